Background: an optimization exercise with open tools, aiming at small area. Do not read the settings as production practice.
In this exercise RTL edits were held to simulation tests only and were not proved equivalent to the original.
The runs stand in the order in which they began. Some may have run side by side, so a run need not build on the results above it, and the first need not be the original design.
Some runs may be left out. An edit can pass the tests and still lose a function that they never use.

## design/flow/config.mk

```make
export PLATFORM = sky130hd
export DESIGN_NAME = SystolicArray
export DESIGN_NICKNAME = SystolicArray
export VERILOG_FILES = /design/flow/design.v
export SDC_FILE = /design/flow/constraint.sdc
export NUM_CORES = 4
export LEC_CHECK = 0
export CAP_MARGIN = 20
export CORE_MARGIN = 2
export CORE_UTILIZATION = 45
export PLACE_DENSITY = 0.6
export SLEW_MARGIN = 20
```

## design/flow/constraint.sdc

```tcl
create_clock -name core_clock -period 10.0 [get_ports {clock}]
set_input_delay 2.0000 -clock core_clock [delete_from_list [all_inputs] [get_ports {clock}]]
set_output_delay 2.0000 -clock core_clock [all_outputs]
set_load 0.01 [all_outputs]
```

## design/flow/design.v

```verilog
module PE(
  input         clock,
  input  [15:0] io_inAct,
  input  [39:0] io_inWtPS,
  output [39:0] io_outWtPS,
  output [15:0] io_outAct,
  input         io_inwtValid
);
  reg [15:0] weightReg;  
  reg [15:0] actReg;  
  reg [39:0] parSumReg;  
  wire [31:0] _parSumReg_T = $signed(weightReg) * $signed(actReg);  
  wire [39:0] _GEN_2 = {{8{_parSumReg_T[31]}},_parSumReg_T};  
  wire [39:0] _GEN_0 = io_inwtValid ? $signed(io_inWtPS) : $signed({{24{weightReg[15]}},weightReg});  
  assign io_outWtPS = io_inwtValid ? $signed({{24{weightReg[15]}},weightReg}) : $signed(parSumReg);  
  assign io_outAct = actReg;  
  always @(posedge clock) begin
    weightReg <= _GEN_0[15:0];
    actReg <= io_inAct;  
    parSumReg <= $signed(io_inWtPS) + $signed(_GEN_2);  
  end
endmodule
module SystolicArray(
  input         clock,
  input  [15:0] io_inAct_0,
  input  [15:0] io_inAct_1,
  input  [15:0] io_inAct_2,
  input  [15:0] io_inAct_3,
  input  [15:0] io_inWeight_0,
  input  [15:0] io_inWeight_1,
  input  [15:0] io_inWeight_2,
  input  [15:0] io_inWeight_3,
  output [39:0] io_outSum_0,
  output [39:0] io_outSum_1,
  output [39:0] io_outSum_2,
  output [39:0] io_outSum_3,
  input         io_inwtValid
);
  wire  PEs_0_0_clock;  
  wire [15:0] PEs_0_0_io_inAct;  
  wire [39:0] PEs_0_0_io_inWtPS;  
  wire [39:0] PEs_0_0_io_outWtPS;  
  wire [15:0] PEs_0_0_io_outAct;  
  wire  PEs_0_0_io_inwtValid;  
  wire  PEs_0_1_clock;  
  wire [15:0] PEs_0_1_io_inAct;  
  wire [39:0] PEs_0_1_io_inWtPS;  
  wire [39:0] PEs_0_1_io_outWtPS;  
  wire [15:0] PEs_0_1_io_outAct;  
  wire  PEs_0_1_io_inwtValid;  
  wire  PEs_0_2_clock;  
  wire [15:0] PEs_0_2_io_inAct;  
  wire [39:0] PEs_0_2_io_inWtPS;  
  wire [39:0] PEs_0_2_io_outWtPS;  
  wire [15:0] PEs_0_2_io_outAct;  
  wire  PEs_0_2_io_inwtValid;  
  wire  PEs_0_3_clock;  
  wire [15:0] PEs_0_3_io_inAct;  
  wire [39:0] PEs_0_3_io_inWtPS;  
  wire [39:0] PEs_0_3_io_outWtPS;  
  wire [15:0] PEs_0_3_io_outAct;  
  wire  PEs_0_3_io_inwtValid;  
  wire  PEs_1_0_clock;  
  wire [15:0] PEs_1_0_io_inAct;  
  wire [39:0] PEs_1_0_io_inWtPS;  
  wire [39:0] PEs_1_0_io_outWtPS;  
  wire [15:0] PEs_1_0_io_outAct;  
  wire  PEs_1_0_io_inwtValid;  
  wire  PEs_1_1_clock;  
  wire [15:0] PEs_1_1_io_inAct;  
  wire [39:0] PEs_1_1_io_inWtPS;  
  wire [39:0] PEs_1_1_io_outWtPS;  
  wire [15:0] PEs_1_1_io_outAct;  
  wire  PEs_1_1_io_inwtValid;  
  wire  PEs_1_2_clock;  
  wire [15:0] PEs_1_2_io_inAct;  
  wire [39:0] PEs_1_2_io_inWtPS;  
  wire [39:0] PEs_1_2_io_outWtPS;  
  wire [15:0] PEs_1_2_io_outAct;  
  wire  PEs_1_2_io_inwtValid;  
  wire  PEs_1_3_clock;  
  wire [15:0] PEs_1_3_io_inAct;  
  wire [39:0] PEs_1_3_io_inWtPS;  
  wire [39:0] PEs_1_3_io_outWtPS;  
  wire [15:0] PEs_1_3_io_outAct;  
  wire  PEs_1_3_io_inwtValid;  
  wire  PEs_2_0_clock;  
  wire [15:0] PEs_2_0_io_inAct;  
  wire [39:0] PEs_2_0_io_inWtPS;  
  wire [39:0] PEs_2_0_io_outWtPS;  
  wire [15:0] PEs_2_0_io_outAct;  
  wire  PEs_2_0_io_inwtValid;  
  wire  PEs_2_1_clock;  
  wire [15:0] PEs_2_1_io_inAct;  
  wire [39:0] PEs_2_1_io_inWtPS;  
  wire [39:0] PEs_2_1_io_outWtPS;  
  wire [15:0] PEs_2_1_io_outAct;  
  wire  PEs_2_1_io_inwtValid;  
  wire  PEs_2_2_clock;  
  wire [15:0] PEs_2_2_io_inAct;  
  wire [39:0] PEs_2_2_io_inWtPS;  
  wire [39:0] PEs_2_2_io_outWtPS;  
  wire [15:0] PEs_2_2_io_outAct;  
  wire  PEs_2_2_io_inwtValid;  
  wire  PEs_2_3_clock;  
  wire [15:0] PEs_2_3_io_inAct;  
  wire [39:0] PEs_2_3_io_inWtPS;  
  wire [39:0] PEs_2_3_io_outWtPS;  
  wire [15:0] PEs_2_3_io_outAct;  
  wire  PEs_2_3_io_inwtValid;  
  wire  PEs_3_0_clock;  
  wire [15:0] PEs_3_0_io_inAct;  
  wire [39:0] PEs_3_0_io_inWtPS;  
  wire [39:0] PEs_3_0_io_outWtPS;  
  wire [15:0] PEs_3_0_io_outAct;  
  wire  PEs_3_0_io_inwtValid;  
  wire  PEs_3_1_clock;  
  wire [15:0] PEs_3_1_io_inAct;  
  wire [39:0] PEs_3_1_io_inWtPS;  
  wire [39:0] PEs_3_1_io_outWtPS;  
  wire [15:0] PEs_3_1_io_outAct;  
  wire  PEs_3_1_io_inwtValid;  
  wire  PEs_3_2_clock;  
  wire [15:0] PEs_3_2_io_inAct;  
  wire [39:0] PEs_3_2_io_inWtPS;  
  wire [39:0] PEs_3_2_io_outWtPS;  
  wire [15:0] PEs_3_2_io_outAct;  
  wire  PEs_3_2_io_inwtValid;  
  wire  PEs_3_3_clock;  
  wire [15:0] PEs_3_3_io_inAct;  
  wire [39:0] PEs_3_3_io_inWtPS;  
  wire [39:0] PEs_3_3_io_outWtPS;  
  wire [15:0] PEs_3_3_io_outAct;  
  wire  PEs_3_3_io_inwtValid;  
  reg  validReg;  
  PE PEs_0_0 (  
    .clock(PEs_0_0_clock),
    .io_inAct(PEs_0_0_io_inAct),
    .io_inWtPS(PEs_0_0_io_inWtPS),
    .io_outWtPS(PEs_0_0_io_outWtPS),
    .io_outAct(PEs_0_0_io_outAct),
    .io_inwtValid(PEs_0_0_io_inwtValid)
  );
  PE PEs_0_1 (  
    .clock(PEs_0_1_clock),
    .io_inAct(PEs_0_1_io_inAct),
    .io_inWtPS(PEs_0_1_io_inWtPS),
    .io_outWtPS(PEs_0_1_io_outWtPS),
    .io_outAct(PEs_0_1_io_outAct),
    .io_inwtValid(PEs_0_1_io_inwtValid)
  );
  PE PEs_0_2 (  
    .clock(PEs_0_2_clock),
    .io_inAct(PEs_0_2_io_inAct),
    .io_inWtPS(PEs_0_2_io_inWtPS),
    .io_outWtPS(PEs_0_2_io_outWtPS),
    .io_outAct(PEs_0_2_io_outAct),
    .io_inwtValid(PEs_0_2_io_inwtValid)
  );
  PE PEs_0_3 (  
    .clock(PEs_0_3_clock),
    .io_inAct(PEs_0_3_io_inAct),
    .io_inWtPS(PEs_0_3_io_inWtPS),
    .io_outWtPS(PEs_0_3_io_outWtPS),
    .io_outAct(PEs_0_3_io_outAct),
    .io_inwtValid(PEs_0_3_io_inwtValid)
  );
  PE PEs_1_0 (  
    .clock(PEs_1_0_clock),
    .io_inAct(PEs_1_0_io_inAct),
    .io_inWtPS(PEs_1_0_io_inWtPS),
    .io_outWtPS(PEs_1_0_io_outWtPS),
    .io_outAct(PEs_1_0_io_outAct),
    .io_inwtValid(PEs_1_0_io_inwtValid)
  );
  PE PEs_1_1 (  
    .clock(PEs_1_1_clock),
    .io_inAct(PEs_1_1_io_inAct),
    .io_inWtPS(PEs_1_1_io_inWtPS),
    .io_outWtPS(PEs_1_1_io_outWtPS),
    .io_outAct(PEs_1_1_io_outAct),
    .io_inwtValid(PEs_1_1_io_inwtValid)
  );
  PE PEs_1_2 (  
    .clock(PEs_1_2_clock),
    .io_inAct(PEs_1_2_io_inAct),
    .io_inWtPS(PEs_1_2_io_inWtPS),
    .io_outWtPS(PEs_1_2_io_outWtPS),
    .io_outAct(PEs_1_2_io_outAct),
    .io_inwtValid(PEs_1_2_io_inwtValid)
  );
  PE PEs_1_3 (  
    .clock(PEs_1_3_clock),
    .io_inAct(PEs_1_3_io_inAct),
    .io_inWtPS(PEs_1_3_io_inWtPS),
    .io_outWtPS(PEs_1_3_io_outWtPS),
    .io_outAct(PEs_1_3_io_outAct),
    .io_inwtValid(PEs_1_3_io_inwtValid)
  );
  PE PEs_2_0 (  
    .clock(PEs_2_0_clock),
    .io_inAct(PEs_2_0_io_inAct),
    .io_inWtPS(PEs_2_0_io_inWtPS),
    .io_outWtPS(PEs_2_0_io_outWtPS),
    .io_outAct(PEs_2_0_io_outAct),
    .io_inwtValid(PEs_2_0_io_inwtValid)
  );
  PE PEs_2_1 (  
    .clock(PEs_2_1_clock),
    .io_inAct(PEs_2_1_io_inAct),
    .io_inWtPS(PEs_2_1_io_inWtPS),
    .io_outWtPS(PEs_2_1_io_outWtPS),
    .io_outAct(PEs_2_1_io_outAct),
    .io_inwtValid(PEs_2_1_io_inwtValid)
  );
  PE PEs_2_2 (  
    .clock(PEs_2_2_clock),
    .io_inAct(PEs_2_2_io_inAct),
    .io_inWtPS(PEs_2_2_io_inWtPS),
    .io_outWtPS(PEs_2_2_io_outWtPS),
    .io_outAct(PEs_2_2_io_outAct),
    .io_inwtValid(PEs_2_2_io_inwtValid)
  );
  PE PEs_2_3 (  
    .clock(PEs_2_3_clock),
    .io_inAct(PEs_2_3_io_inAct),
    .io_inWtPS(PEs_2_3_io_inWtPS),
    .io_outWtPS(PEs_2_3_io_outWtPS),
    .io_outAct(PEs_2_3_io_outAct),
    .io_inwtValid(PEs_2_3_io_inwtValid)
  );
  PE PEs_3_0 (  
    .clock(PEs_3_0_clock),
    .io_inAct(PEs_3_0_io_inAct),
    .io_inWtPS(PEs_3_0_io_inWtPS),
    .io_outWtPS(PEs_3_0_io_outWtPS),
    .io_outAct(PEs_3_0_io_outAct),
    .io_inwtValid(PEs_3_0_io_inwtValid)
  );
  PE PEs_3_1 (  
    .clock(PEs_3_1_clock),
    .io_inAct(PEs_3_1_io_inAct),
    .io_inWtPS(PEs_3_1_io_inWtPS),
    .io_outWtPS(PEs_3_1_io_outWtPS),
    .io_outAct(PEs_3_1_io_outAct),
    .io_inwtValid(PEs_3_1_io_inwtValid)
  );
  PE PEs_3_2 (  
    .clock(PEs_3_2_clock),
    .io_inAct(PEs_3_2_io_inAct),
    .io_inWtPS(PEs_3_2_io_inWtPS),
    .io_outWtPS(PEs_3_2_io_outWtPS),
    .io_outAct(PEs_3_2_io_outAct),
    .io_inwtValid(PEs_3_2_io_inwtValid)
  );
  PE PEs_3_3 (  
    .clock(PEs_3_3_clock),
    .io_inAct(PEs_3_3_io_inAct),
    .io_inWtPS(PEs_3_3_io_inWtPS),
    .io_outWtPS(PEs_3_3_io_outWtPS),
    .io_outAct(PEs_3_3_io_outAct),
    .io_inwtValid(PEs_3_3_io_inwtValid)
  );
  assign io_outSum_0 = PEs_3_0_io_outWtPS;  
  assign io_outSum_1 = PEs_3_1_io_outWtPS;  
  assign io_outSum_2 = PEs_3_2_io_outWtPS;  
  assign io_outSum_3 = PEs_3_3_io_outWtPS;  
  assign PEs_0_0_clock = clock;
  assign PEs_0_0_io_inAct = io_inAct_0;  
  assign PEs_0_0_io_inWtPS = {{24{io_inWeight_0[15]}},io_inWeight_0};  
  assign PEs_0_0_io_inwtValid = validReg;  
  assign PEs_0_1_clock = clock;
  assign PEs_0_1_io_inAct = PEs_0_0_io_outAct;  
  assign PEs_0_1_io_inWtPS = {{24{io_inWeight_1[15]}},io_inWeight_1};  
  assign PEs_0_1_io_inwtValid = validReg;  
  assign PEs_0_2_clock = clock;
  assign PEs_0_2_io_inAct = PEs_0_1_io_outAct;  
  assign PEs_0_2_io_inWtPS = {{24{io_inWeight_2[15]}},io_inWeight_2};  
  assign PEs_0_2_io_inwtValid = validReg;  
  assign PEs_0_3_clock = clock;
  assign PEs_0_3_io_inAct = PEs_0_2_io_outAct;  
  assign PEs_0_3_io_inWtPS = {{24{io_inWeight_3[15]}},io_inWeight_3};  
  assign PEs_0_3_io_inwtValid = validReg;  
  assign PEs_1_0_clock = clock;
  assign PEs_1_0_io_inAct = io_inAct_1;  
  assign PEs_1_0_io_inWtPS = PEs_0_0_io_outWtPS;  
  assign PEs_1_0_io_inwtValid = validReg;  
  assign PEs_1_1_clock = clock;
  assign PEs_1_1_io_inAct = PEs_1_0_io_outAct;  
  assign PEs_1_1_io_inWtPS = PEs_0_1_io_outWtPS;  
  assign PEs_1_1_io_inwtValid = validReg;  
  assign PEs_1_2_clock = clock;
  assign PEs_1_2_io_inAct = PEs_1_1_io_outAct;  
  assign PEs_1_2_io_inWtPS = PEs_0_2_io_outWtPS;  
  assign PEs_1_2_io_inwtValid = validReg;  
  assign PEs_1_3_clock = clock;
  assign PEs_1_3_io_inAct = PEs_1_2_io_outAct;  
  assign PEs_1_3_io_inWtPS = PEs_0_3_io_outWtPS;  
  assign PEs_1_3_io_inwtValid = validReg;  
  assign PEs_2_0_clock = clock;
  assign PEs_2_0_io_inAct = io_inAct_2;  
  assign PEs_2_0_io_inWtPS = PEs_1_0_io_outWtPS;  
  assign PEs_2_0_io_inwtValid = validReg;  
  assign PEs_2_1_clock = clock;
  assign PEs_2_1_io_inAct = PEs_2_0_io_outAct;  
  assign PEs_2_1_io_inWtPS = PEs_1_1_io_outWtPS;  
  assign PEs_2_1_io_inwtValid = validReg;  
  assign PEs_2_2_clock = clock;
  assign PEs_2_2_io_inAct = PEs_2_1_io_outAct;  
  assign PEs_2_2_io_inWtPS = PEs_1_2_io_outWtPS;  
  assign PEs_2_2_io_inwtValid = validReg;  
  assign PEs_2_3_clock = clock;
  assign PEs_2_3_io_inAct = PEs_2_2_io_outAct;  
  assign PEs_2_3_io_inWtPS = PEs_1_3_io_outWtPS;  
  assign PEs_2_3_io_inwtValid = validReg;  
  assign PEs_3_0_clock = clock;
  assign PEs_3_0_io_inAct = io_inAct_3;  
  assign PEs_3_0_io_inWtPS = PEs_2_0_io_outWtPS;  
  assign PEs_3_0_io_inwtValid = validReg;  
  assign PEs_3_1_clock = clock;
  assign PEs_3_1_io_inAct = PEs_3_0_io_outAct;  
  assign PEs_3_1_io_inWtPS = PEs_2_1_io_outWtPS;  
  assign PEs_3_1_io_inwtValid = validReg;  
  assign PEs_3_2_clock = clock;
  assign PEs_3_2_io_inAct = PEs_3_1_io_outAct;  
  assign PEs_3_2_io_inWtPS = PEs_2_2_io_outWtPS;  
  assign PEs_3_2_io_inwtValid = validReg;  
  assign PEs_3_3_clock = clock;
  assign PEs_3_3_io_inAct = PEs_3_2_io_outAct;  
  assign PEs_3_3_io_inWtPS = PEs_2_3_io_outWtPS;  
  assign PEs_3_3_io_inwtValid = validReg;  
  always @(posedge clock) begin
    validReg <= io_inwtValid;  
  end
endmodule
```

## design/flow/run.sh

```bash
#!/bin/bash
# synth_recipe.tcl (not shown) runs the flow's synth.tcl, then flattens the netlist and writes it again
# the make line also repeats each setting of config.mk as NAME=value (left out here)
make -C /OpenROAD-flow-scripts/flow DESIGN_CONFIG=/design/flow/config.mk WORK_HOME=/design/flow/orfs CLKGATE_MAP_FILE= SYNTH_SCRIPT=/design/flow/synth_recipe.tcl finish
```

==> flow_metrics.tcl, run 1 <==
set metrics [dict create \
    yosysUniqueCellTypes 89 \
    r2r-end "PEs_3_2.parSumReg[37]" \
    place_congestion 0.8805 \
    synth_fa_ha_area_share_pct 56.22 \
    reg2reg_depth 18 \
    drtIter0Drc 7773 \
    synth-edff-count 256 \
    detail-route-antenna-nets 0 \
    drive_gt1_share_pct 2.885 \
    status "complete, no violations" \
    synth_compound_area_share_pct 5.157 \
    relSlewSlack_pct 20.75 \
    core_um2 479300 \
    tightestPinTransition_ns 1.187 \
    cap_violations 0 \
    hold_ws_ns 0.4305 \
    seq_area_frac_synth_pct 11.56 \
    hpwlAfterDp_um 443700 \
    synth_top_family_by_area "adder cells" \
    clkSlewWorstSetupHoldPaths_ns 0.07 \
    hp-class "reg2reg" \
    holdPathEnd "PEs_2_3.actReg[15]" \
    finalCritPeriodShare_pct 81.97 \
    synth-seq-cells 1125 \
    cts_root_buf "clkbuf_16" \
    cts_resized 0 \
    nets 29350 \
    cts_buffers 161 \
    layout_commonest_cell "inv_1" \
    clock-sinks 1125 \
    r2r_slack_ns 1.80 \
    wl_per_cell_um 18.87 \
    finalClockSkew_ns 0.05754 \
    grt_max_degree 114 \
    grt_pass1_vias 162300 \
    drt_pass1_iterations 6 \
    hold_depth 0 \
    required_ns 10.79 \
    rsz0062_at_grt "false" \
    ys.flop_type "dfxtp_1" \
    synthXorXnorAreaFrac_pct 2.217 \
    fp-row-count 254 \
    htreeDepth 4 \
    synth_top_area_share_pct 46.51 \
    layout_min_cycle_time_ns 8.197 \
    synthSimpleGateAreaFrac_pct 11.30 \
    report.final.slew_viol_count 0 \
    clock_latency_ns 0.92 \
    synth_area_leaders "fa_1, inv_1, ha_1" \
    synth_area_um2 216900 \
    gr-total-overflow 0 \
    dieArea_um2 487600 \
    worstSetupPathType "reg2reg" \
    num_io_pins 290 \
    cts_tree "done" \
    cts_hold_buf 0 \
    cp_max_fo 86 \
    grt_usage_pct 23.18 \
    post-cts-setup-buffers 0 \
    clockBufferDepth 4 \
    setup_viol 0 \
    vias 145100 \
    cp-start-kind "register" \
    avgSynthCellArea_um2 9.600 \
    regToRegStartpoint "validReg" \
    finalSetupTns_ns 0 \
    yosys.area.top_type "fa_1" \
    portBuffers 289 \
    start_util_pct 45.26 \
    cp.arrival_ns 8.98 \
    muxShareOfSynthArea_pct 1.269 \
    max_freq_mhz 122.0 \
    dieHeight_um 698.3 \
    synth_async_sr_flop_share_pct 0 \
    crit_path_end_kind "register" \
    wl_um 548000 \
    synth_cells 22600 \
    area_delta_synth_final_pct 6.817 \
    finalNonFillerCells 29040 \
    ys.warnings.count 2 \
    drc 0 \
    die_w_um 698.3 \
    hold_violations 0 \
    grt_pass1_wl_um 895800 \
    antenna_found_initial 25 \
    dp_cells 28740 \
    final_cell_mix "inv_1, fa_1, nand2_1" \
    via_per_inst 4.995 \
    min_from "PEs_2_2.actReg[15]" \
]
[cell usage after synthesis (25+ instances only)]
cell      count
nor2_1      488
nand4_1      30
mux2_2      240
dfxtp_1     869
nor3_1       81
a21oi_1     433
clkbuf_1    633
edfxtp_1    256
ha_1       1684
inv_1      6442
o21a_1       98
o21bai_1     84
nand2_1    2328
and3_1       43
nor2b_1      57
a21o_1      210
xnor2_1     430
nand2b_1    108
fa_1       5040
and2_1     1756
o31ai_1      25
a211oi_1     55
nand3_1      79
xor2_1      119
a31oi_1      42
o21ai_0     610
o211ai_1     36
[how the worst max path moves through the flow]
stage	startpoint	endpoint	depth (start not counted)
after floorplan	validReg	PEs_2_1.parSumReg[28]	25
after global placement	io_inWeight_2[15]	PEs_0_2.parSumReg[31]	21
after detailed placement	io_inWeight_2[15]	PEs_0_2.parSumReg[31]	21
after CTS	validReg	PEs_1_0.parSumReg[39]	21
after global routing	validReg	PEs_1_0.parSumReg[39]	21
final	validReg	PEs_3_2.parSumReg[37]	18
[metrics by stage]
step                      setup slack (ns)  instance area, um2  utilization [%]
after floorplan                     0.8888              216900                -
after global placement               1.570              226200            47.19
after detailed placement             1.606              226200            47.20
after CTS                            1.784              231700            48.34
after global routing                 1.301              231700            48.35
final                                1.803              231700            48.35
[worst max-delay path, cell delays in order (launching register included)]
cell      delay (ns)
dfxtp_4         0.98
buf_12          0.34
nand2_1         0.57
o21a_1          0.30
fa_1            0.53
inv_1           0.05
fa_1            0.53
fa_1            0.45
fa_1            0.54
inv_1           0.05
fa_1            0.47
inv_1           0.04
ha_1            0.35
nand3_1         0.13
o311ai_1        0.84
nand3_1         0.34
a21oi_1         0.75
nor4bb_1        0.15
a211o_1         0.25
[area by class of cell]
cell class,count,area (um2)
Antenna cell,12,30.03
Clock buffer,202,4493
Clock inverter,93,1012
Fill cell,45560,247500
Inverter,6442,24180
Multi-Input combinational cell,14380,165200
Sequential cell,1125,25090
Tap cell,6400,8008
Timing Repair Buffer,386,3671
[sequential cells by signal, indices dropped and copies added, names as in the netlist, 33 cells and up]
register / count
PEs_1_0.parSumReg: 40
PEs_1_1.parSumReg: 40
PEs_1_2.parSumReg: 40
PEs_1_3.parSumReg: 40
PEs_2_0.parSumReg: 40
PEs_2_1.parSumReg: 40
PEs_2_2.parSumReg: 40
PEs_2_3.parSumReg: 40
PEs_3_0.parSumReg: 40
PEs_3_1.parSumReg: 40
PEs_3_2.parSumReg: 40
PEs_3_3.parSumReg: 40
PEs_0_0.parSumReg: 33
PEs_0_1.parSumReg: 33
PEs_0_2.parSumReg: 33
PEs_0_3.parSumReg: 33
[logic make-up after synthesis]
logic type	Yosys count
AOI/OAI and AO/OA	1804
buffers and inverters	7088
muxes	245
adders and majority gates	6724
DFF	1125
xor gates and xnor gates	549
and+or+nand+nor	5062
[per-layer routing]
layer / vias up / global-route usage (%) / share of wire [%]
li1: 65710 / - / -
met1: 75210 / 30.97 / 44
met2: 3391 / 40.00 / 49
met3: 760 / 2.634 / 4.7
met4: 14 / 6.357 / 3.0
met5: - / 0 / 0.015
Power of run 1 is not shown: default switching activity piles up to over one toggle a cycle in this logic, so the estimate is an artifact.
==> run 2: too many edits to list; what changed since run 1 <==
design/flow/design.v: 335 -> 4087 lines; modules unchanged: 0
  FA: new, 4 lines
  HA: new, 4 lines
  HAN: new, 4 lines
  BPP0: new, 3 lines
  BPP1: new, 3 lines
  MAC0: new, 935 lines, not shown
  MAC1: new, 987 lines, not shown
  MAC2: new, 992 lines, not shown
  MAC3: new, 1002 lines, shown in part
  SystolicArray: edited, 313 -> 153 lines
  removed: PE
==> module FA as of run 2 <==
module FA(input a, input b, input ci, output s, output co);
  assign s = a ^ b ^ ci;
  assign co = (a & b) | (ci & (a ^ b));
endmodule
==> module HA as of run 2 <==
module HA(input a, input b, output s, output co);
  assign s = a ^ b;
  assign co = a & b;
endmodule
==> module HAN as of run 2 <==
module HAN(input a, input b, output s, output co);
  assign s = ~(a ^ b);
  assign co = a | b;
endmodule
==> module BPP0 as of run 2 <==
module BPP0(input one, input two, input neg, input x, input xm, output p);
  assign p = (((one & x) | (two & xm)) ^ neg);
endmodule
==> module BPP1 as of run 2 <==
module BPP1(input one, input two, input neg, input x, input xm, output p);
  assign p = ~(((one & x) | (two & xm)) ^ neg);
endmodule
==> module MAC3 as of run 2, first 130 of 1002 lines <==
module MAC3(input [15:0] w, input [15:0] a, input [32:0] u, output [33:0] s);
  wire one1;
  wire two2;
  wire neg3;
  wire pp4;
  wire pp5;
  wire pp6;
  wire pp7;
  wire pp8;
  wire pp9;
  wire pp10;
  wire pp11;
  wire pp12;
  wire pp13;
  wire pp14;
  wire pp15;
  wire pp16;
  wire pp17;
  wire pp18;
  wire pp19;
  wire pp20;
  wire one21;
  wire two22;
  wire neg23;
  wire pp24;
  wire pp25;
  wire pp26;
  wire pp27;
  wire pp28;
  wire pp29;
  wire pp30;
  wire pp31;
  wire pp32;
  wire pp33;
  wire pp34;
  wire pp35;
  wire pp36;
  wire pp37;
  wire pp38;
  wire pp39;
  wire pp40;
  wire one41;
  wire two42;
  wire neg43;
  wire pp44;
  wire pp45;
  wire pp46;
  wire pp47;
  wire pp48;
  wire pp49;
  wire pp50;
  wire pp51;
  wire pp52;
  wire pp53;
  wire pp54;
  wire pp55;
  wire pp56;
  wire pp57;
  wire pp58;
  wire pp59;
  wire pp60;
  wire one61;
  wire two62;
  wire neg63;
  wire pp64;
  wire pp65;
  wire pp66;
  wire pp67;
  wire pp68;
  wire pp69;
  wire pp70;
  wire pp71;
  wire pp72;
  wire pp73;
  wire pp74;
  wire pp75;
  wire pp76;
  wire pp77;
  wire pp78;
  wire pp79;
  wire pp80;
  wire one81;
  wire two82;
  wire neg83;
  wire pp84;
  wire pp85;
  wire pp86;
  wire pp87;
  wire pp88;
  wire pp89;
  wire pp90;
  wire pp91;
  wire pp92;
  wire pp93;
  wire pp94;
  wire pp95;
  wire pp96;
  wire pp97;
  wire pp98;
  wire pp99;
  wire pp100;
  wire one101;
  wire two102;
  wire neg103;
  wire pp104;
  wire pp105;
  wire pp106;
  wire pp107;
  wire pp108;
  wire pp109;
  wire pp110;
  wire pp111;
  wire pp112;
  wire pp113;
  wire pp114;
  wire pp115;
  wire pp116;
  wire pp117;
  wire pp118;
  wire pp119;
  wire pp120;
  wire one121;
  wire two122;
  wire neg123;
  wire pp124;
  wire pp125;
  wire pp126;
  wire pp127;
  wire pp128;
  wire pp129;
==> module SystolicArray as of run 2 <==
module SystolicArray(
  input         clock,
  input  [15:0] io_inAct_0,
  input  [15:0] io_inAct_1,
  input  [15:0] io_inAct_2,
  input  [15:0] io_inAct_3,
  input  [15:0] io_inWeight_0,
  input  [15:0] io_inWeight_1,
  input  [15:0] io_inWeight_2,
  input  [15:0] io_inWeight_3,
  output [39:0] io_outSum_0,
  output [39:0] io_outSum_1,
  output [39:0] io_outSum_2,
  output [39:0] io_outSum_3,
  input         io_inwtValid
);
  reg validReg;
  reg [15:0] w_0_0, a_0_0;
  reg [31:0] p_0_0;
  wire [31:0] s_0_0;
  reg [15:0] w_0_1, a_0_1;
  reg [31:0] p_0_1;
  wire [31:0] s_0_1;
  reg [15:0] w_0_2, a_0_2;
  reg [31:0] p_0_2;
  wire [31:0] s_0_2;
  reg [15:0] w_0_3, a_0_3;
  reg [31:0] p_0_3;
  wire [31:0] s_0_3;
  reg [15:0] w_1_0, a_1_0;
  reg [32:0] p_1_0;
  wire [32:0] s_1_0;
  reg [15:0] w_1_1, a_1_1;
  reg [32:0] p_1_1;
  wire [32:0] s_1_1;
  reg [15:0] w_1_2, a_1_2;
  reg [32:0] p_1_2;
  wire [32:0] s_1_2;
  reg [15:0] w_1_3, a_1_3;
  reg [32:0] p_1_3;
  wire [32:0] s_1_3;
  reg [15:0] w_2_0, a_2_0;
  reg [32:0] p_2_0;
  wire [32:0] s_2_0;
  reg [15:0] w_2_1, a_2_1;
  reg [32:0] p_2_1;
  wire [32:0] s_2_1;
  reg [15:0] w_2_2, a_2_2;
  reg [32:0] p_2_2;
  wire [32:0] s_2_2;
  reg [15:0] w_2_3, a_2_3;
  reg [32:0] p_2_3;
  wire [32:0] s_2_3;
  reg [15:0] w_3_0, a_3_0;
  reg [33:0] p_3_0;
  wire [33:0] s_3_0;
  reg [15:0] w_3_1, a_3_1;
  reg [33:0] p_3_1;
  wire [33:0] s_3_1;
  reg [15:0] w_3_2, a_3_2;
  reg [33:0] p_3_2;
  wire [33:0] s_3_2;
  reg [15:0] w_3_3, a_3_3;
  reg [33:0] p_3_3;
  wire [33:0] s_3_3;
  wire [31:0] d_0_0 = validReg ? {{16{w_0_0[15]}}, w_0_0} : p_0_0;
  wire [31:0] d_0_1 = validReg ? {{16{w_0_1[15]}}, w_0_1} : p_0_1;
  wire [31:0] d_0_2 = validReg ? {{16{w_0_2[15]}}, w_0_2} : p_0_2;
  wire [31:0] d_0_3 = validReg ? {{16{w_0_3[15]}}, w_0_3} : p_0_3;
  wire [32:0] d_1_0 = validReg ? {{17{w_1_0[15]}}, w_1_0} : p_1_0;
  wire [32:0] d_1_1 = validReg ? {{17{w_1_1[15]}}, w_1_1} : p_1_1;
  wire [32:0] d_1_2 = validReg ? {{17{w_1_2[15]}}, w_1_2} : p_1_2;
  wire [32:0] d_1_3 = validReg ? {{17{w_1_3[15]}}, w_1_3} : p_1_3;
  wire [32:0] d_2_0 = validReg ? {{17{w_2_0[15]}}, w_2_0} : p_2_0;
  wire [32:0] d_2_1 = validReg ? {{17{w_2_1[15]}}, w_2_1} : p_2_1;
  wire [32:0] d_2_2 = validReg ? {{17{w_2_2[15]}}, w_2_2} : p_2_2;
  wire [32:0] d_2_3 = validReg ? {{17{w_2_3[15]}}, w_2_3} : p_2_3;
  wire [33:0] d_3_0 = validReg ? {{18{w_3_0[15]}}, w_3_0} : p_3_0;
  wire [33:0] d_3_1 = validReg ? {{18{w_3_1[15]}}, w_3_1} : p_3_1;
  wire [33:0] d_3_2 = validReg ? {{18{w_3_2[15]}}, w_3_2} : p_3_2;
  wire [33:0] d_3_3 = validReg ? {{18{w_3_3[15]}}, w_3_3} : p_3_3;
  MAC0 mac_0_0(.w(w_0_0), .a(a_0_0), .u(io_inWeight_0), .s(s_0_0));
  MAC0 mac_0_1(.w(w_0_1), .a(a_0_1), .u(io_inWeight_1), .s(s_0_1));
  MAC0 mac_0_2(.w(w_0_2), .a(a_0_2), .u(io_inWeight_2), .s(s_0_2));
  MAC0 mac_0_3(.w(w_0_3), .a(a_0_3), .u(io_inWeight_3), .s(s_0_3));
  MAC1 mac_1_0(.w(w_1_0), .a(a_1_0), .u(d_0_0), .s(s_1_0));
  MAC1 mac_1_1(.w(w_1_1), .a(a_1_1), .u(d_0_1), .s(s_1_1));
  MAC1 mac_1_2(.w(w_1_2), .a(a_1_2), .u(d_0_2), .s(s_1_2));
  MAC1 mac_1_3(.w(w_1_3), .a(a_1_3), .u(d_0_3), .s(s_1_3));
  MAC2 mac_2_0(.w(w_2_0), .a(a_2_0), .u(d_1_0), .s(s_2_0));
  MAC2 mac_2_1(.w(w_2_1), .a(a_2_1), .u(d_1_1), .s(s_2_1));
  MAC2 mac_2_2(.w(w_2_2), .a(a_2_2), .u(d_1_2), .s(s_2_2));
  MAC2 mac_2_3(.w(w_2_3), .a(a_2_3), .u(d_1_3), .s(s_2_3));
  MAC3 mac_3_0(.w(w_3_0), .a(a_3_0), .u(d_2_0), .s(s_3_0));
  MAC3 mac_3_1(.w(w_3_1), .a(a_3_1), .u(d_2_1), .s(s_3_1));
  MAC3 mac_3_2(.w(w_3_2), .a(a_3_2), .u(d_2_2), .s(s_3_2));
  MAC3 mac_3_3(.w(w_3_3), .a(a_3_3), .u(d_2_3), .s(s_3_3));
  assign io_outSum_0 = {{6{d_3_0[33]}}, d_3_0};
  assign io_outSum_1 = {{6{d_3_1[33]}}, d_3_1};
  assign io_outSum_2 = {{6{d_3_2[33]}}, d_3_2};
  assign io_outSum_3 = {{6{d_3_3[33]}}, d_3_3};
  always @(posedge clock) begin
    validReg <= io_inwtValid;
    if (validReg) w_0_0 <= io_inWeight_0;
    a_0_0 <= io_inAct_0;
    p_0_0 <= s_0_0;
    if (validReg) w_0_1 <= io_inWeight_1;
    a_0_1 <= a_0_0;
    p_0_1 <= s_0_1;
    if (validReg) w_0_2 <= io_inWeight_2;
    a_0_2 <= a_0_1;
    p_0_2 <= s_0_2;
    if (validReg) w_0_3 <= io_inWeight_3;
    a_0_3 <= a_0_2;
    p_0_3 <= s_0_3;
    if (validReg) w_1_0 <= w_0_0;
    a_1_0 <= io_inAct_1;
    p_1_0 <= s_1_0;
    if (validReg) w_1_1 <= w_0_1;
    a_1_1 <= a_1_0;
    p_1_1 <= s_1_1;
    if (validReg) w_1_2 <= w_0_2;
    a_1_2 <= a_1_1;
    p_1_2 <= s_1_2;
    if (validReg) w_1_3 <= w_0_3;
    a_1_3 <= a_1_2;
    p_1_3 <= s_1_3;
    if (validReg) w_2_0 <= w_1_0;
    a_2_0 <= io_inAct_2;
    p_2_0 <= s_2_0;
    if (validReg) w_2_1 <= w_1_1;
    a_2_1 <= a_2_0;
    p_2_1 <= s_2_1;
    if (validReg) w_2_2 <= w_1_2;
    a_2_2 <= a_2_1;
    p_2_2 <= s_2_2;
    if (validReg) w_2_3 <= w_1_3;
    a_2_3 <= a_2_2;
    p_2_3 <= s_2_3;
    if (validReg) w_3_0 <= w_2_0;
    a_3_0 <= io_inAct_3;
    p_3_0 <= s_3_0;
    if (validReg) w_3_1 <= w_2_1;
    a_3_1 <= a_3_0;
    p_3_1 <= s_3_1;
    if (validReg) w_3_2 <= w_2_2;
    a_3_2 <= a_3_1;
    p_3_2 <= s_3_2;
    if (validReg) w_3_3 <= w_2_3;
    a_3_3 <= a_3_2;
    p_3_3 <= s_3_3;
  end
endmodule
--- a/design/flow/config.mk
+++ b/design/flow/config.mk
@@ -11,2 +11,4 @@
 export PLACE_DENSITY = 0.6
 export SLEW_MARGIN = 20
+export SYNTH_HIERARCHICAL = 1
+export SYNTH_MINIMUM_KEEP_SIZE = 0
==> run 2 against run 1 <==
Net effect:
- design area fell by 32%
- critical endpoint is now p_1_2[27]
- via count fell by 37%
- core utilization rose by 1.9 points
- synthesized area fell by 34%
- worst setup slack got worse by 0.060 ns
- die area fell by 34%
- largest cell class unchanged
- maximum frequency fell by 0.73%
- non-clock buffer count rose by 421
- sequential cell count fell by 84
==> flow_metrics.tcl, run 2 <==
set metrics [dict create \
    nets 14620 \
    regToRegStartpoint "w_1_2[1]" \
    wl_um 399700 \
    final_cell_mix "fa_1, xnor2_1, a22oi_2" \
    grtUsageMet3_pct 3.388 \
    gr-total-overflow 0 \
    yosys.area.top_type "fa_1" \
    yosysMostFrequentCell "fa_1" \
    finalNonFillerCells 15710 \
    synth_area_um2 142900 \
    grt_pass1_vias 100000 \
    via_per_inst 5.799 \
    vias 91100 \
    yosysUniqueCellTypes 42 \
    layout_min_cycle_time_ns 8.257 \
    report.final.slew_viol_count 0 \
    reg2reg_depth 22 \
    synth-seq-cells 1041 \
    cp_max_fo 17 \
    rsz0062_at_grt "false" \
    num_io_pins 290 \
    finalClockSkew_ns 0.06978 \
    antenna_found_initial 9 \
    drt_pass1_iterations 5 \
    area_delta_synth_final_pct 10.92 \
    portBuffers 289 \
    cp-start-kind "register" \
    clock_latency_ns 0.84 \
    synth-edff-count 256 \
    hpwlAfterDp_um 307000 \
    r2r-end "p_1_2[27]" \
    drive_gt1_share_pct 32.95 \
    hold_ws_ns 0.5561 \
    final_util_pct 50.24 \
    drtIter0Drc 6357 \
    finalSetupTns_ns 0 \
    core_um2 315500 \
    tightestPinTransition_ns 1.181 \
    synth_async_sr_flop_share_pct 0 \
    drc 0 \
    grt_pass1_wl_um 628800 \
    cts_tree "done" \
    endpoint "p_1_2[27]" \
    grt_usage_pct 24.99 \
    grtUsageMet2_pct 39.42 \
    clockBufferDepth 4 \
    post-cts-setup-buffers 0 \
    fp-row-count 206 \
    start_util_pct 45.29 \
    hp-class "reg2reg" \
    avgSynthCellArea_um2 13.40 \
    crit_path_end_kind "register" \
    busiest_layer "met2" \
    seq_area_frac_synth_pct 16.38 \
    wl_per_cell_um 25.44 \
    synth_top_area_share_pct 32.34 \
    yosys-top-cells-count "fa_1, xnor2_1, a22oi_2, dfxtp_1, ha_1" \
    worstSetupPathType "reg2reg" \
    die_w_um 567.5 \
    grt_max_degree 83 \
    hold_violations 0 \
    finalCritPeriodShare_pct 82.57 \
    required_ns 10.68 \
    crit_start "w_1_2[1]" \
    cts_hold_buf 0 \
    cts_resized 0 \
    ys.warnings.count 7 \
    met1_usage_pct 36.86 \
    dieArea_um2 322000 \
    detail-route-antenna-nets 0 \
    cp.arrival_ns 8.93 \
    relSlewSlack_pct 21.14 \
    htreeDepth 4 \
    ys.flop_type "dfxtp_1" \
    cts_buffers 139 \
    place_congestion 0.8970 \
    clock-sinks 1041 \
    synth_area_leaders "fa_1, a22oi_2, xnor2_1" \
    setup_viol 0 \
    r2r_slack_ns 1.74 \
    cap_violations 0 \
    max_freq_mhz 121.1 \
    dieHeight_um 567.5 \
    clkSlewWorstSetupHoldPaths_ns 0.06 \
    cts_root_buf "clkbuf_16" \
    layout_commonest_cell "fa_1" \
    status "complete, no violations" \
    dp_cells 15450 \
    synth_cells 10660 \
]
-- run 2: changes by cell type after synthesis, sizes merged, moves of 1749 or more --
cell   before   now
inv      6442   168
fa       5040  2308
nand2    2328   128
a22oi       5  2176
xnor2     430  2212
and2     1757     8
-- run 2: through the flow --
| step | area, um2 | worst slack (ns) |
|---|---|---|
| floorplan | 143300 | 1.279 |
| global placement | 153700 | 1.516 |
| detailed placement | 153700 | 1.514 |
| CTS | 158400 | 1.768 |
| global route | 158500 | 1.339 |
| finish | 158500 | 1.743 |
-- run 2: cell type report --
cell class / count / area [um2]
diodes: 7 / 17.52
clock buffers: 179 / 3919
clock inverters: 72 / 704.4
fillers: 27420 / 157000
inverters: 168 / 630.6
multi-input cells: 9276 / 117700
flip-flops and latches: 1041 / 23420
well taps: 4160 / 5205
repair buffers: 807 / 6870
-- run 2: metal layers --
layer	wire length, um	part of all wire (%)
met1	186300	47
met2	182600	46
met3	24060	6.0
met4	6716	1.7
met5	13	0.0033
-- run 2: worst min path at each step --
stage	startpoint	end	depth (start not counted)
after floorplan	w_0_0[10]	w_1_0[10]	0
after global placement	w_0_3[4]	w_1_3[4]	0
after detailed placement	w_0_3[4]	w_1_3[4]	0
after CTS	w_0_3[4]	w_1_3[4]	0
after global routing	w_0_3[4]	w_1_3[4]	0
final	w_0_3[4]	w_1_3[4]	0
-- run 2: worst max-delay path: stages, from the launching register on --
cell	delay, ns
edfxtp_1	0.82
buf_4	0.33
nand2_1	0.09
o21ai_2	0.85
a22oi_2	0.12
xnor2_1	0.20
ha_1	0.26
fa_1	0.38
fa_1	0.52
fa_1	0.45
fa_1	0.47
ha_1	0.23
fa_1	0.37
fa_1	0.38
fa_1	0.39
fa_1	0.39
fa_1	0.46
fa_1	0.52
nand4_1	0.12
o21bai_1	0.14
or2_2	0.31
ha_1	0.21
xor2_1	0.16
-- run 2: kinds of logic after synthesis --
logic type	Yosys count	share of synthesized area [%]
adder cells (fa/ha/maj)	3052	38.85
XOR/XNOR	2464	15.10
AO/OA/AOI/OAI	2360	19.99
flip-flops	1041	16.38
AND/OR/NAND/NOR	732	3.359
multiplexers	528	4.161
buffers and inverters	459	2.081
other	28	0.07356
-- run 2: per-module statistics from Yosys (local to each module, per instance) --
| module | cells | copies in the design | cell area [um2] | flops+latches |
|---|---|---|---|---|
| SystolicArray | 1668 | 1 | 30250 | 1041 |
| MAC1 | 110 | 4 | 829.5 | 0 |
| MAC3 | 112 | 4 | 807.0 | 0 |
| MAC0 | 109 | 4 | 805.8 | 0 |
| MAC2 | 107 | 4 | 767.0 | 0 |
| BPP0 | 2 | 2048 | 21.27 | 0 |
| BPP1 | 2 | 128 | 21.27 | 0 |
| FA | 1 | 2308 | 20.02 | 0 |
| HA | 1 | 584 | 12.51 | 0 |
Power of run 2 is left out for the same reason.
--- run 3: outline of the changes from run 2 ---
design/flow/design.v: 4087 -> 3835 lines; modules unchanged: 6
  BPP2: new, 4 lines
  MAC0: edited, 935 -> 871 lines, not shown
  MAC1: edited, 987 -> 923 lines, not shown
  MAC2: edited, 992 -> 928 lines, not shown
  MAC3: edited, 1002 -> 938 lines, shown in part
==> module BPP2 as of run 3 <==
module BPP2(input one, input two, input neg, input x0, input x1, input xm, output p0, output p1);
  assign p0 = ((one & x0) | (two & xm)) ^ neg;
  assign p1 = ((one & x1) | (two & x0)) ^ neg;
endmodule
==> module MAC3, changes in run 3, first 127 of 1304 lines <==
@@ -4,139 +4,99 @@
   wire neg3;
   wire pp4;
-  wire pp5;
-  wire pp6;
+  wire pq5;
   wire pp7;
-  wire pp8;
-  wire pp9;
+  wire pq8;
   wire pp10;
-  wire pp11;
-  wire pp12;
+  wire pq11;
   wire pp13;
-  wire pp14;
-  wire pp15;
+  wire pq14;
   wire pp16;
-  wire pp17;
-  wire pp18;
+  wire pq17;
   wire pp19;
-  wire pp20;
-  wire one21;
-  wire two22;
-  wire neg23;
-  wire pp24;
+  wire pq20;
+  wire pp22;
+  wire pq23;
   wire pp25;
-  wire pp26;
-  wire pp27;
+  wire pq26;
   wire pp28;
-  wire pp29;
-  wire pp30;
-  wire pp31;
+  wire one29;
+  wire two30;
+  wire neg31;
   wire pp32;
-  wire pp33;
-  wire pp34;
+  wire pq33;
   wire pp35;
-  wire pp36;
-  wire pp37;
+  wire pq36;
   wire pp38;
-  wire pp39;
-  wire pp40;
-  wire one41;
-  wire two42;
-  wire neg43;
+  wire pq39;
+  wire pp41;
+  wire pq42;
   wire pp44;
-  wire pp45;
-  wire pp46;
+  wire pq45;
   wire pp47;
-  wire pp48;
-  wire pp49;
+  wire pq48;
   wire pp50;
-  wire pp51;
-  wire pp52;
+  wire pq51;
   wire pp53;
-  wire pp54;
-  wire pp55;
+  wire pq54;
   wire pp56;
-  wire pp57;
-  wire pp58;
-  wire pp59;
+  wire one57;
+  wire two58;
+  wire neg59;
   wire pp60;
-  wire one61;
-  wire two62;
-  wire neg63;
-  wire pp64;
-  wire pp65;
+  wire pq61;
+  wire pp63;
+  wire pq64;
   wire pp66;
-  wire pp67;
-  wire pp68;
+  wire pq67;
   wire pp69;
-  wire pp70;
-  wire pp71;
+  wire pq70;
   wire pp72;
-  wire pp73;
-  wire pp74;
+  wire pq73;
   wire pp75;
-  wire pp76;
-  wire pp77;
+  wire pq76;
   wire pp78;
-  wire pp79;
-  wire pp80;
-  wire one81;
-  wire two82;
-  wire neg83;
+  wire pq79;
+  wire pp81;
+  wire pq82;
   wire pp84;
-  wire pp85;
-  wire pp86;
-  wire pp87;
+  wire one85;
+  wire two86;
+  wire neg87;
   wire pp88;
-  wire pp89;
-  wire pp90;
+  wire pq89;
==> run 3 against run 2 <==
Net effect:
- die area fell by 7.1%
- worst setup slack improved by 0.19 ns
- critical path depth did not move
- maximum frequency rose by 2.3%
- clock-buffer cell count fell by 2
- wire length fell by 4.2%
- worst hold slack got worse by 0.028 ns
- synthesized area fell by 7.2%
- sequential cell count did not move
- sequential share of layout area rose by 1.3 points
- critical endpoint unchanged
- highest routed layer is now met4
==> flow_metrics.tcl, run 3 <==
set metrics [dict create \
    status "complete, no violations" \
    yosys.area.top_type "fa_1" \
    synth_area_leaders "fa_1, xnor2_1, dfxtp_1" \
    die_w_um 546.9 \
    finalWorstSetupSlack_ns 1.933 \
    layout_commonest_cell "fa_1" \
    synth_cells 10660 \
    multi_input_area_um2 107100 \
    grt_pass1_wl_um 598300 \
    clockBufferDepth 4 \
    place_congestion 0.9420 \
    drt_pass1_iterations 8 \
    critPathSlowestCell "edfxtp_1" \
    relSlewSlack_pct 21.13 \
    wl_per_cell_um 25.09 \
    portBuffers 289 \
    htreeDepth 4 \
    hold_violations 0 \
    grt_usage_pct 25.47 \
    muxShareOfSynthArea_pct 4.483 \
    slowest_delay_ns 0.77 \
    gr-total-overflow 0 \
    post-cts-setup-buffers 0 \
    worstSetupPathType "reg2reg" \
    n_fill_cell 25730 \
    dieHeight_um 546.9 \
    ys.warnings.count 7 \
    reg2reg_depth 22 \
    finalCritPeriodShare_pct 80.67 \
    cts_tree "done" \
    synth-edff-count 256 \
    required_ns 10.75 \
    antenna_found_initial 11 \
    place_ws_ns 1.609 \
    yosysMostFrequentCell "fa_1" \
    dp_cells 15010 \
    cp_max_fo 13 \
    avgSynthCellArea_um2 12.44 \
    wl_um 382900 \
    max_freq_mhz 124.0 \
    cts_hold_buf 0 \
    cp.arrival_ns 8.82 \
    synth-seq-cells 1041 \
    dieArea_um2 299100 \
    nets 14410 \
    grt_pass1_vias 96460 \
    ys.flop_type "dfxtp_1" \
    hold_depth 0 \
    rsz0062_at_grt "false" \
    area_delta_synth_final_pct 10.03 \
    cp-start-kind "register" \
    synth_fa_ha_area_share_pct 41.86 \
    vias 90820 \
    yosys-top-cells-count "fa_1, xnor2_1, a22oi_1, dfxtp_1, ha_1" \
    tightestPinTransition_ns 1.183 \
    synth_async_sr_flop_share_pct 0 \
    synth_compound_area_share_pct 13.81 \
    yosysUniqueCellTypes 43 \
    clock-sinks 1041 \
    clock_latency_ns 0.85 \
    path_common_cell "fa_1" \
    finalNonFillerCells 15260 \
    hpwlAfterDp_um 287400 \
    cts_buffers 137 \
    report.final.slew_viol_count 0 \
    fp-row-count 199 \
    setup_viol 0 \
    synthSimpleGateAreaFrac_pct 3.619 \
    drc 0 \
    layout_min_cycle_time_ns 8.067 \
    clkSlewWorstSetupHoldPaths_ns 0.06 \
    start_util_pct 45.18 \
    final_util_pct 49.71 \
    cap_violations 0 \
    synthXorXnorAreaFrac_pct 16.27 \
    drtIter0Drc 9267 \
    via_per_inst 5.951 \
    synth_area_um2 132600 \
    grt_max_degree 66 \
    detail-route-antenna-nets 0 \
    path_cells "buf_4 > nand2_1 > o21ai_1 > a22oi_1 > xnor2_1 > ha_1 > fa_1 > fa_1 > fa_1 > fa_1 > ha_1 > fa_1 > fa_1 > fa_1 > fa_1 > fa_1 > fa_1 > nand4_1 > o21bai_1 > or2_2 > ha_1 > xor2_1" \
    finalSetupTns_ns 0 \
    finalClockSkew_ns 0.03885 \
    seq_area_frac_synth_pct 17.64 \
    synth_top_area_share_pct 34.84 \
    cts_root_buf "clkbuf_16" \
    final_cell_mix "fa_1, xnor2_1, a22oi_1" \
    crit_path_end_kind "register" \
    drive_gt1_share_pct 12.69 \
    cts_resized 0 \
    num_io_pins 290 \
    core_um2 293600 \
    synth_top_family_by_area "adder cells" \
    hp-class "reg2reg" \
    regArea_um2 23410 \
]
## run 3: layout make-up
type	instances	share of cell area, %
Clock buffer	177	2.653
Sequential cell	1041	16.04
Tap cell	3919	3.360
Multi-Input combinational cell	9276	73.39
Clock inverter	70	0.4519
Inverter	168	0.4321
Timing Repair Buffer	607	3.670
Antenna cell	4	0.006859
## run 3: kinds of logic (layout without fill, tap and decap cells)
| family | count (synthesis) | after routing |
|---|---|---|
| adder cells (fa/ha/maj) | 3052 | 3052 |
| XOR/XNOR | 2464 | 2464 |
| multiplexers | 528 | 528 |
| flip-flops | 1041 | 1041 |
| AND/OR/NAND/NOR | 732 | 732 |
| buffers and inverters | 459 | 1022 |
| AO/OA/AOI/OAI | 2360 | 2360 |
| other | 28 | 144 |
## run 3: worst max-delay path, delay by kind of cell (launching register included)
family	cells	cell delay (ns)
fa+ha+maj	13	5.01
flops	1	0.77
compound gates	3	1.11
simple gates	3	0.40
xor+xnor	2	0.34
buf+inv	1	0.34
## run 3: final timing paths
path / from / to / slack [ns]
worst max-delay path: w_1_2[1] / p_1_2[27] / 1.93
worst max register to register: w_1_2[1] / p_1_2[27] / 1.93
worst min-delay path: w_0_1[14] / w_1_1[14] / 0.53
worst min register to register: w_0_1[14] / w_1_1[14] / 0.53
## run 3: per-layer routing
layer  share of wire [%]  wire, um  up-vias  GRT usage [%]
li1                    -         -    39270              -
met1                  46    176900    47050          38.59
met2                  43    165300     3987          37.76
met3                 8.5     32660      520          4.615
met4                 2.1      8049        0          5.497
met5                   0         0        -              0
## run 3: Yosys stat by module (local to each module, per instance)
module | copies in the design | flip-flops and latches | area (um2) | cells inside
BPP1 | 128 | 0 | 21.27 | 2
BPP2 | 1024 | 0 | 32.53 | 4
FA | 2308 | 0 | 20.02 | 1
HA | 584 | 0 | 12.51 | 1
MAC0 | 4 | 0 | 805.8 | 109
MAC1 | 4 | 0 | 829.5 | 110
MAC2 | 4 | 0 | 767.0 | 107
MAC3 | 4 | 0 | 807.0 | 112
SystolicArray | 1 | 1041 | 30250 | 1668
## run 3: per-stage QoR
step | hold slack (ns) | instance area [um2]
2_1_floorplan | 0.4853 | 133100
5_1_grt | 0.5617 | 145900
3_5_place_dp | 0.5248 | 141300
6_report | 0.5281 | 145900
4_1_cts | 0.5345 | 145900
3_3_place_gp | 0.5094 | 141300
Power of run 3 is left out for the same reason.
==> inputs of run 4 (changes only) <==
--- a/design/flow/config.mk
+++ b/design/flow/config.mk
@@ -8,6 +8,8 @@
 export CAP_MARGIN = 20
 export CORE_MARGIN = 2
-export CORE_UTILIZATION = 45
-export PLACE_DENSITY = 0.6
+export CORE_UTILIZATION = 60
+export CTS_BUF_LIST = sky130_fd_sc_hd__clkbuf_4
+export CTS_CLUSTER_SIZE = 16
+export PLACE_DENSITY = 0.7
 export SLEW_MARGIN = 20
 export SYNTH_HIERARCHICAL = 1
==> run 4 against run 3 <==
Net effect:
- critical path depth is 1 lower
- maximum frequency is 0.47% lower
- design area shrank 1.5%
- worst setup slack lost 0.038 ns
- sequential cell count unchanged
- non-clock buffer count is 17 lower
- highest routed layer is now met5
- critical path type unchanged
- first-iteration DRC count is 4.7% higher
- die area fell by 25%
- clock-buffer cell count is 246 higher
- via count up 2.1%
- register-to-register slack got worse by 0.04 ns
- clock skew increased by 0.090 ns
- still clean
==> flow_metrics.tcl, run 4 <==
set metrics [dict create \
    gr-total-overflow 0 \
    hold_violations 0 \
    max_freq_mhz 123.4 \
    cp-start-kind "register" \
    synth-seq-cells 1041 \
    slowest_delay_ns 0.80 \
    relSlewSlack_pct 21.50 \
    die_w_um 474.2 \
    start_util_pct 60.36 \
    worst-path-buf-inv 2 \
    clock_latency_ns 1.37 \
    hp-class "reg2reg" \
    synth-edff-count 256 \
    crit_path_end_kind "register" \
    r2r-end "p_3_2[27]" \
    grt_pass1_vias 97290 \
    drive_gt1_share_pct 14.30 \
    setup_viol 0 \
    cap_violations 0 \
    core_um2 219700 \
    clockBufferDepth 4 \
    num_io_pins 290 \
    reg2reg_depth 21 \
    dieHeight_um 474.2 \
    synth_cells 10660 \
    tightestPinTransition_ns 1.176 \
    nets 14560 \
    crit_start "validReg" \
    report.final.slew_viol_count 0 \
    post-cts-setup-buffers 0 \
    drc 0 \
    avgSynthCellArea_um2 12.44 \
    grt_max_degree 76 \
    synth_top_area_share_pct 34.84 \
    ys.flop_type "dfxtp_1" \
    clock-sinks 1041 \
    cp_max_fo 68 \
    n_fill_cell 17030 \
    yosysMostFrequentCell "fa_1" \
    finalClockSkew_ns 0.1289 \
    htreeDepth 5 \
    ys.warnings.count 7 \
    finalCritPeriodShare_pct 81.06 \
    area_delta_synth_final_pct 8.389 \
    layout_commonest_cell "fa_1" \
    layout_min_cycle_time_ns 8.106 \
    worstSetupPathType "reg2reg" \
    cts_resized 0 \
    place_congestion 0.9454 \
    status "complete, no violations" \
    fp-row-count 172 \
    min_from "w_0_1[6]" \
    synth_async_sr_flop_share_pct 0 \
    cp.arrival_ns 9.26 \
    wl_um 362800 \
    detail-route-antenna-nets 0 \
    wl_per_cell_um 24.93 \
    drtIter0Drc 9700 \
    required_ns 11.16 \
    via_per_inst 6.370 \
    clkSlewWorstSetupHoldPaths_ns 0.07 \
    regToRegStartpoint "validReg" \
    vias 92730 \
    seq_area_frac_synth_pct 17.64 \
    yosysUniqueCellTypes 43 \
    rsz0062_at_grt "false" \
    cts_root_buf "clkbuf_4" \
    r2r_slack_ns 1.89 \
    hold_depth 0 \
    portBuffers 289 \
    crit_family "adder cells" \
    holdPathEnd "w_1_1[6]" \
    path_common_cell "fa_1" \
    grt_pass1_wl_um 569800 \
    yosys-top-cells-count "fa_1, xnor2_1, a22oi_1, dfxtp_1, ha_1" \
    yosys.area.top_type "fa_1" \
    cts_hold_buf 0 \
    antenna_found_initial 12 \
    critPathSlowestCell "dfxtp_4" \
    synth_area_um2 132600 \
    grt_usage_pct 32.39 \
    cts_tree "done" \
    final_cell_mix "fa_1, xnor2_1, a22oi_1" \
    drt_pass1_iterations 6 \
    hpwlAfterDp_um 271500 \
    finalSetupTns_ns 0 \
    synth_area_leaders "fa_1, xnor2_1, dfxtp_1" \
    dieArea_um2 224800 \
    cts_buffers 305 \
    path_cells "buf_16 > buf_12 > mux2_2 > ha_1 > ha_1 > fa_1 > fa_1 > fa_1 > fa_1 > fa_1 > fa_1 > fa_1 > fa_1 > fa_1 > fa_1 > fa_1 > nand4_4 > o21bai_4 > a21o_4 > ha_1 > xor2_1" \
]
[run 4: cell types whose count changed in the layout (fill, tap and decap cells not counted), moves of 7 or more]
cell and change:
clkbuf_4 +423, clkbuf_16 -147, clkinv_1 +48, clkbuf_1 -22, buf_4 -17, inv_2 +10
clkinvlp_4 -9, o21ai_1 +9, o21ai_2 -9, clkbuf_8 -8, clkinv_4 -7, inv_6 -7
[run 4: metal layers]
layer | track usage (%) | vias up | wire, um
met2 | 46.61 | 5020 | 156200
met3 | 8.721 | 601 | 42110
met5 | 0 | - | 16
met1 | 48.36 | 47390 | 157200
met4 | 8.226 | 4 | 7341
li1 | - | 39720 | -
[run 4: cells by family (layout without fill, tap and decap cells)]
| group | count (synthesis) | in the layout | share of synthesized area (%) |
|---|---|---|---|
| AND/OR/NAND/NOR | 732 | 732 | 3.619 |
| buffers and inverters | 459 | 1274 | 2.241 |
| XOR/XNOR | 2464 | 2464 | 16.27 |
| other | 28 | 148 | 0.07924 |
| AO/OA/AOI/OAI | 2360 | 2360 | 13.81 |
| flip-flops | 1041 | 1041 | 17.64 |
| multiplexers | 528 | 528 | 4.483 |
| adder cells (fa/ha/maj) | 3052 | 3052 | 41.86 |
[run 4: area by class of cell]
class	count	area (um2)	area share [%]
multi-input combinational	9276	107100	74.47
sequential	1041	23410	16.28
timing repair buffer	590	5235	3.642
tap	2958	3701	2.574
clock buffer	423	3176	2.209
inverter	168	630.6	0.4387
clock inverter	93	538.0	0.3742
antenna	8	20.02	0.01393
[run 4: how the worst max path moves through the flow]
stage,end,slack [ns],depth (start not counted)
after floorplan,p_1_0[27],1.28,22
after global placement,p_0_0[27],1.64,18
after detailed placement,p_0_0[27],1.62,18
after CTS,p_3_1[27],1.93,21
after global routing,p_1_0[27],1.67,20
final,p_3_2[27],1.89,21
[run 4: through the flow]
stage,cell area (um2),instances,worst slack (ns),hold slack (ns),utilization [%]
floorplan,133100,10780,1.279,0.4853,-
global placement,140000,14030,1.645,0.5113,63.70
detailed placement,140000,14030,1.616,0.5206,63.72
CTS,143700,14550,1.929,0.5169,65.41
global route,143700,14550,1.667,0.5510,65.42
finish,143800,14560,1.894,0.5379,65.43
[run 4: worst register-to-register path: stages (launching register included)]
cell and delay, ns:
dfxtp_4 0.80, buf_16 0.35, buf_12 0.40, mux2_2 0.48, ha_1 0.28, ha_1 0.19
fa_1 0.39, fa_1 0.41, fa_1 0.41, fa_1 0.41, fa_1 0.42, fa_1 0.44
fa_1 0.41, fa_1 0.40, fa_1 0.40, fa_1 0.40, fa_1 0.46, nand4_4 0.17
o21bai_4 0.10, a21o_4 0.24, ha_1 0.19, xor2_1 0.15
[run 4: Yosys stat by module (local to each module, per instance)]
| module | flops+latches | cell area [um2] | cells | copies in the design |
|---|---|---|---|---|
| FA | 0 | 20.02 | 1 | 2308 |
| BPP2 | 0 | 32.53 | 4 | 1024 |
| MAC1 | 0 | 829.5 | 110 | 4 |
| BPP1 | 0 | 21.27 | 2 | 128 |
| HA | 0 | 12.51 | 1 | 584 |
| MAC3 | 0 | 807.0 | 112 | 4 |
| MAC2 | 0 | 767.0 | 107 | 4 |
| MAC0 | 0 | 805.8 | 109 | 4 |
| SystolicArray | 1041 | 30250 | 1668 | 1 |
Power of run 4 is left out for the same reason.
==> inputs of run 5 (changes only) <==
--- a/design/flow/design.v
+++ b/design/flow/design.v
@@ -11,4 +11,8 @@
   assign co = a | b;
 endmodule
+module BPP2Z(input one, input two, input neg, input x0, input x1, output p0, output p1);
+  assign p0 = (one & x0) ^ neg;
+  assign p1 = ((one & x1) | (two & x0)) ^ neg;
+endmodule
 module BPP2(input one, input two, input neg, input x0, input x1, input xm, output p0, output p1);
   assign p0 = ((one & x0) | (two & xm)) ^ neg;
@@ -547,5 +551,5 @@
   assign two2 = (w[1] & ~w[0] & ~1'b0) | (~w[1] & w[0] & 1'b0);
   assign neg3 = w[1] & ~(w[0] & 1'b0);
-  BPP2 bp5(.one(one1), .two(two2), .neg(neg3), .x0(a[0]), .x1(a[1]), .xm(1'b0), .p0(pp4), .p1(pq5));
+  BPP2Z bp5(.one(one1), .two(two2), .neg(neg3), .x0(a[0]), .x1(a[1]), .p0(pp4), .p1(pq5));
   BPP2 bp8(.one(one1), .two(two2), .neg(neg3), .x0(a[2]), .x1(a[3]), .xm(a[1]), .p0(pp7), .p1(pq8));
   BPP2 bp11(.one(one1), .two(two2), .neg(neg3), .x0(a[4]), .x1(a[5]), .xm(a[3]), .p0(pp10), .p1(pq11));
@@ -559,5 +563,5 @@
   assign two30 = (w[3] & ~w[2] & ~w[1]) | (~w[3] & w[2] & w[1]);
   assign neg31 = w[3] & ~(w[2] & w[1]);
-  BPP2 bp33(.one(one29), .two(two30), .neg(neg31), .x0(a[0]), .x1(a[1]), .xm(1'b0), .p0(pp32), .p1(pq33));
+  BPP2Z bp33(.one(one29), .two(two30), .neg(neg31), .x0(a[0]), .x1(a[1]), .p0(pp32), .p1(pq33));
   BPP2 bp36(.one(one29), .two(two30), .neg(neg31), .x0(a[2]), .x1(a[3]), .xm(a[1]), .p0(pp35), .p1(pq36));
   BPP2 bp39(.one(one29), .two(two30), .neg(neg31), .x0(a[4]), .x1(a[5]), .xm(a[3]), .p0(pp38), .p1(pq39));
@@ -571,5 +575,5 @@
   assign two58 = (w[5] & ~w[4] & ~w[3]) | (~w[5] & w[4] & w[3]);
   assign neg59 = w[5] & ~(w[4] & w[3]);
-  BPP2 bp61(.one(one57), .two(two58), .neg(neg59), .x0(a[0]), .x1(a[1]), .xm(1'b0), .p0(pp60), .p1(pq61));
+  BPP2Z bp61(.one(one57), .two(two58), .neg(neg59), .x0(a[0]), .x1(a[1]), .p0(pp60), .p1(pq61));
   BPP2 bp64(.one(one57), .two(two58), .neg(neg59), .x0(a[2]), .x1(a[3]), .xm(a[1]), .p0(pp63), .p1(pq64));
   BPP2 bp67(.one(one57), .two(two58), .neg(neg59), .x0(a[4]), .x1(a[5]), .xm(a[3]), .p0(pp66), .p1(pq67));
@@ -583,5 +587,5 @@
   assign two86 = (w[7] & ~w[6] & ~w[5]) | (~w[7] & w[6] & w[5]);
   assign neg87 = w[7] & ~(w[6] & w[5]);
-  BPP2 bp89(.one(one85), .two(two86), .neg(neg87), .x0(a[0]), .x1(a[1]), .xm(1'b0), .p0(pp88), .p1(pq89));
+  BPP2Z bp89(.one(one85), .two(two86), .neg(neg87), .x0(a[0]), .x1(a[1]), .p0(pp88), .p1(pq89));
   BPP2 bp92(.one(one85), .two(two86), .neg(neg87), .x0(a[2]), .x1(a[3]), .xm(a[1]), .p0(pp91), .p1(pq92));
   BPP2 bp95(.one(one85), .two(two86), .neg(neg87), .x0(a[4]), .x1(a[5]), .xm(a[3]), .p0(pp94), .p1(pq95));
@@ -595,5 +599,5 @@
   assign two114 = (w[9] & ~w[8] & ~w[7]) | (~w[9] & w[8] & w[7]);
   assign neg115 = w[9] & ~(w[8] & w[7]);
-  BPP2 bp117(.one(one113), .two(two114), .neg(neg115), .x0(a[0]), .x1(a[1]), .xm(1'b0), .p0(pp116), .p1(pq117));
+  BPP2Z bp117(.one(one113), .two(two114), .neg(neg115), .x0(a[0]), .x1(a[1]), .p0(pp116), .p1(pq117));
   BPP2 bp120(.one(one113), .two(two114), .neg(neg115), .x0(a[2]), .x1(a[3]), .xm(a[1]), .p0(pp119), .p1(pq120));
   BPP2 bp123(.one(one113), .two(two114), .neg(neg115), .x0(a[4]), .x1(a[5]), .xm(a[3]), .p0(pp122), .p1(pq123));
@@ -607,5 +611,5 @@
   assign two142 = (w[11] & ~w[10] & ~w[9]) | (~w[11] & w[10] & w[9]);
   assign neg143 = w[11] & ~(w[10] & w[9]);
-  BPP2 bp145(.one(one141), .two(two142), .neg(neg143), .x0(a[0]), .x1(a[1]), .xm(1'b0), .p0(pp144), .p1(pq145));
+  BPP2Z bp145(.one(one141), .two(two142), .neg(neg143), .x0(a[0]), .x1(a[1]), .p0(pp144), .p1(pq145));
   BPP2 bp148(.one(one141), .two(two142), .neg(neg143), .x0(a[2]), .x1(a[3]), .xm(a[1]), .p0(pp147), .p1(pq148));
   BPP2 bp151(.one(one141), .two(two142), .neg(neg143), .x0(a[4]), .x1(a[5]), .xm(a[3]), .p0(pp150), .p1(pq151));
@@ -619,5 +623,5 @@
   assign two170 = (w[13] & ~w[12] & ~w[11]) | (~w[13] & w[12] & w[11]);
   assign neg171 = w[13] & ~(w[12] & w[11]);
-  BPP2 bp173(.one(one169), .two(two170), .neg(neg171), .x0(a[0]), .x1(a[1]), .xm(1'b0), .p0(pp172), .p1(pq173));
+  BPP2Z bp173(.one(one169), .two(two170), .neg(neg171), .x0(a[0]), .x1(a[1]), .p0(pp172), .p1(pq173));
   BPP2 bp176(.one(one169), .two(two170), .neg(neg171), .x0(a[2]), .x1(a[3]), .xm(a[1]), .p0(pp175), .p1(pq176));
   BPP2 bp179(.one(one169), .two(two170), .neg(neg171), .x0(a[4]), .x1(a[5]), .xm(a[3]), .p0(pp178), .p1(pq179));
@@ -631,5 +635,5 @@
   assign two198 = (w[15] & ~w[14] & ~w[13]) | (~w[15] & w[14] & w[13]);
   assign neg199 = w[15] & ~(w[14] & w[13]);
-  BPP2 bp201(.one(one197), .two(two198), .neg(neg199), .x0(a[0]), .x1(a[1]), .xm(1'b0), .p0(pp200), .p1(pq201));
+  BPP2Z bp201(.one(one197), .two(two198), .neg(neg199), .x0(a[0]), .x1(a[1]), .p0(pp200), .p1(pq201));
   BPP2 bp204(.one(one197), .two(two198), .neg(neg199), .x0(a[2]), .x1(a[3]), .xm(a[1]), .p0(pp203), .p1(pq204));
   BPP2 bp207(.one(one197), .two(two198), .neg(neg199), .x0(a[4]), .x1(a[5]), .xm(a[3]), .p0(pp206), .p1(pq207));
@@ -1451,5 +1455,5 @@
   assign two2 = (w[1] & ~w[0] & ~1'b0) | (~w[1] & w[0] & 1'b0);
   assign neg3 = w[1] & ~(w[0] & 1'b0);
-  BPP2 bp5(.one(one1), .two(two2), .neg(neg3), .x0(a[0]), .x1(a[1]), .xm(1'b0), .p0(pp4), .p1(pq5));
+  BPP2Z bp5(.one(one1), .two(two2), .neg(neg3), .x0(a[0]), .x1(a[1]), .p0(pp4), .p1(pq5));
   BPP2 bp8(.one(one1), .two(two2), .neg(neg3), .x0(a[2]), .x1(a[3]), .xm(a[1]), .p0(pp7), .p1(pq8));
   BPP2 bp11(.one(one1), .two(two2), .neg(neg3), .x0(a[4]), .x1(a[5]), .xm(a[3]), .p0(pp10), .p1(pq11));
@@ -1463,5 +1467,5 @@
   assign two30 = (w[3] & ~w[2] & ~w[1]) | (~w[3] & w[2] & w[1]);
   assign neg31 = w[3] & ~(w[2] & w[1]);
-  BPP2 bp33(.one(one29), .two(two30), .neg(neg31), .x0(a[0]), .x1(a[1]), .xm(1'b0), .p0(pp32), .p1(pq33));
+  BPP2Z bp33(.one(one29), .two(two30), .neg(neg31), .x0(a[0]), .x1(a[1]), .p0(pp32), .p1(pq33));
   BPP2 bp36(.one(one29), .two(two30), .neg(neg31), .x0(a[2]), .x1(a[3]), .xm(a[1]), .p0(pp35), .p1(pq36));
   BPP2 bp39(.one(one29), .two(two30), .neg(neg31), .x0(a[4]), .x1(a[5]), .xm(a[3]), .p0(pp38), .p1(pq39));
@@ -1475,5 +1479,5 @@
   assign two58 = (w[5] & ~w[4] & ~w[3]) | (~w[5] & w[4] & w[3]);
   assign neg59 = w[5] & ~(w[4] & w[3]);
-  BPP2 bp61(.one(one57), .two(two58), .neg(neg59), .x0(a[0]), .x1(a[1]), .xm(1'b0), .p0(pp60), .p1(pq61));
+  BPP2Z bp61(.one(one57), .two(two58), .neg(neg59), .x0(a[0]), .x1(a[1]), .p0(pp60), .p1(pq61));
   BPP2 bp64(.one(one57), .two(two58), .neg(neg59), .x0(a[2]), .x1(a[3]), .xm(a[1]), .p0(pp63), .p1(pq64));
   BPP2 bp67(.one(one57), .two(two58), .neg(neg59), .x0(a[4]), .x1(a[5]), .xm(a[3]), .p0(pp66), .p1(pq67));
@@ -1487,5 +1491,5 @@
   assign two86 = (w[7] & ~w[6] & ~w[5]) | (~w[7] & w[6] & w[5]);
   assign neg87 = w[7] & ~(w[6] & w[5]);
-  BPP2 bp89(.one(one85), .two(two86), .neg(neg87), .x0(a[0]), .x1(a[1]), .xm(1'b0), .p0(pp88), .p1(pq89));
+  BPP2Z bp89(.one(one85), .two(two86), .neg(neg87), .x0(a[0]), .x1(a[1]), .p0(pp88), .p1(pq89));
   BPP2 bp92(.one(one85), .two(two86), .neg(neg87), .x0(a[2]), .x1(a[3]), .xm(a[1]), .p0(pp91), .p1(pq92));
   BPP2 bp95(.one(one85), .two(two86), .neg(neg87), .x0(a[4]), .x1(a[5]), .xm(a[3]), .p0(pp94), .p1(pq95));
@@ -1499,5 +1503,5 @@
   assign two114 = (w[9] & ~w[8] & ~w[7]) | (~w[9] & w[8] & w[7]);
   assign neg115 = w[9] & ~(w[8] & w[7]);
-  BPP2 bp117(.one(one113), .two(two114), .neg(neg115), .x0(a[0]), .x1(a[1]), .xm(1'b0), .p0(pp116), .p1(pq117));
+  BPP2Z bp117(.one(one113), .two(two114), .neg(neg115), .x0(a[0]), .x1(a[1]), .p0(pp116), .p1(pq117));
   BPP2 bp120(.one(one113), .two(two114), .neg(neg115), .x0(a[2]), .x1(a[3]), .xm(a[1]), .p0(pp119), .p1(pq120));
   BPP2 bp123(.one(one113), .two(two114), .neg(neg115), .x0(a[4]), .x1(a[5]), .xm(a[3]), .p0(pp122), .p1(pq123));
@@ -1511,5 +1515,5 @@
   assign two142 = (w[11] & ~w[10] & ~w[9]) | (~w[11] & w[10] & w[9]);
   assign neg143 = w[11] & ~(w[10] & w[9]);
-  BPP2 bp145(.one(one141), .two(two142), .neg(neg143), .x0(a[0]), .x1(a[1]), .xm(1'b0), .p0(pp144), .p1(pq145));
+  BPP2Z bp145(.one(one141), .two(two142), .neg(neg143), .x0(a[0]), .x1(a[1]), .p0(pp144), .p1(pq145));
   BPP2 bp148(.one(one141), .two(two142), .neg(neg143), .x0(a[2]), .x1(a[3]), .xm(a[1]), .p0(pp147), .p1(pq148));
   BPP2 bp151(.one(one141), .two(two142), .neg(neg143), .x0(a[4]), .x1(a[5]), .xm(a[3]), .p0(pp150), .p1(pq151));
@@ -1523,5 +1527,5 @@
   assign two170 = (w[13] & ~w[12] & ~w[11]) | (~w[13] & w[12] & w[11]);
   assign neg171 = w[13] & ~(w[12] & w[11]);
-  BPP2 bp173(.one(one169), .two(two170), .neg(neg171), .x0(a[0]), .x1(a[1]), .xm(1'b0), .p0(pp172), .p1(pq173));
+  BPP2Z bp173(.one(one169), .two(two170), .neg(neg171), .x0(a[0]), .x1(a[1]), .p0(pp172), .p1(pq173));
   BPP2 bp176(.one(one169), .two(two170), .neg(neg171), .x0(a[2]), .x1(a[3]), .xm(a[1]), .p0(pp175), .p1(pq176));
   BPP2 bp179(.one(one169), .two(two170), .neg(neg171), .x0(a[4]), .x1(a[5]), .xm(a[3]), .p0(pp178), .p1(pq179));
@@ -1535,5 +1539,5 @@
   assign two198 = (w[15] & ~w[14] & ~w[13]) | (~w[15] & w[14] & w[13]);
   assign neg199 = w[15] & ~(w[14] & w[13]);
-  BPP2 bp201(.one(one197), .two(two198), .neg(neg199), .x0(a[0]), .x1(a[1]), .xm(1'b0), .p0(pp200), .p1(pq201));
+  BPP2Z bp201(.one(one197), .two(two198), .neg(neg199), .x0(a[0]), .x1(a[1]), .p0(pp200), .p1(pq201));
   BPP2 bp204(.one(one197), .two(two198), .neg(neg199), .x0(a[2]), .x1(a[3]), .xm(a[1]), .p0(pp203), .p1(pq204));
   BPP2 bp207(.one(one197), .two(two198), .neg(neg199), .x0(a[4]), .x1(a[5]), .xm(a[3]), .p0(pp206), .p1(pq207));
@@ -2377,5 +2381,5 @@
   assign two2 = (w[1] & ~w[0] & ~1'b0) | (~w[1] & w[0] & 1'b0);
   assign neg3 = w[1] & ~(w[0] & 1'b0);
-  BPP2 bp5(.one(one1), .two(two2), .neg(neg3), .x0(a[0]), .x1(a[1]), .xm(1'b0), .p0(pp4), .p1(pq5));
+  BPP2Z bp5(.one(one1), .two(two2), .neg(neg3), .x0(a[0]), .x1(a[1]), .p0(pp4), .p1(pq5));
   BPP2 bp8(.one(one1), .two(two2), .neg(neg3), .x0(a[2]), .x1(a[3]), .xm(a[1]), .p0(pp7), .p1(pq8));
   BPP2 bp11(.one(one1), .two(two2), .neg(neg3), .x0(a[4]), .x1(a[5]), .xm(a[3]), .p0(pp10), .p1(pq11));
@@ -2389,5 +2393,5 @@
   assign two30 = (w[3] & ~w[2] & ~w[1]) | (~w[3] & w[2] & w[1]);
   assign neg31 = w[3] & ~(w[2] & w[1]);
-  BPP2 bp33(.one(one29), .two(two30), .neg(neg31), .x0(a[0]), .x1(a[1]), .xm(1'b0), .p0(pp32), .p1(pq33));
+  BPP2Z bp33(.one(one29), .two(two30), .neg(neg31), .x0(a[0]), .x1(a[1]), .p0(pp32), .p1(pq33));
   BPP2 bp36(.one(one29), .two(two30), .neg(neg31), .x0(a[2]), .x1(a[3]), .xm(a[1]), .p0(pp35), .p1(pq36));
   BPP2 bp39(.one(one29), .two(two30), .neg(neg31), .x0(a[4]), .x1(a[5]), .xm(a[3]), .p0(pp38), .p1(pq39));
@@ -2401,5 +2405,5 @@
   assign two58 = (w[5] & ~w[4] & ~w[3]) | (~w[5] & w[4] & w[3]);
   assign neg59 = w[5] & ~(w[4] & w[3]);
-  BPP2 bp61(.one(one57), .two(two58), .neg(neg59), .x0(a[0]), .x1(a[1]), .xm(1'b0), .p0(pp60), .p1(pq61));
+  BPP2Z bp61(.one(one57), .two(two58), .neg(neg59), .x0(a[0]), .x1(a[1]), .p0(pp60), .p1(pq61));
   BPP2 bp64(.one(one57), .two(two58), .neg(neg59), .x0(a[2]), .x1(a[3]), .xm(a[1]), .p0(pp63), .p1(pq64));
   BPP2 bp67(.one(one57), .two(two58), .neg(neg59), .x0(a[4]), .x1(a[5]), .xm(a[3]), .p0(pp66), .p1(pq67));
@@ -2413,5 +2417,5 @@
   assign two86 = (w[7] & ~w[6] & ~w[5]) | (~w[7] & w[6] & w[5]);
   assign neg87 = w[7] & ~(w[6] & w[5]);
-  BPP2 bp89(.one(one85), .two(two86), .neg(neg87), .x0(a[0]), .x1(a[1]), .xm(1'b0), .p0(pp88), .p1(pq89));
+  BPP2Z bp89(.one(one85), .two(two86), .neg(neg87), .x0(a[0]), .x1(a[1]), .p0(pp88), .p1(pq89));
   BPP2 bp92(.one(one85), .two(two86), .neg(neg87), .x0(a[2]), .x1(a[3]), .xm(a[1]), .p0(pp91), .p1(pq92));
   BPP2 bp95(.one(one85), .two(two86), .neg(neg87), .x0(a[4]), .x1(a[5]), .xm(a[3]), .p0(pp94), .p1(pq95));
@@ -2425,5 +2429,5 @@
   assign two114 = (w[9] & ~w[8] & ~w[7]) | (~w[9] & w[8] & w[7]);
   assign neg115 = w[9] & ~(w[8] & w[7]);
-  BPP2 bp117(.one(one113), .two(two114), .neg(neg115), .x0(a[0]), .x1(a[1]), .xm(1'b0), .p0(pp116), .p1(pq117));
+  BPP2Z bp117(.one(one113), .two(two114), .neg(neg115), .x0(a[0]), .x1(a[1]), .p0(pp116), .p1(pq117));
   BPP2 bp120(.one(one113), .two(two114), .neg(neg115), .x0(a[2]), .x1(a[3]), .xm(a[1]), .p0(pp119), .p1(pq120));
   BPP2 bp123(.one(one113), .two(two114), .neg(neg115), .x0(a[4]), .x1(a[5]), .xm(a[3]), .p0(pp122), .p1(pq123));
@@ -2437,5 +2441,5 @@
   assign two142 = (w[11] & ~w[10] & ~w[9]) | (~w[11] & w[10] & w[9]);
   assign neg143 = w[11] & ~(w[10] & w[9]);
-  BPP2 bp145(.one(one141), .two(two142), .neg(neg143), .x0(a[0]), .x1(a[1]), .xm(1'b0), .p0(pp144), .p1(pq145));
+  BPP2Z bp145(.one(one141), .two(two142), .neg(neg143), .x0(a[0]), .x1(a[1]), .p0(pp144), .p1(pq145));
   BPP2 bp148(.one(one141), .two(two142), .neg(neg143), .x0(a[2]), .x1(a[3]), .xm(a[1]), .p0(pp147), .p1(pq148));
   BPP2 bp151(.one(one141), .two(two142), .neg(neg143), .x0(a[4]), .x1(a[5]), .xm(a[3]), .p0(pp150), .p1(pq151));
@@ -2449,5 +2453,5 @@
   assign two170 = (w[13] & ~w[12] & ~w[11]) | (~w[13] & w[12] & w[11]);
   assign neg171 = w[13] & ~(w[12] & w[11]);
-  BPP2 bp173(.one(one169), .two(two170), .neg(neg171), .x0(a[0]), .x1(a[1]), .xm(1'b0), .p0(pp172), .p1(pq173));
+  BPP2Z bp173(.one(one169), .two(two170), .neg(neg171), .x0(a[0]), .x1(a[1]), .p0(pp172), .p1(pq173));
   BPP2 bp176(.one(one169), .two(two170), .neg(neg171), .x0(a[2]), .x1(a[3]), .xm(a[1]), .p0(pp175), .p1(pq176));
   BPP2 bp179(.one(one169), .two(two170), .neg(neg171), .x0(a[4]), .x1(a[5]), .xm(a[3]), .p0(pp178), .p1(pq179));
@@ -2461,5 +2465,5 @@
   assign two198 = (w[15] & ~w[14] & ~w[13]) | (~w[15] & w[14] & w[13]);
   assign neg199 = w[15] & ~(w[14] & w[13]);
-  BPP2 bp201(.one(one197), .two(two198), .neg(neg199), .x0(a[0]), .x1(a[1]), .xm(1'b0), .p0(pp200), .p1(pq201));
+  BPP2Z bp201(.one(one197), .two(two198), .neg(neg199), .x0(a[0]), .x1(a[1]), .p0(pp200), .p1(pq201));
   BPP2 bp204(.one(one197), .two(two198), .neg(neg199), .x0(a[2]), .x1(a[3]), .xm(a[1]), .p0(pp203), .p1(pq204));
   BPP2 bp207(.one(one197), .two(two198), .neg(neg199), .x0(a[4]), .x1(a[5]), .xm(a[3]), .p0(pp206), .p1(pq207));
@@ -3309,5 +3313,5 @@
   assign two2 = (w[1] & ~w[0] & ~1'b0) | (~w[1] & w[0] & 1'b0);
   assign neg3 = w[1] & ~(w[0] & 1'b0);
-  BPP2 bp5(.one(one1), .two(two2), .neg(neg3), .x0(a[0]), .x1(a[1]), .xm(1'b0), .p0(pp4), .p1(pq5));
+  BPP2Z bp5(.one(one1), .two(two2), .neg(neg3), .x0(a[0]), .x1(a[1]), .p0(pp4), .p1(pq5));
   BPP2 bp8(.one(one1), .two(two2), .neg(neg3), .x0(a[2]), .x1(a[3]), .xm(a[1]), .p0(pp7), .p1(pq8));
   BPP2 bp11(.one(one1), .two(two2), .neg(neg3), .x0(a[4]), .x1(a[5]), .xm(a[3]), .p0(pp10), .p1(pq11));
@@ -3321,5 +3325,5 @@
   assign two30 = (w[3] & ~w[2] & ~w[1]) | (~w[3] & w[2] & w[1]);
   assign neg31 = w[3] & ~(w[2] & w[1]);
-  BPP2 bp33(.one(one29), .two(two30), .neg(neg31), .x0(a[0]), .x1(a[1]), .xm(1'b0), .p0(pp32), .p1(pq33));
+  BPP2Z bp33(.one(one29), .two(two30), .neg(neg31), .x0(a[0]), .x1(a[1]), .p0(pp32), .p1(pq33));
   BPP2 bp36(.one(one29), .two(two30), .neg(neg31), .x0(a[2]), .x1(a[3]), .xm(a[1]), .p0(pp35), .p1(pq36));
   BPP2 bp39(.one(one29), .two(two30), .neg(neg31), .x0(a[4]), .x1(a[5]), .xm(a[3]), .p0(pp38), .p1(pq39));
@@ -3333,5 +3337,5 @@
   assign two58 = (w[5] & ~w[4] & ~w[3]) | (~w[5] & w[4] & w[3]);
   assign neg59 = w[5] & ~(w[4] & w[3]);
-  BPP2 bp61(.one(one57), .two(two58), .neg(neg59), .x0(a[0]), .x1(a[1]), .xm(1'b0), .p0(pp60), .p1(pq61));
+  BPP2Z bp61(.one(one57), .two(two58), .neg(neg59), .x0(a[0]), .x1(a[1]), .p0(pp60), .p1(pq61));
   BPP2 bp64(.one(one57), .two(two58), .neg(neg59), .x0(a[2]), .x1(a[3]), .xm(a[1]), .p0(pp63), .p1(pq64));
   BPP2 bp67(.one(one57), .two(two58), .neg(neg59), .x0(a[4]), .x1(a[5]), .xm(a[3]), .p0(pp66), .p1(pq67));
@@ -3345,5 +3349,5 @@
   assign two86 = (w[7] & ~w[6] & ~w[5]) | (~w[7] & w[6] & w[5]);
   assign neg87 = w[7] & ~(w[6] & w[5]);
-  BPP2 bp89(.one(one85), .two(two86), .neg(neg87), .x0(a[0]), .x1(a[1]), .xm(1'b0), .p0(pp88), .p1(pq89));
+  BPP2Z bp89(.one(one85), .two(two86), .neg(neg87), .x0(a[0]), .x1(a[1]), .p0(pp88), .p1(pq89));
   BPP2 bp92(.one(one85), .two(two86), .neg(neg87), .x0(a[2]), .x1(a[3]), .xm(a[1]), .p0(pp91), .p1(pq92));
   BPP2 bp95(.one(one85), .two(two86), .neg(neg87), .x0(a[4]), .x1(a[5]), .xm(a[3]), .p0(pp94), .p1(pq95));
@@ -3357,5 +3361,5 @@
   assign two114 = (w[9] & ~w[8] & ~w[7]) | (~w[9] & w[8] & w[7]);
   assign neg115 = w[9] & ~(w[8] & w[7]);
-  BPP2 bp117(.one(one113), .two(two114), .neg(neg115), .x0(a[0]), .x1(a[1]), .xm(1'b0), .p0(pp116), .p1(pq117));
+  BPP2Z bp117(.one(one113), .two(two114), .neg(neg115), .x0(a[0]), .x1(a[1]), .p0(pp116), .p1(pq117));
   BPP2 bp120(.one(one113), .two(two114), .neg(neg115), .x0(a[2]), .x1(a[3]), .xm(a[1]), .p0(pp119), .p1(pq120));
   BPP2 bp123(.one(one113), .two(two114), .neg(neg115), .x0(a[4]), .x1(a[5]), .xm(a[3]), .p0(pp122), .p1(pq123));
@@ -3369,5 +3373,5 @@
   assign two142 = (w[11] & ~w[10] & ~w[9]) | (~w[11] & w[10] & w[9]);
   assign neg143 = w[11] & ~(w[10] & w[9]);
-  BPP2 bp145(.one(one141), .two(two142), .neg(neg143), .x0(a[0]), .x1(a[1]), .xm(1'b0), .p0(pp144), .p1(pq145));
+  BPP2Z bp145(.one(one141), .two(two142), .neg(neg143), .x0(a[0]), .x1(a[1]), .p0(pp144), .p1(pq145));
   BPP2 bp148(.one(one141), .two(two142), .neg(neg143), .x0(a[2]), .x1(a[3]), .xm(a[1]), .p0(pp147), .p1(pq148));
   BPP2 bp151(.one(one141), .two(two142), .neg(neg143), .x0(a[4]), .x1(a[5]), .xm(a[3]), .p0(pp150), .p1(pq151));
@@ -3381,5 +3385,5 @@
   assign two170 = (w[13] & ~w[12] & ~w[11]) | (~w[13] & w[12] & w[11]);
   assign neg171 = w[13] & ~(w[12] & w[11]);
-  BPP2 bp173(.one(one169), .two(two170), .neg(neg171), .x0(a[0]), .x1(a[1]), .xm(1'b0), .p0(pp172), .p1(pq173));
+  BPP2Z bp173(.one(one169), .two(two170), .neg(neg171), .x0(a[0]), .x1(a[1]), .p0(pp172), .p1(pq173));
   BPP2 bp176(.one(one169), .two(two170), .neg(neg171), .x0(a[2]), .x1(a[3]), .xm(a[1]), .p0(pp175), .p1(pq176));
   BPP2 bp179(.one(one169), .two(two170), .neg(neg171), .x0(a[4]), .x1(a[5]), .xm(a[3]), .p0(pp178), .p1(pq179));
@@ -3393,5 +3397,5 @@
   assign two198 = (w[15] & ~w[14] & ~w[13]) | (~w[15] & w[14] & w[13]);
   assign neg199 = w[15] & ~(w[14] & w[13]);
-  BPP2 bp201(.one(one197), .two(two198), .neg(neg199), .x0(a[0]), .x1(a[1]), .xm(1'b0), .p0(pp200), .p1(pq201));
+  BPP2Z bp201(.one(one197), .two(two198), .neg(neg199), .x0(a[0]), .x1(a[1]), .p0(pp200), .p1(pq201));
   BPP2 bp204(.one(one197), .two(two198), .neg(neg199), .x0(a[2]), .x1(a[3]), .xm(a[1]), .p0(pp203), .p1(pq204));
   BPP2 bp207(.one(one197), .two(two198), .neg(neg199), .x0(a[4]), .x1(a[5]), .xm(a[3]), .p0(pp206), .p1(pq207));
--- a/design/flow/config.mk
+++ b/design/flow/config.mk
@@ -8,8 +8,7 @@
 export CAP_MARGIN = 20
 export CORE_MARGIN = 2
-export CORE_UTILIZATION = 60
-export CTS_BUF_LIST = sky130_fd_sc_hd__clkbuf_4
-export CTS_CLUSTER_SIZE = 16
-export PLACE_DENSITY = 0.7
+export CORE_UTILIZATION = 65
+export GPL_TIMING_DRIVEN = 0
+export PLACE_DENSITY = 0.75
 export SLEW_MARGIN = 20
 export SYNTH_HIERARCHICAL = 1
==> run 5 against run 4 <==
Net effect:
- cell count down 4.1%
- critical path type unchanged
- register-to-register slack worse by 0.82 ns
- critical path depth up 2
- critical endpoint is now p_3_0[27]
- highest routed layer is now met4
==> flow_metrics.tcl, run 5 <==
set metrics [dict create \
    cts_root_buf "clkbuf_16" \
    crit_path_end_kind "register" \
    yosys.area.top_type "fa_1" \
    clock_latency_ns 0.79 \
    wl_um 364400 \
    finalCritPeriodShare_pct 89.23 \
    yosys-top-cells-count "fa_1, xnor2_1, a22oi_1, dfxtp_1, ha_1" \
    status "complete, no violations" \
    antenna_found_initial 3 \
    start_util_pct 65.54 \
    cp_max_fo 52 \
    hpwlAfterDp_um 274800 \
    relSlewSlack_pct 24.91 \
    gr-total-overflow 0 \
    ys.warnings.count 7 \
    vias 91820 \
    clkSlewWorstSetupHoldPaths_ns 0.07 \
    yosysMostFrequentCell "fa_1" \
    die_w_um 455.9 \
    wl_per_cell_um 26.10 \
    grt_usage_pct 34.97 \
    fp-row-count 165 \
    rsz0062_at_grt "false" \
    synth_top_area_share_pct 34.81 \
    place_congestion 0.9500 \
    nets 14370 \
    drtIter0Drc 10040 \
    portBuffers 289 \
    area_delta_synth_final_pct 9.920 \
    avgSynthCellArea_um2 12.47 \
    num_io_pins 290 \
    max_freq_mhz 112.1 \
    grt_max_degree 53 \
    layout_min_cycle_time_ns 8.923 \
    post-cts-setup-buffers 0 \
    finalNonFillerCells 13960 \
    cts_tree "done" \
    htreeDepth 3 \
    cp-start-kind "register" \
    via_per_inst 6.576 \
    grt_pass1_vias 96320 \
    synth_cells 10650 \
    tightestPinTransition_ns 1.125 \
    core_um2 202500 \
    final_cell_mix "fa_1, xnor2_1, a22oi_1" \
    setup_viol 0 \
    synth_area_um2 132700 \
    cts_hold_buf 0 \
    report.final.slew_viol_count 0 \
    layout_commonest_cell "fa_1" \
    cts_resized 0 \
    dieHeight_um 455.9 \
    dieArea_um2 207800 \
    ys.flop_type "dfxtp_1" \
    dp_cells 13740 \
    drc 0 \
    drive_gt1_share_pct 15.38 \
    cp.arrival_ns 9.55 \
    clock-sinks 1041 \
    grt_pass1_wl_um 571400 \
    required_ns 10.63 \
    finalClockSkew_ns 0.05488 \
    hold_ws_ns 0.5318 \
    synth-seq-cells 1041 \
    worstSetupPathType "reg2reg" \
    yosysUniqueCellTypes 43 \
    hold_violations 0 \
    cts_buffers 113 \
    synth-edff-count 256 \
    hp-class "reg2reg" \
    clockBufferDepth 3 \
    drt_pass1_iterations 8 \
    synth_async_sr_flop_share_pct 0 \
    cap_violations 0 \
    detail-route-antenna-nets 0 \
    synth_area_leaders "fa_1, xnor2_1, dfxtp_1" \
    seq_area_frac_synth_pct 17.63 \
]
run 5: metrics by stage:
step / worst slack, ns / utilization (%) / setup TNS (ns) / area [um2]
floorplan: 1.279 / - / 0 / 132700
global placement: -0.6432 / 68.62 / -43.79 / 139000
detailed placement: 1.189 / 69.97 / 0 / 141700
CTS: 1.066 / 71.93 / 0 / 145700
global route: 0.8407 / 72.04 / 0 / 145900
finish: 1.077 / 72.04 / 0 / 145900
run 5: worst paths after layout:
path	from	slack (ns)	end	cells after the start
max	validReg	1.08	p_3_0[27]	23
min	w_0_3[10]	0.53	w_1_3[10]	0
max reg2reg	validReg	1.08	p_3_0[27]	23
min reg2reg	w_0_3[10]	0.53	w_1_3[10]	0
run 5: logic make-up after synthesis:
family          Yosys count  share of synthesized area, %
xor+xnor               2464                         16.26
simple gates            860                         3.978
buf+inv                 459                         2.240
fa+ha+maj              3052                         41.82
other cells              12                       0.03393
compound gates         2232                         13.56
flops                  1041                         17.63
mux                     528                         4.479
run 5: layout make-up:
cell class              instances  area (um2)
flip-flops and latches       1041       23420
diodes                          1       2.502
clock inverters                65       815.8
clock buffers                 150        3163
well taps                    2672        3343
plain buffers                 291        2342
inverters                     168       630.6
repair buffers                428        4746
fillers                     14220       56630
multi-input cells            9148      107400
run 5: Yosys stat by module, one instance, submodules excluded:
module         area (um2)  cells
MAC3                803.3    111
SystolicArray       30250   1668
MAC2                763.2    106
BPP2                32.53      4
MAC0                802.0    108
BPP1                21.27      2
BPP2Z               33.78      4
FA                  20.02      1
HA                  12.51      1
MAC1                825.8    109
run 5: layer usage:
metal	up-vias	routed length (um)	global-route usage (%)
li1	39080	-	-
met1	47090	152200	51.10
met2	5107	162500	52.85
met3	548	42600	9.066
met4	0	7095	7.123
met5	-	0	0
run 5: worst max-delay path: stages, from the launching register on:
cell      delay, ns
dfxtp_4        0.78
buf_16         0.32
buf_16         0.27
buf_4          0.31
buf_6          0.28
buf_6          0.25
mux2_2         0.40
ha_1           0.30
fa_1           0.52
fa_1           0.49
fa_1           0.40
fa_1           0.41
fa_1           0.41
fa_1           0.42
fa_1           0.40
fa_1           0.42
fa_1           0.42
fa_1           0.41
fa_1           0.46
nand4_4        0.16
o21bai_4       0.11
a21o_4         0.24
ha_1           0.19
xor2_1         0.16
Power of run 5 is left out for the same reason.
==> run 6: too many edits to list; what changed since run 5 <==
design/flow/design.v: 3839 -> 3656 lines; modules unchanged: 7
  BPP3: new, 5 lines
  MAC0: edited, 871 -> 819 lines, not shown
  MAC1: edited, 923 -> 865 lines, not shown
  MAC2: edited, 928 -> 865 lines, not shown
  MAC3: edited, 938 -> 935 lines, shown in part
  SystolicArray: edited, 153 -> 141 lines
==> module BPP3 as of run 6 <==
module BPP3(input one, input two, input neg, input x13, input x14, input x15, output p14, output p15, output ps);
  assign p14 = ((one & x14) | (two & x13)) ^ neg;
  assign p15 = ((one & x15) | (two & x14)) ^ neg;
  assign ps = ~(((one | two) & x15) ^ neg);
endmodule
==> module MAC3, changes in run 6, first 110 of 1106 lines <==
@@ -1,3 +1,4 @@
-module MAC3(input [15:0] w, input [15:0] a, input [32:0] u, output [33:0] s);
+module MAC3(input [15:0] w, input [15:0] a, input v, input [15:0] wu, input [33:0] pu, output [33:0] s);
+  wire [33:0] u = v ? {18'hffff, ~wu[15], wu[14:0]} : pu;
   wire one1;
   wire two2;
@@ -19,50 +20,48 @@
   wire pp25;
   wire pq26;
-  wire pp28;
-  wire one29;
-  wire two30;
-  wire neg31;
-  wire pp32;
-  wire pq33;
-  wire pp35;
-  wire pq36;
-  wire pp38;
-  wire pq39;
-  wire pp41;
-  wire pq42;
-  wire pp44;
-  wire pq45;
-  wire pp47;
-  wire pq48;
-  wire pp50;
-  wire pq51;
-  wire pp53;
-  wire pq54;
-  wire pp56;
-  wire one57;
-  wire two58;
-  wire neg59;
-  wire pp60;
-  wire pq61;
-  wire pp63;
-  wire pq64;
-  wire pp66;
-  wire pq67;
-  wire pp69;
-  wire pq70;
-  wire pp72;
-  wire pq73;
-  wire pp75;
-  wire pq76;
-  wire pp78;
-  wire pq79;
-  wire pp81;
-  wire pq82;
-  wire pp84;
-  wire one85;
-  wire two86;
-  wire neg87;
-  wire pp88;
-  wire pq89;
+  wire pq27;
+  wire one30;
+  wire two31;
+  wire neg32;
+  wire pp33;
+  wire pq34;
+  wire pp36;
+  wire pq37;
+  wire pp39;
+  wire pq40;
+  wire pp42;
+  wire pq43;
+  wire pp45;
+  wire pq46;
+  wire pp48;
+  wire pq49;
+  wire pp51;
+  wire pq52;
+  wire pp54;
+  wire pq55;
+  wire pq56;
+  wire one59;
+  wire two60;
+  wire neg61;
+  wire pp62;
+  wire pq63;
+  wire pp65;
+  wire pq66;
+  wire pp68;
+  wire pq69;
+  wire pp71;
+  wire pq72;
+  wire pp74;
+  wire pq75;
+  wire pp77;
+  wire pq78;
+  wire pp80;
+  wire pq81;
+  wire pp83;
+  wire pq84;
+  wire pq85;
+  wire one88;
+  wire two89;
+  wire neg90;
   wire pp91;
   wire pq92;
@@ -80,51 +79,49 @@
   wire pq110;
   wire pp112;
-  wire one113;
-  wire two114;
-  wire neg115;
-  wire pp116;
-  wire pq117;
-  wire pp119;
==> module SystolicArray as of run 6 <==
module SystolicArray(
  input         clock,
  input  [15:0] io_inAct_0,
  input  [15:0] io_inAct_1,
  input  [15:0] io_inAct_2,
  input  [15:0] io_inAct_3,
  input  [15:0] io_inWeight_0,
  input  [15:0] io_inWeight_1,
  input  [15:0] io_inWeight_2,
  input  [15:0] io_inWeight_3,
  output [39:0] io_outSum_0,
  output [39:0] io_outSum_1,
  output [39:0] io_outSum_2,
  output [39:0] io_outSum_3,
  input         io_inwtValid
);
  reg validReg;
  reg [15:0] w_0_0, a_0_0;
  reg [33:0] p_0_0;
  wire [33:0] s_0_0;
  reg [15:0] w_0_1, a_0_1;
  reg [33:0] p_0_1;
  wire [33:0] s_0_1;
  reg [15:0] w_0_2, a_0_2;
  reg [33:0] p_0_2;
  wire [33:0] s_0_2;
  reg [15:0] w_0_3, a_0_3;
  reg [33:0] p_0_3;
  wire [33:0] s_0_3;
  reg [15:0] w_1_0, a_1_0;
  reg [33:0] p_1_0;
  wire [33:0] s_1_0;
  reg [15:0] w_1_1, a_1_1;
  reg [33:0] p_1_1;
  wire [33:0] s_1_1;
  reg [15:0] w_1_2, a_1_2;
  reg [33:0] p_1_2;
  wire [33:0] s_1_2;
  reg [15:0] w_1_3, a_1_3;
  reg [33:0] p_1_3;
  wire [33:0] s_1_3;
  reg [15:0] w_2_0, a_2_0;
  reg [33:0] p_2_0;
  wire [33:0] s_2_0;
  reg [15:0] w_2_1, a_2_1;
  reg [33:0] p_2_1;
  wire [33:0] s_2_1;
  reg [15:0] w_2_2, a_2_2;
  reg [33:0] p_2_2;
  wire [33:0] s_2_2;
  reg [15:0] w_2_3, a_2_3;
  reg [33:0] p_2_3;
  wire [33:0] s_2_3;
  reg [15:0] w_3_0, a_3_0;
  reg [33:0] p_3_0;
  wire [33:0] s_3_0;
  reg [15:0] w_3_1, a_3_1;
  reg [33:0] p_3_1;
  wire [33:0] s_3_1;
  reg [15:0] w_3_2, a_3_2;
  reg [33:0] p_3_2;
  wire [33:0] s_3_2;
  reg [15:0] w_3_3, a_3_3;
  reg [33:0] p_3_3;
  wire [33:0] s_3_3;
  wire [33:0] d_3_0 = validReg ? {{18{w_3_0[15]}}, w_3_0} : p_3_0;
  wire [33:0] d_3_1 = validReg ? {{18{w_3_1[15]}}, w_3_1} : p_3_1;
  wire [33:0] d_3_2 = validReg ? {{18{w_3_2[15]}}, w_3_2} : p_3_2;
  wire [33:0] d_3_3 = validReg ? {{18{w_3_3[15]}}, w_3_3} : p_3_3;
  MAC0 mac_0_0(.w(w_0_0), .a(a_0_0), .u(io_inWeight_0), .s(s_0_0));
  MAC0 mac_0_1(.w(w_0_1), .a(a_0_1), .u(io_inWeight_1), .s(s_0_1));
  MAC0 mac_0_2(.w(w_0_2), .a(a_0_2), .u(io_inWeight_2), .s(s_0_2));
  MAC0 mac_0_3(.w(w_0_3), .a(a_0_3), .u(io_inWeight_3), .s(s_0_3));
  MAC1 mac_1_0(.w(w_1_0), .a(a_1_0), .v(validReg), .wu(w_0_0), .pu(p_0_0), .s(s_1_0));
  MAC1 mac_1_1(.w(w_1_1), .a(a_1_1), .v(validReg), .wu(w_0_1), .pu(p_0_1), .s(s_1_1));
  MAC1 mac_1_2(.w(w_1_2), .a(a_1_2), .v(validReg), .wu(w_0_2), .pu(p_0_2), .s(s_1_2));
  MAC1 mac_1_3(.w(w_1_3), .a(a_1_3), .v(validReg), .wu(w_0_3), .pu(p_0_3), .s(s_1_3));
  MAC2 mac_2_0(.w(w_2_0), .a(a_2_0), .v(validReg), .wu(w_1_0), .pu(p_1_0), .s(s_2_0));
  MAC2 mac_2_1(.w(w_2_1), .a(a_2_1), .v(validReg), .wu(w_1_1), .pu(p_1_1), .s(s_2_1));
  MAC2 mac_2_2(.w(w_2_2), .a(a_2_2), .v(validReg), .wu(w_1_2), .pu(p_1_2), .s(s_2_2));
  MAC2 mac_2_3(.w(w_2_3), .a(a_2_3), .v(validReg), .wu(w_1_3), .pu(p_1_3), .s(s_2_3));
  MAC3 mac_3_0(.w(w_3_0), .a(a_3_0), .v(validReg), .wu(w_2_0), .pu(p_2_0), .s(s_3_0));
  MAC3 mac_3_1(.w(w_3_1), .a(a_3_1), .v(validReg), .wu(w_2_1), .pu(p_2_1), .s(s_3_1));
  MAC3 mac_3_2(.w(w_3_2), .a(a_3_2), .v(validReg), .wu(w_2_2), .pu(p_2_2), .s(s_3_2));
  MAC3 mac_3_3(.w(w_3_3), .a(a_3_3), .v(validReg), .wu(w_2_3), .pu(p_2_3), .s(s_3_3));
  assign io_outSum_0 = {{6{d_3_0[33]}}, d_3_0};
  assign io_outSum_1 = {{6{d_3_1[33]}}, d_3_1};
  assign io_outSum_2 = {{6{d_3_2[33]}}, d_3_2};
  assign io_outSum_3 = {{6{d_3_3[33]}}, d_3_3};
  always @(posedge clock) begin
    validReg <= io_inwtValid;
    if (validReg) w_0_0 <= io_inWeight_0;
    a_0_0 <= io_inAct_0;
    p_0_0 <= s_0_0;
    if (validReg) w_0_1 <= io_inWeight_1;
    a_0_1 <= a_0_0;
    p_0_1 <= s_0_1;
    if (validReg) w_0_2 <= io_inWeight_2;
    a_0_2 <= a_0_1;
    p_0_2 <= s_0_2;
    if (validReg) w_0_3 <= io_inWeight_3;
    a_0_3 <= a_0_2;
    p_0_3 <= s_0_3;
    if (validReg) w_1_0 <= w_0_0;
    a_1_0 <= io_inAct_1;
    p_1_0 <= s_1_0;
    if (validReg) w_1_1 <= w_0_1;
    a_1_1 <= a_1_0;
    p_1_1 <= s_1_1;
    if (validReg) w_1_2 <= w_0_2;
    a_1_2 <= a_1_1;
    p_1_2 <= s_1_2;
    if (validReg) w_1_3 <= w_0_3;
    a_1_3 <= a_1_2;
    p_1_3 <= s_1_3;
    if (validReg) w_2_0 <= w_1_0;
    a_2_0 <= io_inAct_2;
    p_2_0 <= s_2_0;
    if (validReg) w_2_1 <= w_1_1;
    a_2_1 <= a_2_0;
    p_2_1 <= s_2_1;
    if (validReg) w_2_2 <= w_1_2;
    a_2_2 <= a_2_1;
    p_2_2 <= s_2_2;
    if (validReg) w_2_3 <= w_1_3;
    a_2_3 <= a_2_2;
    p_2_3 <= s_2_3;
    if (validReg) w_3_0 <= w_2_0;
    a_3_0 <= io_inAct_3;
    p_3_0 <= s_3_0;
    if (validReg) w_3_1 <= w_2_1;
    a_3_1 <= a_3_0;
    p_3_1 <= s_3_1;
    if (validReg) w_3_2 <= w_2_2;
    a_3_2 <= a_3_1;
    p_3_2 <= s_3_2;
    if (validReg) w_3_3 <= w_2_3;
    a_3_3 <= a_3_2;
    p_3_3 <= s_3_3;
  end
endmodule
--- a/design/flow/config.mk
+++ b/design/flow/config.mk
@@ -8,7 +8,8 @@
 export CAP_MARGIN = 20
 export CORE_MARGIN = 2
-export CORE_UTILIZATION = 65
-export GPL_TIMING_DRIVEN = 0
-export PLACE_DENSITY = 0.75
+export CORE_UTILIZATION = 60
+export CTS_BUF_LIST = sky130_fd_sc_hd__clkbuf_4
+export CTS_CLUSTER_SIZE = 16
+export PLACE_DENSITY = 0.7
 export SLEW_MARGIN = 20
 export SYNTH_HIERARCHICAL = 1
==> run 6 against run 5 <==
Net effect:
- critical path depth is 3 lower
- synthesized area down 4.0%
- register-to-register slack improved by 0.69 ns
- first-iteration DRC count is 1.2% lower
- largest cell class unchanged
- highest routed layer is now met5
==> flow_metrics.tcl, run 6 <==
set metrics [dict create \
    setup_viol 0 \
    finalSetupTns_ns 0 \
    num_io_pins 290 \
    area_delta_synth_final_pct 8.622 \
    drc 0 \
    die_w_um 464.9 \
    layout_commonest_cell "xnor2_1" \
    start_util_pct 60.20 \
    detail-route-antenna-nets 0 \
    status "complete, no violations" \
    drtIter0Drc 9916 \
    finalClockSkew_ns 0.1132 \
    antenna_found_initial 9 \
    dieArea_um2 216100 \
    ys.warnings.count 7 \
    clock_latency_ns 1.37 \
    rsz0062_at_grt "false" \
    yosys-top-cells-count "xnor2_1, fa_1, a22oi_1, dfxtp_1, ha_1" \
    synth_top_area_share_pct 35.13 \
    fp-row-count 169 \
    clockBufferDepth 4 \
    clock-sinks 1057 \
    final_cell_mix "xnor2_1, fa_1, a22oi_1" \
    cts_buffers 305 \
    report.final.slew_viol_count 0 \
    avgSynthCellArea_um2 12.30 \
    ys.flop_type "dfxtp_1" \
    synth_area_leaders "fa_1, xnor2_1, dfxtp_1" \
    seq_area_frac_synth_pct 18.62 \
    nets 14000 \
    post-cts-setup-buffers 0 \
    tightestPinTransition_ns 1.120 \
    synth-seq-cells 1057 \
    hpwlAfterDp_um 263700 \
    grt_usage_pct 33.22 \
    wl_per_cell_um 25.57 \
    drive_gt1_share_pct 13.64 \
    hold_depth 1 \
    crit_path_end_kind "register" \
    hold_ws_ns 0.4679 \
    hold_violations 0 \
    cp_max_fo 23 \
    synth_cells 10360 \
    wl_um 358900 \
    reg2reg_depth 20 \
    cp-start-kind "register" \
    required_ns 11.24 \
    synth_async_sr_flop_share_pct 0 \
    finalCritPeriodShare_pct 82.38 \
    cts_root_buf "clkbuf_4" \
    yosysUniqueCellTypes 37 \
    dieHeight_um 464.9 \
    clkSlewWorstSetupHoldPaths_ns 0.07 \
    critPathSlowestCell "edfxtp_1" \
    portBuffers 289 \
    cts_hold_buf 0 \
    gr-total-overflow 0 \
    slowest_delay_ns 1.06 \
    place_congestion 0.9562 \
    layout_min_cycle_time_ns 8.238 \
    cp.arrival_ns 9.48 \
    worstSetupPathType "reg2reg" \
    core_um2 211700 \
    via_per_inst 6.405 \
    cts_tree "done" \
    synth_area_um2 127400 \
    yosys.area.top_type "fa_1" \
    path_cells "nor2b_1 > a22oi_2 > xnor2_1 > ha_1 > fa_1 > fa_1 > fa_1 > fa_1 > fa_1 > fa_1 > fa_1 > fa_1 > fa_1 > fa_1 > fa_1 > nand4_2 > o21bai_2 > a31o_2 > ha_1 > xor2_1" \
    cap_violations 0 \
    yosysMostFrequentCell "xnor2_1" \
    grt_max_degree 97 \
    hp-class "reg2reg" \
    cts_resized 0 \
    relSlewSlack_pct 24.99 \
    htreeDepth 5 \
    drt_pass1_iterations 8 \
    vias 89900 \
    grt_pass1_wl_um 561500 \
    grt_pass1_vias 94830 \
    synth-edff-count 256 \
    max_freq_mhz 121.4 \
    path_common_cell "fa_1" \
]
run 6: changes by cell type after synthesis, sizes merged, moves of 72 or more:
cell   delta
o21ai   +116
inv     -100
a22oi   -128
fa       -72
ha       -96
nor2b    +84
mux2    -212
or2     +120
run 6: logic make-up after synthesis:
kind of cell	count (synthesis)	synth area share (%)
other	12	0.03534
muxes	324	2.973
xor gates and xnor gates	2480	17.14
buffers and inverters	367	1.816
DFF	1057	18.62
AOI/OAI and AO/OA	2212	13.13
and+or+nand+nor	1028	4.795
adders and majority gates	2884	41.49
run 6: stage by stage:
step | setup WS (ns) | cells | cell area [um2] | utilization (%)
4_1_cts | 1.865 | 14030 | 138400 | 65.38
3_3_place_gp | 1.738 | 13500 | 134400 | 63.52
6_report | 1.762 | 14040 | 138400 | 65.39
2_1_floorplan | 1.445 | 10400 | 127600 | -
3_5_place_dp | 1.645 | 13500 | 134500 | 63.52
5_1_grt | 1.412 | 14030 | 138400 | 65.39
run 6: final cells by class:
class	count	area [um2]
multi-input combinational	8972	101800
fill	16390	73250
sequential	1057	23730
timing repair buffer	583	5137
tap	2821	3530
clock buffer	427	3206
clock inverter	104	738.2
inverter	68	255.2
antenna	5	12.51
run 6: worst max-delay path: cells and delay by family (launching register included):
family | cells | cell delay, ns
AOI/OAI and AO/OA | 3 | 0.48
adders and majority gates | 13 | 5.08
xor gates and xnor gates | 2 | 0.35
and+or+nand+nor | 2 | 1.10
DFF | 1 | 1.06
run 6: Yosys stat by module (local to each module, per instance), a selection:
module         copies in the design  cell area, um2
BPP2Z                           128           33.78
SystolicArray                     1           25710
HA                              488           12.51
MAC3                              4            1076
BPP2                            768           32.53
MAC2                              4            1046
run 6: layer usage:
| layer | GRT usage [%] | part of all wire, % | up-vias |
|---|---|---|---|
| met5 | 0 | 0.0075 | - |
| met4 | 7.866 | 1.9 | 4 |
| met3 | 9.519 | 12 | 601 |
| met2 | 48.38 | 43 | 5192 |
| met1 | 49.01 | 42 | 46020 |
| li1 | - | - | 38090 |
run 6: path summary, 6_finish.rpt:
path                            slack (ns)      from         to
worst max-delay path                  1.76  w_3_1[1]  p_3_1[27]
worst min-delay path                  0.47  a_0_1[2]   a_0_2[2]
worst max register to register        1.76  w_3_1[1]  p_3_1[27]
worst min register to register        0.47  a_0_1[2]   a_0_2[2]
Power of run 6 is left out for the same reason.
==> inputs of run 7 (changes only) <==
==> design/flow/config.mk (replaced) <==
export PLATFORM = sky130hd
export DESIGN_NAME = SystolicArray
export DESIGN_NICKNAME = SystolicArray
export VERILOG_FILES = /design/flow/design.v
export SDC_FILE = /design/flow/constraint.sdc
export NUM_CORES = 4
export LEC_CHECK = 0
export CAP_MARGIN = 10
export CORE_MARGIN = 2
export CORE_UTILIZATION = 60
export CTS_BUF_LIST = sky130_fd_sc_hd__clkbuf_4 sky130_fd_sc_hd__clkbuf_8
export CTS_CLUSTER_SIZE = 24
export PLACE_DENSITY = 0.7
export SLEW_MARGIN = 10
export SYNTH_HIERARCHICAL = 1
export SYNTH_MINIMUM_KEEP_SIZE = 0
==> run 7 against run 6 <==
Net effect:
- still clean on timing, DRC and antenna
- sequential cell count stayed put
- sequential share of layout area is 0.056 points lower
- synthesized cell count stayed put
- non-clock buffer count stayed put
- critical path depth stayed put
- clock skew is 0.031 ns lower
- via count is 0.96% lower
- synthesized area stayed put
- cell count is 1.3% lower
- critical endpoint unchanged
==> flow_metrics.tcl, run 7 <==
set metrics [dict create \
    hp-class "reg2reg" \
    finalWorstSetupSlack_ns 1.824 \
    layout_min_cycle_time_ns 8.176 \
    r2r_slack_ns 1.82 \
    max_freq_mhz 122.3 \
    drtIter0Drc 10340 \
    hpwlAfterDp_um 263600 \
    final_util_pct 65.61 \
    finalCritPeriodShare_pct 81.76 \
    clock_latency_ns 0.99 \
    finalClockSkew_ns 0.08184 \
    synth_async_sr_flop_share_pct 0 \
    detail-route-antenna-nets 0 \
    gr-total-overflow 0 \
    synth_cells 10360 \
    status "complete, no violations" \
    cts_root_buf "clkbuf_8" \
    clkSlewWorstSetupHoldPaths_ns 0.06 \
    cp_max_fo 23 \
    fp-row-count 169 \
    area_delta_synth_final_pct 8.979 \
    vias 89040 \
    yosysUniqueCellTypes 37 \
    drive_gt1_share_pct 12.64 \
    report.final.slew_viol_count 0 \
    multi_input_area_um2 101800 \
    core_um2 211700 \
    clock-sinks 1057 \
    num_io_pins 290 \
    place_ws_ns 1.657 \
    avgSynthCellArea_um2 12.30 \
    finalSetupTns_ns 0 \
    wl_per_cell_um 25.81 \
    synth_area_leaders "fa_1, xnor2_1, dfxtp_1" \
    via_per_inst 6.429 \
    start_util_pct 60.20 \
    setup_viol 0 \
    grt_max_degree 97 \
    cp-start-kind "register" \
    hold_depth 0 \
    synth-edff-count 256 \
    yosys-top-cells-count "xnor2_1, fa_1, a22oi_1, dfxtp_1, ha_1" \
    die_w_um 464.9 \
    htreeDepth 4 \
    hold_violations 0 \
    min_from "w_0_0[14]" \
    final_cell_mix "xnor2_1, fa_1, a22oi_1" \
    yosysMostFrequentCell "xnor2_1" \
    synth_top_area_share_pct 35.13 \
    drt_pass1_iterations 8 \
    drc 0 \
    synth_area_um2 127400 \
    regArea_um2 23730 \
    cts_tree "done" \
    nets 13880 \
    synth-seq-cells 1057 \
    seq_area_frac_synth_pct 18.62 \
    holdPathEnd "w_1_0[14]" \
    r2r-end "p_3_1[27]" \
    cts_buffers 186 \
    wl_um 357400 \
    grt_pass1_vias 93490 \
    yosys.area.top_type "fa_1" \
    antenna_found_initial 5 \
    grt_pass1_wl_um 559300 \
    crit_path_end_kind "register" \
    layout_commonest_cell "xnor2_1" \
    cts_resized 0 \
    grt_usage_pct 33.12 \
    ys.flop_type "dfxtp_1" \
    worstSetupPathType "reg2reg" \
    ys.warnings.count 7 \
    rsz0062_at_grt "false" \
    dieHeight_um 464.9 \
    required_ns 10.88 \
    reg2reg_depth 20 \
    portBuffers 289 \
    cp.arrival_ns 9.06 \
    regToRegStartpoint "w_3_1[1]" \
    place_congestion 0.9562 \
    relSlewSlack_pct 15.66 \
    n_fill_cell 16120 \
    cap_violations 0 \
    dieArea_um2 216100 \
    clockBufferDepth 3 \
    post-cts-setup-buffers 0 \
    tightestPinTransition_ns 1.262 \
    cts_hold_buf 0 \
]
run 7: cell counts after synthesis:
No cell type changed its count.
run 7: modules after synthesis, one instance, submodules excluded:
module | cells | flops+latches
MAC2 | 135 | 0
BPP3 | 6 | 0
BPP2 | 4 | 0
HA | 1 | 0
MAC0 | 99 | 0
MAC1 | 135 | 0
FA | 1 | 0
SystolicArray | 1236 | 1057
MAC3 | 144 | 0
BPP2Z | 4 | 0
run 7: critical path, cell delays in order, from the launching register on:
cell	delay, ns
edfxtp_1	1.06
nor2b_1	0.93
a22oi_2	0.11
xnor2_1	0.19
ha_1	0.35
fa_1	0.43
fa_1	0.40
fa_1	0.41
fa_1	0.40
fa_1	0.47
fa_1	0.42
fa_1	0.39
fa_1	0.40
fa_1	0.40
fa_1	0.39
fa_1	0.43
nand4_2	0.16
o21bai_2	0.11
a31o_2	0.26
ha_1	0.20
xor2_1	0.15
run 7: final cells by class:
type	count	share of cell area, %
Multi-Input combinational cell	8972	73.30
Sequential cell	1057	17.09
Timing Repair Buffer	583	3.699
Tap cell	2821	2.542
Clock buffer	268	2.426
Clock inverter	78	0.7559
Inverter	68	0.1838
Antenna cell	3	0.005406
run 7: cell families after synthesis:
kind of cell / share of synthesized area (%)
adder cells (fa/ha/maj): 41.49
AND/OR/NAND/NOR: 4.795
flip-flops: 18.62
XOR/XNOR: 17.14
AO/OA/AOI/OAI: 13.13
buffers and inverters: 1.816
other: 0.03534
multiplexers: 2.973
run 7: metrics by stage:
step	hold WS (ns)	std cells	cell area, um2
global route	0.5554	13850	138900
detailed placement	0.5231	13500	134400
finish	0.5384	13850	138900
global placement	0.5200	13500	134400
floorplan	0.4797	10400	127600
CTS	0.5200	13850	138900
run 7: routing by layer:
metal  global-route usage [%]  vias to the layer above  routed length (um)
met4                    7.713                        4                7286
li1                         -                    37720                   -
met3                    8.707                      615               43380
met1                    49.74                    45580              153000
met5                        0                        -                  34
met2                    47.91                     5116              153800
run 7: worst max path at each step:
stage / from / end / slack (ns) / cells after the start
2_1_floorplan: validReg / p_3_0[24] / 1.44 / 20
3_3_place_gp: io_inWeight_0[1] / p_0_0[27] / 1.74 / 18
3_5_place_dp: io_inWeight_2[1] / p_0_2[27] / 1.66 / 18
4_1_cts: w_3_1[1] / p_3_1[27] / 1.91 / 20
5_1_grt: w_3_1[1] / p_3_1[27] / 1.54 / 20
6_report: w_3_1[1] / p_3_1[27] / 1.82 / 20
Power of run 7 is left out for the same reason.
==> inputs of run 8 (changes only) <==
==> design/flow/config.mk (replaced) <==
export PLATFORM = sky130hd
export DESIGN_NAME = SystolicArray
export DESIGN_NICKNAME = SystolicArray
export VERILOG_FILES = /design/flow/design.v
export SDC_FILE = /design/flow/constraint.sdc
export NUM_CORES = 4
export LEC_CHECK = 0
export CAP_MARGIN = 20
export CORE_MARGIN = 2
export CORE_UTILIZATION = 60
export CTS_BUF_LIST = sky130_fd_sc_hd__clkbuf_16
export CTS_CLUSTER_DIAMETER = 100
export CTS_CLUSTER_SIZE = 30
export PLACE_DENSITY = 0.7
export SLEW_MARGIN = 20
export SYNTH_HIERARCHICAL = 1
export SYNTH_MINIMUM_KEEP_SIZE = 0
==> run 8 against run 7 <==
Net effect:
- still clean
- clock-buffer cell count fell by 205
- register-to-register slack better by 0.02 ns
- synthesized cell count did not move
- maximum frequency increased by 0.29%
- via count is 0.86% lower
- global-route usage shrank 0.41 points
- sequential share of layout area grew 0.25 points
- core utilization down 0.95 points
==> flow_metrics.tcl, run 8 <==
set metrics [dict create \
    cts_root_buf "clkbuf_16" \
    finalClockSkew_ns 0.08110 \
    place_congestion 0.9562 \
    cp-start-kind "register" \
    crit_path_end_kind "register" \
    synth_async_sr_flop_share_pct 0 \
    critPathSlowestCell "edfxtp_1" \
    fp-row-count 169 \
    drive_gt1_share_pct 10.84 \
    wl_per_cell_um 26.04 \
    seq_area_frac_synth_pct 18.62 \
    avgSynthCellArea_um2 12.30 \
    cp_max_fo 23 \
    placedInstanceArea_um2 134500 \
    finalSetupTns_ns 0 \
    setup_viol 0 \
    worstSetupPathType "reg2reg" \
    ys.flop_type "dfxtp_1" \
    num_io_pins 290 \
    synth_cells 10360 \
    layout_min_cycle_time_ns 8.152 \
    relSlewSlack_pct 24.37 \
    cp.arrival_ns 8.86 \
    cts_buffers 61 \
    die_w_um 464.9 \
    clockBufferDepth 3 \
    gr-total-overflow 0 \
    layout_commonest_cell "xnor2_1" \
    grt_max_degree 97 \
    tightestPinTransition_ns 1.129 \
    cts_tree "done" \
    clock-sinks 1057 \
    path_cells "nor2b_1 > a22oi_2 > xnor2_1 > ha_1 > fa_1 > fa_1 > fa_1 > fa_1 > fa_1 > fa_1 > fa_1 > fa_1 > fa_1 > fa_1 > fa_1 > nand4_2 > o21bai_2 > a31o_2 > ha_1 > xor2_1" \
    post-cts-setup-buffers 0 \
    htreeDepth 2 \
    start_util_pct 60.20 \
    synth_top_area_share_pct 35.13 \
    slowest_delay_ns 1.07 \
    multi_input_area_um2 101800 \
    dieArea_um2 216100 \
    report.final.slew_viol_count 0 \
    yosysUniqueCellTypes 37 \
    finalCritPeriodShare_pct 81.52 \
    drtIter0Drc 9835 \
    vias 88280 \
    grt_pass1_wl_um 554500 \
    rsz0062_at_grt "false" \
    area_delta_synth_final_pct 7.404 \
    required_ns 10.71 \
    yosysMostFrequentCell "xnor2_1" \
    synth_area_leaders "fa_1, xnor2_1, dfxtp_1" \
    ys.warnings.count 7 \
    drt_pass1_iterations 7 \
    drc 0 \
    grt_usage_pct 32.71 \
    via_per_inst 6.480 \
    dieHeight_um 464.9 \
    synth-edff-count 256 \
    regArea_um2 23730 \
    final_cell_area_um2 136900 \
    clkSlewWorstSetupHoldPaths_ns 0.11 \
    grt_pass1_vias 92640 \
    antenna_found_initial 5 \
    cts_resized 0 \
    max_freq_mhz 122.7 \
    cts_hold_buf 0 \
    hp-class "reg2reg" \
    status "complete, no violations" \
    hold_violations 0 \
    core_um2 211700 \
    wl_um 354700 \
    clock_latency_ns 0.83 \
    path_common_cell "fa_1" \
    synth_area_um2 127400 \
    synth-seq-cells 1057 \
    nets 13760 \
    detail-route-antenna-nets 0 \
    yosys-top-cells-count "xnor2_1, fa_1, a22oi_1, dfxtp_1, ha_1" \
    n_fill_cell 16370 \
    portBuffers 289 \
    cap_violations 0 \
    final_cell_mix "xnor2_1, fa_1, a22oi_1" \
    yosys.area.top_type "fa_1" \
    hpwlAfterDp_um 263700 \
    final_util_pct 64.66 \
]
[run 8: logic make-up after synthesis]
group                      count (synthesis)  share of synthesized area, %
and+or+nand+nor                         1028                         4.795
muxes                                    324                         2.973
xor gates and xnor gates                2480                         17.14
adders and majority gates               2884                         41.49
DFF                                     1057                         18.62
buffers and inverters                    367                         1.816
other                                     12                       0.03534
AOI/OAI and AO/OA                       2212                         13.13
[run 8: final timing paths]
kind,from,endpoint,slack [ns],depth (start not counted)
max reg2reg,w_3_1[1],p_3_1[27],1.85,20
max,w_3_1[1],p_3_1[27],1.85,20
min,w_0_3[15],w_1_3[15],0.55,0
min reg2reg,w_0_3[15],w_1_3[15],0.55,0
[run 8: worst max-delay path: cells and delay by family, from the launching register on]
family / cells / cell delay, ns
fa+ha+maj: 13 / 5.05
simple gates: 2 / 1.11
flops: 1 / 1.07
compound gates: 3 / 0.46
xor+xnor: 2 / 0.35
[run 8: area by class of cell]
type                    instances  share of cell area, %
inverters                      68                 0.1865
diodes                          6                0.01097
multi-input cells            8972                  74.39
clock buffers                  63                  1.152
flip-flops and latches       1057                  17.34
clock inverters                53                 0.5833
well taps                    2821                  2.579
repair buffers                584                  3.765
[run 8: per-stage QoR]
stage                     instances  hold WS [ns]  worst slack [ns]
after floorplan               10400        0.4797             1.445
after global placement        13500        0.5200             1.738
after detailed placement      13500        0.5231             1.645
after CTS                     13620        0.5425             1.926
after global routing          13620        0.5672             1.504
final                         13620        0.5507             1.848
[run 8: Yosys stat by module (local to each module, per instance)]
module         flip-flops and latches  cell area, um2
HA                                  0           12.51
MAC3                                0            1076
BPP3                                0           46.29
BPP2Z                               0           33.78
MAC1                                0            1047
MAC2                                0            1046
BPP2                                0           32.53
FA                                  0           20.02
MAC0                                0           734.5
SystolicArray                    1057           25710
[run 8: per-layer routing]
metal  part of all wire (%)  routed length (um)  GRT usage (%)
met1                     43              151900          49.12
met3                     12               42970          8.505
met2                     43              153400          47.89
met4                    1.8                6412          6.567
met5                      0                   0              0
Power of run 8 is left out for the same reason.
==> inputs of run 9 (changes only) <==
==> design/flow/flow/run.sh (new file) <==
#!/bin/bash
set -euo pipefail
CTS="-sink_clustering_enable -repair_clock_nets -sink_clustering_size 30 -sink_clustering_max_diameter 100"
CTS="$CTS -buf_list sky130_fd_sc_hd__clkbuf_16 -dont_use_dummy_load"
bash standard.sh "BUFFER_PORTS_ARGS=-buffer_cell sky130_fd_sc_hd__buf_1" "CTS_ARGS=$CTS" finish > standard_make.log 2>&1
==> design/flow/standard.sh (new file) <==
#!/bin/bash
# synth_recipe.tcl (not shown) runs the flow's synth.tcl, then flattens the netlist and writes it again
# the make line also repeats each setting of config.mk as NAME=value (left out here)
make -C /OpenROAD-flow-scripts/flow DESIGN_CONFIG=/design/flow/config.mk WORK_HOME=/design/flow/orfs CLKGATE_MAP_FILE= SYNTH_SCRIPT=/design/flow/synth_recipe.tcl "${@:-finish}"
removed: design/flow/run.sh
==> run 9 against run 8 <==
Net effect:
- die area stayed put
- synthesized cell count stayed put
- first-iteration DRC count is 7.4% higher
- sequential share of layout area is 0.34 points higher
- still clean on timing, DRC and antenna
- worst hold slack worse by 0.040 ns
- non-clock buffer count is 8 higher
- design area is 1.9% lower
- via count hardly changed
- global-route usage is 0.23 points lower
- critical path type unchanged
==> flow_metrics.tcl, run 9 <==
set metrics [dict create \
    status "complete, no violations" \
    synth-edff-count 256 \
    detail-route-antenna-nets 0 \
    htreeDepth 2 \
    start_util_pct 60.20 \
    hp-class "reg2reg" \
    layout_min_cycle_time_ns 8.153 \
    avgSynthCellArea_um2 12.30 \
    slowest_delay_ns 1.05 \
    die_w_um 464.9 \
    yosysMostFrequentCell "xnor2_1" \
    grt_usage_pct 32.48 \
    cts_tree "done" \
    max_freq_mhz 122.7 \
    cts_root_buf "clkbuf_16" \
    grt_pass1_wl_um 549400 \
    finalSetupTns_ns 0 \
    post-cts-setup-buffers 0 \
    tightestPinTransition_ns 1.105 \
    synth_area_um2 127400 \
    synth_async_sr_flop_share_pct 0 \
    path_common_cell "fa_1" \
    synth_top_area_share_pct 35.13 \
    setup_viol 0 \
    rsz0062_at_grt "false" \
    synth_cells 10360 \
    grt_pass1_vias 90680 \
    portBuffers 289 \
    cts_hold_buf 0 \
    final_cell_mix "xnor2_1, fa_1, a22oi_1" \
    area_delta_synth_final_pct 5.352 \
    cp_max_fo 72 \
    clock_latency_ns 0.79 \
    synth-seq-cells 1057 \
    finalCritPeriodShare_pct 81.53 \
    ys.warnings.count 7 \
    hold_violations 0 \
    gr-total-overflow 0 \
    synth_area_leaders "fa_1, xnor2_1, dfxtp_1" \
    drc 0 \
    via_per_inst 6.501 \
    seq_area_frac_synth_pct 18.62 \
    crit_path_end_kind "register" \
    dieArea_um2 216100 \
    finalClockSkew_ns 0.08363 \
    worstSetupPathType "reg2reg" \
    cts_buffers 60 \
    report.final.slew_viol_count 0 \
    cap_violations 0 \
    drive_gt1_share_pct 10.52 \
    layout_commonest_cell "xnor2_1" \
    clkSlewWorstSetupHoldPaths_ns 0.10 \
    num_io_pins 290 \
    core_um2 211700 \
    hpwlAfterDp_um 263000 \
    required_ns 10.60 \
    nets 13770 \
    yosys.area.top_type "fa_1" \
    relSlewSlack_pct 26.35 \
    clock-sinks 1057 \
    drtIter0Drc 10560 \
    vias 88240 \
    drt_pass1_iterations 6 \
    clockBufferDepth 3 \
    cts_resized 0 \
    fp-row-count 169 \
    path_cells "buf_4 > mux2_2 > fa_1 > fa_1 > fa_1 > fa_1 > ha_1 > fa_1 > fa_1 > fa_1 > fa_1 > fa_1 > fa_1 > nand4_1 > o21bai_2 > a31o_2 > nand4_1 > xnor2_1" \
    wl_per_cell_um 26.05 \
    yosys-top-cells-count "xnor2_1, fa_1, a22oi_1, dfxtp_1, ha_1" \
    wl_um 353600 \
    ys.flop_type "dfxtp_1" \
    dieHeight_um 464.9 \
    antenna_found_initial 5 \
    place_congestion 0.9753 \
    critPathSlowestCell "dfxtp_4" \
    yosysUniqueCellTypes 37 \
    grt_max_degree 100 \
    cp.arrival_ns 8.76 \
    cp-start-kind "register" \
]
[run 9: cell counts after synthesis]
No cell type changed its count.
[run 9: per-module statistics from Yosys (local to each module, per instance)]
module         cells inside  area [um2]  flip-flops and latches
BPP2                      4       32.53                       0
MAC0                     99       734.5                       0
HA                        1       12.51                       0
MAC1                    135        1047                       0
MAC3                    144        1076                       0
MAC2                    135        1046                       0
SystolicArray          1236       25710                    1057
BPP3                      6       46.29                       0
FA                        1       20.02                       0
BPP2Z                     4       33.78                       0
[run 9: worst max-delay path, delay by kind of cell, from the launching register on]
family                   cells  cell delay, ns
AO/OA/AOI/OAI                2            0.49
AND/OR/NAND/NOR              2            0.25
flip-flops                   1            1.05
XOR/XNOR                     1            0.14
multiplexers                 1            0.44
buffers and inverters        1            0.89
adder cells (fa/ha/maj)     11            4.68
[run 9: routing by layer]
layer  vias up  routed length [um]  GRT usage [%]
li1      37330                   -              -
met1     45370              153600          49.68
met2      5015              150800          46.96
met3       525               42030          7.937
met4         2                7122          6.385
met5         -                  13              0
[run 9: worst paths after layout]
check / start / cells past startpoint / end / slack (ns)
worst min register to register: a_3_1[12] / 1 / a_3_2[12] / 0.51
worst max-delay path: validReg / 18 / p_3_3[30] / 1.85
worst min-delay path: a_3_1[12] / 1 / a_3_2[12] / 0.51
worst max register to register: validReg / 18 / p_3_3[30] / 1.85
[run 9: kinds of logic (layout without fill, tap and decap cells)]
kind of cell               after synthesis  in the layout  share of synthesized area, %
AOI/OAI and AO/OA                     2212           2212                         13.13
other                                   12             48                       0.03534
and+or+nand+nor                       1028           1028                         4.795
adders and majority gates             2884           2884                         41.49
muxes                                  324            324                         2.973
DFF                                   1057           1057                         18.62
xor gates and xnor gates              2480           2480                         17.14
buffers and inverters                  367            720                         1.816
[run 9: area by class of cell]
class,instances,area [um2]
Multi-Input combinational cell,8972,101800
Fill cell,16620,77410
Timing Repair Buffer,592,3417
Clock buffer,60,1501
Inverter,68,255.2
Sequential cell,1057,23730
Tap cell,2821,3530
Antenna cell,4,10.01
[run 9: stage by stage]
stage / hold slack (ns) / instances / worst slack [ns] / area, um2 / util, %
final: 0.5108 / 13570 / 1.847 / 134300 / 63.43
after CTS: 0.5008 / 13570 / 1.792 / 134200 / 63.41
after floorplan: 0.4797 / 10400 / 1.445 / 127600 / -
after detailed placement: 0.5238 / 13510 / 1.867 / 132700 / 62.70
after global routing: 0.5172 / 13570 / 1.515 / 134200 / 63.42
after global placement: 0.5229 / 13510 / 1.951 / 132700 / 62.70
Power of run 9 is left out for the same reason.
==> inputs of run 10 (changes only) <==
==> design/flow/flow/run.sh (replaced) <==
#!/bin/bash
set -euo pipefail
bash standard.sh "BUFFER_PORTS_ARGS=-buffer_cell sky130_fd_sc_hd__buf_1" finish > standard_make.log 2>&1
==> run 10 against run 9 <==
Net effect:
- critical path depth unchanged
- global-route usage barely moved
- maximum frequency barely moved
- critical endpoint is now p_3_3[24]
- core utilization grew 0.40 points
- sequential cell count is the same
- still clean
==> flow_metrics.tcl, run 10 <==
set metrics [dict create \
    path_cells "buf_4 > mux2_2 > fa_1 > fa_1 > fa_1 > fa_1 > ha_1 > fa_1 > fa_1 > fa_1 > fa_1 > fa_1 > fa_1 > nand4_1 > o21bai_2 > and3_1 > and4_4 > xor2_2" \
    cap_violations 0 \
    hpwlAfterDp_um 263000 \
    hold_depth 0 \
    r2r_slack_ns 1.85 \
    yosysMostFrequentCell "xnor2_1" \
    muxShareOfSynthArea_pct 2.973 \
    portBuffers 289 \
    vias 88330 \
    dieArea_um2 216100 \
    reg2reg_depth 18 \
    num_io_pins 290 \
    grt_pass1_vias 90980 \
    cts_tree "done" \
    n_fill_cell 16520 \
    start_util_pct 60.20 \
    yosys.area.top_type "fa_1" \
    finalSetupTns_ns 0 \
    nets 13770 \
    synth_area_leaders "fa_1, xnor2_1, dfxtp_1" \
    finalNonFillerCells 13630 \
    holdPathEnd "w_1_3[12]" \
    layout_min_cycle_time_ns 8.150 \
    finalCritPeriodShare_pct 81.50 \
    crit_family "adder cells" \
    critPathSlowestCell "dfxtp_4" \
    drtIter0Drc 10420 \
    min_from "w_0_3[12]" \
    status "complete, no violations" \
    gr-total-overflow 0 \
    cts_resized 0 \
    dieHeight_um 464.9 \
    grt_max_degree 100 \
    drt_pass1_iterations 15 \
    grt_pass1_wl_um 550000 \
    worst-path-buf-inv 1 \
    area_delta_synth_final_pct 6.015 \
    post-cts-setup-buffers 0 \
    clkSlewWorstSetupHoldPaths_ns 0.10 \
    fp-row-count 169 \
    antenna_found_initial 7 \
    synthXorXnorAreaFrac_pct 17.14 \
    report.final.slew_viol_count 0 \
    crit_path_end_kind "register" \
    place_congestion 0.9753 \
    core_um2 211700 \
    grt_usage_pct 32.52 \
    synth-seq-cells 1057 \
    synth_area_um2 127400 \
    cts_root_buf "clkbuf_16" \
    via_per_inst 6.482 \
    place_ws_ns 1.867 \
    dp_cells 13510 \
    yosysUniqueCellTypes 37 \
    clock-sinks 1057 \
    synth_fa_ha_area_share_pct 41.49 \
    synth_cells 10360 \
    synthSimpleGateAreaFrac_pct 4.795 \
    r2r-end "p_3_3[24]" \
    drc 0 \
    synth_compound_area_share_pct 13.13 \
    yosys-top-cells-count "xnor2_1, fa_1, a22oi_1, dfxtp_1, ha_1" \
    finalWorstSetupSlack_ns 1.850 \
    cts_hold_buf 0 \
    ys.flop_type "dfxtp_1" \
    required_ns 10.73 \
    slowest_delay_ns 1.05 \
    cts_buffers 60 \
    relSlewSlack_pct 26.49 \
    setup_viol 0 \
    synth_async_sr_flop_share_pct 0 \
    synth-edff-count 256 \
    final_cell_mix "xnor2_1, fa_1, a22oi_1" \
    wl_per_cell_um 25.97 \
    layout_commonest_cell "xnor2_1" \
    tightestPinTransition_ns 1.103 \
    avgSynthCellArea_um2 12.30 \
    path_common_cell "fa_1" \
    rsz0062_at_grt "false" \
    drive_gt1_share_pct 10.89 \
    synth_top_family_by_area "adder cells" \
    cp-start-kind "register" \
    detail-route-antenna-nets 0 \
    htreeDepth 2 \
    clock_latency_ns 0.81 \
    max_freq_mhz 122.7 \
    synth_top_area_share_pct 35.13 \
    hp-class "reg2reg" \
    seq_area_frac_synth_pct 18.62 \
    cp_max_fo 72 \
    hold_violations 0 \
    worstSetupPathType "reg2reg" \
    finalClockSkew_ns 0.05551 \
    regArea_um2 23730 \
    clockBufferDepth 3 \
    hold_ws_ns 0.5579 \
    die_w_um 464.9 \
    cp.arrival_ns 8.88 \
    multi_input_area_um2 101800 \
    wl_um 353900 \
    regToRegStartpoint "validReg" \
    ys.warnings.count 7 \
]
## run 10: cell types whose count changed in the layout (fill, tap and decap cells not counted)
cell and change:
inv_6 +3, inv_16 +6, clkinv_2 +2, clkbuf_16 +3, clkinv_8 +7, inv_8 +3
inv_2 +1, inv_12 +11, inv_1 +9, clkinv_16 +6, clkinv_4 +1, bufinv_16 +2
## run 10: modules after synthesis (local to each module, per instance), excerpt
module         flip-flops and latches  cell area (um2)  cells inside
HA                                  0            12.51             1
MAC3                                0             1076           144
MAC0                                0            734.5            99
SystolicArray                    1057            25710          1236
BPP3                                0            46.29             6
MAC2                                0             1046           135
FA                                  0            20.02             1
MAC1                                0             1047           135
## run 10: kinds of logic after synthesis
family                   Yosys count
multiplexers                     324
other                             12
flip-flops                      1057
AND/OR/NAND/NOR                 1028
XOR/XNOR                        2480
buffers and inverters            367
adder cells (fa/ha/maj)         2884
AO/OA/AOI/OAI                   2212
## run 10: cell type report
cell class	count	share of cell area [%]
inverters	68	0.1889
well taps	2821	2.613
flip-flops and latches	1057	17.56
clock buffers	63	1.167
clock inverters	51	0.5696
repair buffers	592	2.529
diodes	4	0.007409
multi-input cells	8972	75.36
## run 10: routing by layer
layer / GRT usage (%) / share of wire [%]
met2: 46.98 / 43
met3: 8.077 / 12
met1: 49.63 / 43
met4: 6.503 / 2.0
met5: 0 / 0.0076
## run 10: worst max path at each step
stage / from / to / depth (start not counted)
after floorplan: validReg / p_3_0[24] / 20
after CTS: validReg / p_3_3[24] / 18
after global placement: validReg / p_3_3[24] / 18
after global routing: validReg / p_3_3[24] / 18
final: validReg / p_3_3[24] / 18
after detailed placement: validReg / p_3_3[24] / 18
## run 10: stage by stage
step / util, % / cell area, um2
final: 63.82 / 135100
after global routing: 63.82 / 135100
after detailed placement: 62.70 / 132700
after CTS: 63.81 / 135100
after floorplan: - / 127600
after global placement: 62.70 / 132700
Power of run 10 is left out for the same reason.

==> separate check: timing with driven ports <==
The results above use ideal ports. As a check the final layouts listed here were re-extracted and re-timed, cells and wires unchanged.
Step 1, drivers: a clkbuf_16 drives clock and a buf_2 each remaining input, both assumed.
Step 2 adds t to the input delays and takes it off the output delays; t is the mean of the earliest and latest rising clock arrival at the registers after step 1. Input paths then give back, and output paths get back, about the clock's delay inside the block.
a / b / c = no drivers / after step 1 / after step 2; a / b = the first two.
run | shift t [ns] | setup WS [ns] | slew at the worst register clock pin (ns)
run 1 | 1.027 | 1.803 / 1.803 / 1.574 | 0.08 / 0.08
run 2 | 0.909 | 1.743 / 1.743 / 1.466 | 0.07 / 0.07
run 3 | 0.924 | 1.933 / 1.933 / 1.532 | 0.07 / 0.07
run 4 | 1.421 | 1.894 / 1.894 / 1.576 | 0.09 / 0.09
run 5 | 0.855 | 1.077 / 1.077 / 1.077 | 0.07 / 0.07
run 6 | 1.416 | 1.762 / 1.762 / 1.623 | 0.10 / 0.10
run 7 | 1.043 | 1.824 / 1.824 / 1.637 | 0.08 / 0.08
run 8 | 0.879 | 1.848 / 1.848 / 1.620 | 0.12 / 0.12
run 9 | 0.838 | 1.847 / 1.847 / 1.847 | 0.11 / 0.11
run 10 | 0.871 | 1.850 / 1.850 / 1.850 | 0.12 / 0.12
After both steps every run listed still meets setup and hold. For run 3, which loses most, drivers alone change the setup slack by 0.000 ns; drivers and shift together by -0.401 ns.
